This design comes from an exercise in tuning for small area on the open sky130 flow, not from production work. In this exercise RTL edits were held to simulation tests only and were not proved equivalent to the original. Order is by start time. A run may have started before the one above it ended, and the first run may already hold edits. The series may have gaps, and a smaller design here may also do less where the tests do not look. Power is estimated from default activity; no workload was simulated.

`design/flow/constraint.sdc`:
```
create_clock -name core_clock -period 5.0 [get_ports {sdh_clk}]
set_input_delay 1.0000 -clock core_clock [delete_from_list [all_inputs] [get_ports {sdh_clk}]]
set_output_delay 1.0000 -clock core_clock [all_outputs]
set_load 0.01 [all_outputs]
```
`design/flow/config.mk`:
```
export PLATFORM = sky130hd
export DESIGN_NAME = top_sdh_proc
export DESIGN_NICKNAME = top_sdh_proc
export VERILOG_FILES = /design/flow/design.v
export SDC_FILE = /design/flow/constraint.sdc
export NUM_CORES = 4
export LEC_CHECK = 0
export CAP_MARGIN = 20
export CORE_MARGIN = 2
export CORE_UTILIZATION = 40
export SLEW_MARGIN = 20
```
`design/flow/design.v`:
```
`timescale 1ns/1ps
module b1_calculation
       (
        rst_n,
        sdh_clk, 
		    tx_int_scram_data,
		    start_of_frame_d1,
		    b1_cal
       );
input           rst_n, sdh_clk    ; 
input           start_of_frame_d1 ;
input    [7:0]  tx_int_scram_data ;
output   [7:0]  b1_cal ;
reg      [7:0]  b1_cal ;
reg      [7:0]  b1_cal_temp;
  always@(negedge rst_n or posedge sdh_clk)
  begin
	  if(!rst_n)
	  	b1_cal_temp <= 8'd0;
	  else
	  begin
	  	if( start_of_frame_d1 )
	      b1_cal_temp  <= tx_int_scram_data;
	    else
        b1_cal_temp  <= b1_cal_temp ^ tx_int_scram_data;
    end
	end
  always@(negedge rst_n or posedge sdh_clk)
  begin
	  if(!rst_n)
	  	b1_cal <= 8'd0;
	  else
	  begin
	  	if( start_of_frame_d1 )
	      b1_cal  <= b1_cal_temp;
    end
	end
endmodule
`timescale 1 ns/1ps
module tx_scram (
		rst_n, 
		sdh_clk, 
		start_of_frame,
		tx_no_scramble_data,
		tx_scramb_en,
		sdh_gtx_fifo_data,
		sdh_gtx_fifo_wen,
		tx_int_scram_data,
		start_of_frame_d1
	);
	input			        rst_n, sdh_clk     ;
	input			        tx_scramb_en       ;
	input             start_of_frame     ;
	input  [7:0]		  tx_no_scramble_data;
	output [31:0]	    sdh_gtx_fifo_data  ;
	output            sdh_gtx_fifo_wen   ;
	output [7:0]      tx_int_scram_data  ;
	output            start_of_frame_d1  ;
	reg    [31:0]		  sdh_gtx_fifo_data  ;
	reg               sdh_gtx_fifo_wen   ;
	reg               start_of_frame_d1  ;
  reg    [7:0]	    tx_scramb_byte;
  reg    [7:0]	    tx_int_scram_data;
  reg               sdh_gtx_fifo_wen_p2,   sdh_gtx_fifo_wen_p1;
  always@(negedge rst_n or posedge sdh_clk)
  	begin
		if(!rst_n)
			tx_scramb_byte <= 8'd0;
		else
			begin
				if(!tx_scramb_en)
					tx_scramb_byte <= 8'hfe;
				else
					begin
						tx_scramb_byte[7] <= tx_scramb_byte[6] ^ tx_scramb_byte[5];
						tx_scramb_byte[6] <= tx_scramb_byte[5] ^ tx_scramb_byte[4];
						tx_scramb_byte[5] <= tx_scramb_byte[4] ^ tx_scramb_byte[3];
						tx_scramb_byte[4] <= tx_scramb_byte[3] ^ tx_scramb_byte[2];
						tx_scramb_byte[3] <= tx_scramb_byte[2] ^ tx_scramb_byte[1];
						tx_scramb_byte[2] <= tx_scramb_byte[1] ^ tx_scramb_byte[0];
						tx_scramb_byte[1] <= tx_scramb_byte[0] ^ (tx_scramb_byte[6] ^ tx_scramb_byte[5]);
						tx_scramb_byte[0] <= tx_scramb_byte[6] ^ tx_scramb_byte[4];
					end
			end
	end
always@(negedge rst_n or posedge sdh_clk)
	begin
		if(!rst_n)
		begin
			tx_int_scram_data <= 16'd0;
			start_of_frame_d1 <= 1'b0;
		end
		else
			begin
				if(tx_scramb_en)
					tx_int_scram_data <= tx_no_scramble_data ^ tx_scramb_byte;
				else
					tx_int_scram_data <= tx_no_scramble_data;
				start_of_frame_d1 <= start_of_frame;
			end
	end
reg   [1:0]     btye_cnt     ;
always@(negedge rst_n or posedge sdh_clk)
	begin
		if(!rst_n)
		begin
			sdh_gtx_fifo_data <= 32'd0;
			btye_cnt <= 2'd0;
			sdh_gtx_fifo_wen_p2 <= 1'b0;
			sdh_gtx_fifo_wen_p1 <= 1'b0;
			sdh_gtx_fifo_wen <= 1'b0;
		end
		else
			begin
				btye_cnt <= btye_cnt + 1'b1;
				if(btye_cnt == 2'd3)
				  sdh_gtx_fifo_wen_p2 <= 1'b1;
				else
				  sdh_gtx_fifo_wen_p2 <= 1'b0;
				sdh_gtx_fifo_wen_p1 <= sdh_gtx_fifo_wen_p2  ;
				sdh_gtx_fifo_wen    <= sdh_gtx_fifo_wen_p1  ;
				sdh_gtx_fifo_data <= {sdh_gtx_fifo_data[23:0], tx_int_scram_data};
			end
	end
 endmodule
`timescale 1ns/1ps
module tx_sdh_framer 
           (
                   input             rst_n,
                   input             sdh_clk, 
                   input [7:0]       sdh_tx_din,
                   output reg        sdh_tx_din_req, 
                   input [7:0]       b1_cal,
				           output reg [7:0]	 tx_no_scramble_data,
				           output reg        start_of_frame,
				           output reg        tx_scramb_en
            			);
reg [1:0]			stm_mu_cnt;
reg [8:0]			stm_col; 	 
reg [3:0]			stm_row; 	 
always @(posedge sdh_clk or negedge rst_n)
begin
  if(!rst_n)
  	 stm_mu_cnt <= 2'b00;
  else
	   stm_mu_cnt <= stm_mu_cnt + 1'b1;
end		
always @(posedge sdh_clk or negedge rst_n)
begin
  if(!rst_n)
	  stm_col <= 9'd0;
  else
  begin
	if((stm_mu_cnt == 2'd3)&&(stm_col == 9'd269))
	  stm_col <= 9'd0;
	else if(stm_mu_cnt == 2'd3)
	  stm_col <= stm_col + 1'b1;
  end
end		
always @(posedge sdh_clk or negedge rst_n)
begin
  if(!rst_n)
	stm_row <= 4'd0;
  else
  begin
	if ((stm_mu_cnt == 2'd3)&&(stm_col  == 9'd269)&&(stm_row == 4'd8))
	  stm_row <= 4'd0;
	else if ((stm_mu_cnt == 2'd3)&&(stm_col  == 9'd269))
	  stm_row <= stm_row + 1'b1;
  end
end		
always @(posedge sdh_clk or negedge rst_n)
begin
  if(!rst_n)
	  sdh_tx_din_req <= 1'b0;                    
  else
	begin
	  if((stm_mu_cnt == 2'd2)&&(stm_col == 9'd269))
	    sdh_tx_din_req <= 1'b0;
	  else if((stm_mu_cnt == 2'd2)&&(stm_col == 9'd8))
		  sdh_tx_din_req <= 1'b1;
	end
end		
always @(posedge sdh_clk or negedge rst_n)
begin
  if(!rst_n)
  begin
	  tx_no_scramble_data <= 8'd0;
	  start_of_frame <= 1'b0;
	  tx_scramb_en <= 1'b0;
  end
  else
  begin
    if(stm_row == 4'd0 && stm_col <= 9'd2)
      tx_no_scramble_data <= 8'hf6;
    else if(stm_row == 4'd0 &&stm_col <= 9'd5)
      tx_no_scramble_data <= 8'h28;
    else if((stm_row == 4'd1) && (stm_col == 9'd0)&&(stm_mu_cnt == 2'd0))
      tx_no_scramble_data <= b1_cal ;
    else if(stm_col >= 9'd9)
      tx_no_scramble_data <= sdh_tx_din;
    else
      tx_no_scramble_data <= 8'h55;
    if((stm_row == 4'd0) && (stm_col == 9'd0)&&(stm_mu_cnt == 2'd0))   
      start_of_frame <= 1'b1;
    else
      start_of_frame <= 1'b0;
    if(stm_row == 4'd0 && stm_col <= 9'd8)   
      tx_scramb_en <= 1'b0;
    else
      tx_scramb_en <= 1'b1;
  end
end	
endmodule
`timescale 1ns/1ps
module sdh_transmitter 
           (
                   input             rst_n,
                   input             sdh_clk, 
                   input [7:0]       sdh_tx_din,
                   output            sdh_tx_din_req,    
		               output [31:0]	   sdh_gtx_fifo_data  ,
	                 output            sdh_gtx_fifo_wen   
            			);
wire   [7:0]	  tx_no_scramble_data        ;
wire            tx_scramb_en    ;
wire            start_of_frame  ,start_of_frame_d1;
wire   [7:0]    tx_int_scram_data   ;
wire   [7:0]    b1_cal ;
tx_sdh_framer  U_tx_sdh_framer 
           (
            .rst_n         (rst_n),
            .sdh_clk       (sdh_clk),
            .sdh_tx_din    (sdh_tx_din  ), 
            .sdh_tx_din_req(sdh_tx_din_req), 
            .b1_cal        (b1_cal),
			      .tx_no_scramble_data      (tx_no_scramble_data),
			      .start_of_frame           (start_of_frame),
			      .tx_scramb_en             (tx_scramb_en)
             );
tx_scram  U_tx_scram (
		.rst_n                   (rst_n),
		.sdh_clk                 (sdh_clk),
		.tx_no_scramble_data     (tx_no_scramble_data),
    .start_of_frame          (start_of_frame),
		.tx_scramb_en            (tx_scramb_en),
		.sdh_gtx_fifo_data       (sdh_gtx_fifo_data),
		.sdh_gtx_fifo_wen        (sdh_gtx_fifo_wen),
		.tx_int_scram_data       (tx_int_scram_data),
		.start_of_frame_d1       (start_of_frame_d1)
	);
b1_calculation  U_b1_calculation
       (
        .rst_n             (rst_n),
        .sdh_clk           (sdh_clk), 
		    .tx_int_scram_data (tx_int_scram_data),
		    .start_of_frame_d1 (start_of_frame_d1),
		    .b1_cal            (b1_cal)
       );
endmodule
`timescale 1ns/1ps
module b1_check
       (
        rst_n,
        sdh_clk, 
		    rec_b1 ,
		    b1_valid_d2,
		    rx_1st_byte_valid,
		    rx_rec_data,
		    b1_err
       );
input           rst_n, sdh_clk    ; 
input           b1_valid_d2  ;
input    [7:0]  rec_b1       ;
input           rx_1st_byte_valid;
input    [7:0]  rx_rec_data ;
output          b1_err ;
reg      [7:0]  b1_cal ;
reg      [7:0]  b1_cal_temp;
reg             b1_err ;
  always@(negedge rst_n or posedge sdh_clk)
  begin
	  if(!rst_n)
	  	b1_cal_temp <= 8'd0;
	  else
	  begin
	  	if( rx_1st_byte_valid )
	      b1_cal_temp  <= rx_rec_data;
	    else
        b1_cal_temp  <= b1_cal_temp ^ rx_rec_data;
    end
	end
  always@(negedge rst_n or posedge sdh_clk)
  begin
	  if(!rst_n)
	  	b1_cal <= 8'd0;
	  else
	  begin
	  	if( rx_1st_byte_valid )
	      b1_cal  <= b1_cal_temp;
    end
	end
  always@(negedge rst_n or posedge sdh_clk)
  begin
	  if(!rst_n)
	  	b1_err <= 1'b0;
	  else
	  begin
	  	if( b1_valid_d2 && (rec_b1!=b1_cal))
	      b1_err <= 1'b1;
	    else
	      b1_err <= 1'b0;
    end
	end
endmodule
`timescale 1ns/1ps
module rx_descram (
		rst_n, 
		sdh_clk, 
		rx_rec_data,
		rx_data_vld,
		b1_valid,
		rx_cpu_en, 
		rx_los_en, 
		rx_lof_en, 
		rx_oof_en,
		rx_stm_los, 
		rx_stm_oof, 
		rx_stm_lof,
		rx_descramb_en,
		rx_int_data,
		rx_int_data_vld,
		rec_b1 ,    
		b1_valid_d2
	);
	input			      rst_n, sdh_clk;
	input			      rx_cpu_en, rx_los_en, rx_lof_en, rx_oof_en;
	input			      rx_stm_los, rx_stm_oof, rx_stm_lof;
	input			      rx_descramb_en, rx_data_vld;
	input           b1_valid ;
	input  [7:0]		rx_rec_data;
	output [7:0]		rx_int_data;
	output          rx_int_data_vld ;
	output [7:0]		rec_b1;
	output          b1_valid_d2 ;
	reg    [7:0]		rx_int_data;
	reg             rx_int_data_vld, b1_valid_d2 ;
	reg    [7:0]		rec_b1;
  reg			          rx_ais_en;	
  reg      [7:0]	  rx_descramb_byte;
  reg               b1_valid_d1 ;
always@(negedge rst_n or posedge sdh_clk)
	begin
		if(!rst_n)
			rx_ais_en <= 1'd0;
		else
			rx_ais_en <=   rx_lof_en & rx_stm_lof ;
	end
  always@(negedge rst_n or posedge sdh_clk)
  	begin
		if(!rst_n)
			rx_descramb_byte <= 8'd0;
		else
			begin
				if(!rx_descramb_en)
					rx_descramb_byte <= 8'hfe;
				else
					begin
						rx_descramb_byte[7] <= rx_descramb_byte[6] ^ rx_descramb_byte[5];
						rx_descramb_byte[6] <= rx_descramb_byte[5] ^ rx_descramb_byte[4];
						rx_descramb_byte[5] <= rx_descramb_byte[4] ^ rx_descramb_byte[3];
						rx_descramb_byte[4] <= rx_descramb_byte[3] ^ rx_descramb_byte[2];
						rx_descramb_byte[3] <= rx_descramb_byte[2] ^ rx_descramb_byte[1];
						rx_descramb_byte[2] <= rx_descramb_byte[1] ^ rx_descramb_byte[0];
						rx_descramb_byte[1] <= rx_descramb_byte[0] ^ (rx_descramb_byte[6] ^ rx_descramb_byte[5]);
						rx_descramb_byte[0] <= rx_descramb_byte[6] ^ rx_descramb_byte[4];
					end
			end
	end
always@(negedge rst_n or posedge sdh_clk)
	begin
		if(!rst_n)
		begin
			rx_int_data <= 8'd0;
			rx_int_data_vld <= 1'b0;
		end
		else
			begin
				if(rx_ais_en)
					rx_int_data <= 8'hff;
				else if(rx_descramb_en)
					rx_int_data <= rx_rec_data ^ rx_descramb_byte;
				else
					rx_int_data <= rx_rec_data;
			  rx_int_data_vld <= rx_data_vld ;
			end
	end
  always@(negedge rst_n or posedge sdh_clk)
	begin
		if(!rst_n)
		begin
			rec_b1 <= 8'd0;
			b1_valid_d1 <= 1'b0;
			b1_valid_d2 <= 1'b0;
		end
		else
			begin
				if(b1_valid_d1)
					rec_b1 <= rx_int_data;
			  b1_valid_d1 <= b1_valid ;
			  b1_valid_d2 <= b1_valid_d1 ;
			end
	end
  endmodule
`timescale 1ns/1ps
module rx_byte_framer (
        	rst_n, 
        	sdh_clk, 
        	rx_data_i,
        	rx_rec_data_o, 
        	rx_1st_byte_valid,
        	b1_valid,
        	rx_descramb_en, 
        	rx_data_vld,
        	rx_stm_oof, 
        	rx_stm_lof
        );
	input 		      rst_n,  sdh_clk ;
	input    [7:0]	rx_data_i;
	output    		  rx_descramb_en;
	output   [7:0]  rx_rec_data_o;
	output          rx_1st_byte_valid;
	output          rx_data_vld;
  output          b1_valid ;
	output   		    rx_stm_oof, rx_stm_lof;
reg     [7:0]	  rx_rec_data_o;
reg     [7:0]	  rx_data_d1;
reg 	   		    cont_2frm_ok_flag;
wire    [7:0]	  rbyte_0, rbyte_1, rbyte_2, rbyte_3;
wire    [7:0]	  rbyte_4, rbyte_5, rbyte_6, rbyte_7;
wire    		    r_f6_0, r_f6_1, r_f6_2, r_f6_3, r_f6_4, r_f6_5, r_f6_6, r_f6_7;
wire    		    r_28_0, r_28_1, r_28_2, r_28_3, r_28_4, r_28_5, r_28_6, r_28_7;
wire    		    r_f6_int;
reg	    		    r_f6, r_28, rsel_equ, r_byte_pos_int;
reg     [2:0]	  rsel_cur, rsel_last, rsel_end, actual_loc_code;
reg     [4:0]   cont_frm_fnd_cnt;	
reg     			  rsch_sta;
reg     [1:0]   alarm_sta;
reg     [3:0]	  rsch_cnt;
reg     [4:0]	  cont_frm_lost_cnt;
reg     [13:0]	framer_cnt;
reg			        framer_cnt_tc;
reg     [1:0]		stm_mu_cnt;
reg     [8:0]		stm_col; 	 
reg     [3:0]		stm_row; 	 
parameter 	SDH_SEARCH_A1	= 1'b0 ,
          	SDH_SEARCH_A2	= 1'b1 ;
parameter   SDH_ALARM_LOF  = 2'd0 ,
            SDH_ALARM_NORM = 2'd1 ,
            SDH_ALARM_OOF  = 2'd2 ;
parameter   FRM_TOTAL_BYTE_NUM = 14'd9718 ;   
parameter   RSCH_NUM           = 4'd11    ;   
always@( negedge rst_n or posedge sdh_clk)
	begin
		if(!rst_n)
			rx_data_d1 <= 8'd0;
		else 
			rx_data_d1 <= rx_data_i;
	end
assign rbyte_0 =   rx_data_d1;
assign rbyte_1 = { rx_data_d1[6:0], rx_data_i[7]};
assign rbyte_2 = { rx_data_d1[5:0], rx_data_i[7:6]};
assign rbyte_3 = { rx_data_d1[4:0], rx_data_i[7:5]};
assign rbyte_4 = { rx_data_d1[3:0], rx_data_i[7:4]};
assign rbyte_5 = { rx_data_d1[2:0], rx_data_i[7:3]};
assign rbyte_6 = { rx_data_d1[1:0], rx_data_i[7:2]};
assign rbyte_7 = { rx_data_d1[0],   rx_data_i[7:1]};
assign r_f6_0 = ( rbyte_0 == 8'hf6) ? 1'b1 : 1'b0;
assign r_f6_1 = ( rbyte_1 == 8'hf6) ? 1'b1 : 1'b0;
assign r_f6_2 = ( rbyte_2 == 8'hf6) ? 1'b1 : 1'b0;
assign r_f6_3 = ( rbyte_3 == 8'hf6) ? 1'b1 : 1'b0;
assign r_f6_4 = ( rbyte_4 == 8'hf6) ? 1'b1 : 1'b0;
assign r_f6_5 = ( rbyte_5 == 8'hf6) ? 1'b1 : 1'b0;
assign r_f6_6 = ( rbyte_6 == 8'hf6) ? 1'b1 : 1'b0;
assign r_f6_7 = ( rbyte_7 == 8'hf6) ? 1'b1 : 1'b0;
assign r_28_0 = ( rbyte_0 == 8'h28) ? 1'b1 : 1'b0;
assign r_28_1 = ( rbyte_1 == 8'h28) ? 1'b1 : 1'b0;
assign r_28_2 = ( rbyte_2 == 8'h28) ? 1'b1 : 1'b0;
assign r_28_3 = ( rbyte_3 == 8'h28) ? 1'b1 : 1'b0;
assign r_28_4 = ( rbyte_4 == 8'h28) ? 1'b1 : 1'b0;
assign r_28_5 = ( rbyte_5 == 8'h28) ? 1'b1 : 1'b0;
assign r_28_6 = ( rbyte_6 == 8'h28) ? 1'b1 : 1'b0;
assign r_28_7 = ( rbyte_7 == 8'h28) ? 1'b1 : 1'b0;
assign r_f6_int = r_f6_0 | r_f6_1 | r_f6_2 | r_f6_3 |
			            r_f6_4 | r_f6_5 | r_f6_6 | r_f6_7;
always@( negedge rst_n or posedge sdh_clk)
	begin
		if(!rst_n)
			begin
				rsel_cur <= 3'b0;
				rsel_last <= 3'b0;
			end
		else
			begin
				rsel_last <= rsel_cur;
				if(r_f6_int)
					begin
						rsel_cur[0] <= r_f6_1 | r_f6_3 | r_f6_5 | r_f6_7;
						rsel_cur[1] <= r_f6_2 | r_f6_3 | r_f6_6 | r_f6_7;
						rsel_cur[2] <= r_f6_4 | r_f6_5 | r_f6_6 | r_f6_7;
					end
			end
	end
always@( negedge rst_n or posedge sdh_clk )
	begin
		if(!rst_n)
			begin
				r_28 <= 1'b0;
				r_f6 <= 1'b0;
			end
		else
			begin
				r_f6 <= r_f6_int;
				case(rsel_cur)
					3'b000 : r_28  <= r_28_0;
					3'b001 : r_28  <= r_28_1;
					3'b010 : r_28  <= r_28_2;
					3'b011 : r_28  <= r_28_3;
					3'b100 : r_28  <= r_28_4;
					3'b101 : r_28  <= r_28_5;
					3'b110 : r_28  <= r_28_6;
					3'b111 : r_28  <= r_28_7;
					default: r_28  <= r_28_0;
				endcase
			end
	end
always@(*)
	begin
		if( rsel_cur == rsel_last )
			rsel_equ = 1'b1;
		else
			rsel_equ = 1'b0;
	end
always@( negedge rst_n or posedge sdh_clk)
	begin
		if(!rst_n)
			rsch_sta <= SDH_SEARCH_A1;
		else
			case(rsch_sta)
				SDH_SEARCH_A1 :
					if(r_f6)
						begin
							if(rsel_equ)
								begin
									if(rsch_cnt == RSCH_NUM)
										rsch_sta <= SDH_SEARCH_A2;
								end
						end
				SDH_SEARCH_A2 :
					if(r_28)
						begin
							if(rsch_cnt == RSCH_NUM )
								rsch_sta <= SDH_SEARCH_A1;
						end
					else if((rsch_cnt == 4'd0) && r_f6 && rsel_equ)
					  rsch_sta <= SDH_SEARCH_A2;
					else
						rsch_sta <= SDH_SEARCH_A1;
				default : rsch_sta <= SDH_SEARCH_A1;
			endcase
	end
always@( negedge rst_n or posedge sdh_clk)
	begin
		if(!rst_n)
			rsch_cnt <= 4'd0;
		else 
			case(rsch_sta)
				SDH_SEARCH_A1 :
					if(r_f6)
						begin
							if(rsel_equ)
								begin
									if(rsch_cnt == RSCH_NUM)
									  rsch_cnt <= 4'd0;
									else
										rsch_cnt <= rsch_cnt + 1'b1;
								end
							else
								rsch_cnt <= 4'd1;
						end
					else
						rsch_cnt <= 4'd0;
				SDH_SEARCH_A2 :
					if(r_28)
						begin
							if(rsch_cnt == RSCH_NUM )
								rsch_cnt <= 4'd0;
							else
								rsch_cnt <= rsch_cnt + 1'b1;
						end
					else
						begin
							if(r_f6 && (rsch_cnt!=4'd0))
								rsch_cnt <= 4'd1;
							else
								rsch_cnt <= 4'd0;
						end
				default : rsch_cnt <= 4'd0;
			endcase
	end
always@( negedge rst_n or posedge sdh_clk)
	begin
		if(!rst_n)
			r_byte_pos_int <= 1'b0;
		else 
			begin
				if( (rsch_sta == SDH_SEARCH_A2) && r_28 && (rsch_cnt == RSCH_NUM ) )
					r_byte_pos_int <= 1'b1;
				else
					r_byte_pos_int <= 1'b0;
			end
	end
always@( negedge rst_n or posedge sdh_clk)
	begin
		if(!rst_n)
			rsel_end <= 3'b0;
		else 
			begin
				if( (rsch_sta == SDH_SEARCH_A2) && r_28 && (rsch_cnt == RSCH_NUM ) )
					rsel_end <= rsel_cur;
			end
	end
always@( negedge rst_n or posedge sdh_clk)
	begin
		if(!rst_n)
			begin
				framer_cnt <= 12'd0;
				framer_cnt_tc <= 1'b0;
			end
		else 
			begin
				if(r_byte_pos_int)
					begin
						framer_cnt <= 14'd0;
						framer_cnt_tc <= 1'b0;
					end
				else
					begin
						if(framer_cnt == FRM_TOTAL_BYTE_NUM)
							framer_cnt_tc <= 1'b1;
						else
							framer_cnt_tc <= 1'b0;
						if(framer_cnt_tc)
							framer_cnt <= 14'd0;
						else
							framer_cnt <= framer_cnt + 1'b1;
					end
			end
	end
always@(negedge rst_n or posedge sdh_clk)
	begin
		if(!rst_n)
			cont_frm_fnd_cnt <= 5'd0;	
		else 
			begin
				if(r_byte_pos_int)
					begin
						if(cont_frm_fnd_cnt < 5'd31)	
							cont_frm_fnd_cnt <= cont_frm_fnd_cnt + 1'b1;
					end
				else if(framer_cnt_tc)
					cont_frm_fnd_cnt <= 5'd0;	
			end
	end
always@(negedge rst_n or posedge sdh_clk)
	begin
		if(!rst_n)
			cont_2frm_ok_flag <= 1'b0;
		else
			begin
				if(r_byte_pos_int && framer_cnt_tc && (cont_frm_fnd_cnt==5'd1))
					cont_2frm_ok_flag <= 1'b1;
				else
					cont_2frm_ok_flag <= 1'b0;
			end
	end
always@(negedge rst_n or posedge sdh_clk)
	begin
		if(!rst_n)
			actual_loc_code <= 3'b0;
		else 
			begin
				if(cont_2frm_ok_flag)
					actual_loc_code <= rsel_end;
			end
	end
always@( negedge rst_n or posedge sdh_clk)
	begin
		if(!rst_n)
			rx_rec_data_o <= 8'd0;
		else 
			begin
				case(actual_loc_code)
					3'b000 :  rx_rec_data_o <= rbyte_0;
					3'b001 :  rx_rec_data_o <= rbyte_1;
					3'b010 :  rx_rec_data_o <= rbyte_2;
					3'b011 :  rx_rec_data_o <= rbyte_3;
					3'b100 :  rx_rec_data_o <= rbyte_4;
					3'b101 :  rx_rec_data_o <= rbyte_5;
					3'b110 :  rx_rec_data_o <= rbyte_6;
					3'b111 :  rx_rec_data_o <= rbyte_7;
					default : rx_rec_data_o <= rbyte_0;
				endcase
			end
	end
always@(negedge rst_n or posedge sdh_clk)
	begin
		if(!rst_n)
			cont_frm_lost_cnt <= 5'd0;
		else 
			begin
				if(r_byte_pos_int && framer_cnt_tc)
					cont_frm_lost_cnt <= 5'd0;
				else if(framer_cnt_tc)
					begin
						if(cont_frm_lost_cnt < 5'd31)
							cont_frm_lost_cnt <= cont_frm_lost_cnt + 1'b1;
					end
			end
	end
always@( negedge rst_n or posedge sdh_clk)
	begin
		if(!rst_n)
			alarm_sta <= SDH_ALARM_LOF;
		else
			case(alarm_sta)
				SDH_ALARM_LOF :
				begin
					if (cont_frm_fnd_cnt >= 5'd8) 
					  alarm_sta <= SDH_ALARM_NORM;
				end
				SDH_ALARM_NORM :
				begin
					if (cont_frm_lost_cnt >= 5'd5)
					  alarm_sta <= SDH_ALARM_OOF;
				end
				SDH_ALARM_OOF:
				begin
					if (cont_frm_fnd_cnt >= 5'd2)
					  alarm_sta <= SDH_ALARM_NORM;
					else if (cont_frm_lost_cnt >= 5'd24)
					  alarm_sta <= SDH_ALARM_LOF;
				end
				default : alarm_sta <= SDH_ALARM_LOF;
			endcase
	end
	assign  rx_stm_oof  =  (alarm_sta != SDH_ALARM_NORM)?   1'b1 : 1'b0 ;
	assign	rx_stm_lof  =  (alarm_sta == SDH_ALARM_LOF)?    1'b1 : 1'b0 ;
always@(negedge rst_n or posedge sdh_clk)
	begin
		if(!rst_n)
  	  stm_mu_cnt <= 2'b00;
    else
    begin
    	if(cont_2frm_ok_flag)
    	  stm_mu_cnt <= 2'd2;
    	else
	      stm_mu_cnt <= stm_mu_cnt + 1'b1;
	  end
  end		
always@(negedge rst_n or posedge sdh_clk)
	begin
		if(!rst_n)
	    stm_col <= 9'd0;
    else
    begin
    	if(cont_2frm_ok_flag)
    	  stm_col <= 9'd6;
	    else if((stm_mu_cnt == 2'd3)&&(stm_col == 9'd269))
	      stm_col <= 9'd0;
	    else if(stm_mu_cnt == 3'd3)
	      stm_col <= stm_col + 1'b1;
    end
end		
always@(negedge rst_n or posedge sdh_clk)
	begin
		if(!rst_n)
	    stm_row <= 4'd0;
    else
    begin
    	if(cont_2frm_ok_flag)
    	  stm_row <= 4'd0;
	    else if ((stm_mu_cnt == 2'd3)&&(stm_col  == 9'd269)&&(stm_row == 4'd8))
	      stm_row <= 4'd0;
	    else if ((stm_mu_cnt == 2'd3)&&(stm_col  == 9'd269))
	      stm_row <= stm_row + 1'b1;
    end
end		
assign  rx_descramb_en    = ((stm_row==9'd0) && (stm_col<=9'd8))? 1'b0 : 1'b1;
assign  rx_data_vld       = (stm_col<=9'd8)? 1'b0 : 1'b1;
assign  rx_1st_byte_valid = ((stm_row==9'd0) && (stm_col==9'd0) && (stm_mu_cnt==2'd0))? 1'b1 : 1'b0;
assign  b1_valid          = ((stm_row==9'd1) && (stm_col==9'd0) && (stm_mu_cnt==2'd0))? 1'b1 : 1'b0;
endmodule
`timescale 1ns/1ps
module sdh_receiver 
           (
                   input             rst_n,
                   input             sdh_clk, 
                   input  [7:0]      gtx_sdh_fifo_rdata,
                   output [7:0]      rx_int_data,
                   output            rx_int_data_vld,
                   output            warn_out
            			);
wire   [7:0]     rx_rec_data     ;
wire         	   rx_stm_oof      ;
wire         	   rx_stm_lof      ;
wire             rx_data_vld     ;
wire   [7:0]     rec_b1          ;
wire             b1_valid_d2     ;
wire             rx_1st_byte_valid;
wire             b1_err ;
assign   warn_out = rx_stm_oof | rx_stm_lof | b1_err ;
rx_byte_framer U_rx_byte_framer (
		.rst_n              (rst_n             ),
		.sdh_clk            (sdh_clk           ),
		.rx_data_i          (gtx_sdh_fifo_rdata),
		.rx_rec_data_o      (rx_rec_data      ),
		.rx_descramb_en     (rx_descramb_en   ),
		.rx_data_vld        (rx_data_vld      ),
		.rx_1st_byte_valid  (rx_1st_byte_valid),
		.b1_valid           (b1_valid         ),
		.rx_stm_oof         (rx_stm_oof       ),
		.rx_stm_lof         (rx_stm_lof       )
	);
rx_descram  U_rx_descram (
		.rst_n          (rst_n),         
		.sdh_clk        (sdh_clk),
		.rx_rec_data    (rx_rec_data),
		.rx_data_vld    (rx_data_vld),
		.b1_valid       (b1_valid),
		.rx_cpu_en      (1'b0),
		.rx_los_en      (1'b0),
		.rx_lof_en      (1'b1),
		.rx_oof_en      (1'b1),
		.rx_stm_los     (1'b0),
		.rx_stm_oof     (rx_stm_oof),
		.rx_stm_lof     (rx_stm_lof),
		.rx_descramb_en (rx_descramb_en ),
		.rx_int_data    (rx_int_data    ),
		.rx_int_data_vld(rx_int_data_vld),
		.rec_b1         (rec_b1),    
		.b1_valid_d2    (b1_valid_d2)
	);
b1_check  U_b1_check
       (
        .rst_n              (rst_n  ),
        .sdh_clk            (sdh_clk), 
		    .rec_b1             (rec_b1),
		    .b1_valid_d2        (b1_valid_d2),
		    .rx_1st_byte_valid  (rx_1st_byte_valid),
		    .rx_rec_data        (rx_rec_data),
		    .b1_err             (b1_err)
       );
endmodule
`timescale 1ns/1ps
module top_sdh_proc 
           (
                   input             rst_n,
                   input             sdh_clk, 
                   input [7:0]       sdh_tx_din,
                   output            sdh_tx_din_req, 
  				         output [31:0]     sdh_gtx_fifo_data,
                   output            sdh_gtx_fifo_wen,
                   input  [7:0]      gtx_sdh_fifo_rdata,
                   output [7:0]      rx_int_data,
                   output            rx_int_data_vld,
                   output            warn_out
            			);
sdh_transmitter  U_sdh_transmitter 
     (
     .rst_n                (rst_n),
     .sdh_clk              (sdh_clk), 
     .sdh_tx_din           (sdh_tx_din  ),
     .sdh_tx_din_req       (sdh_tx_din_req),
		 .sdh_gtx_fifo_data    (sdh_gtx_fifo_data),
	   .sdh_gtx_fifo_wen     (sdh_gtx_fifo_wen )
   	);
sdh_receiver  U_sdh_receiver 
   (
     .rst_n              (rst_n),
     .sdh_clk            (sdh_clk), 
		 .gtx_sdh_fifo_rdata (gtx_sdh_fifo_rdata),
	   .rx_int_data        (rx_int_data       ),
	   .rx_int_data_vld    (rx_int_data_vld   ),
	   .warn_out           (warn_out          )
     );
endmodule
```
`design/flow/run.sh`:
```
#!/bin/bash
# synth_recipe.tcl (not shown) runs the flow's synth.tcl, then flattens the netlist and writes it again
# the make line also repeats each setting of config.mk as NAME=value (left out here)
make -C /OpenROAD-flow-scripts/flow DESIGN_CONFIG=/design/flow/config.mk WORK_HOME=/design/flow/orfs CLKGATE_MAP_FILE= SYNTH_SCRIPT=/design/flow/synth_recipe.tcl finish
```
==> results.sh, run 1 <==
export IMPL_rows=57
export IMPL_avgViaCountPerCell=5.17
export IMPL_yosys_area_top_type="dfrtp_1"
export IMPL_drtAntennaViolNets=0
export IMPL_crit_path_cell_trace="nand2b_1 > or2_2 > clkdlybuf4s50_1"
export IMPL_syn_nets=975
export IMPL_worst_slew_pin_slew_ns=1.04
export IMPL_clkSinkCount=220
export IMPL_synth_edf_count=0
export IMPL_die_width_um=162
export IMPL_core_area_sq_um=24500
export IMPL_hold_path_class="flip-flop to flip-flop"
export IMPL_dp_cells=1273
export IMPL_postSynth_asyncResetShare_pct=100
export IMPL_drt_first_iter_violations=443
export IMPL_intPower_mw=3.11
export IMPL_hold_violations=0
export IMPL_yosysSeqAreaShare_pct=54.8
export IMPL_n_antenna_cell=0
export IMPL_path_max_fanout=4
export IMPL_fin_ws_ns=2.07
export IMPL_power_frac_clock_pct=42.6
export IMPL_skew_ns=0.0152
export IMPL_ios=62
export IMPL_wirelength_um=19600
export IMPL_p_sw_share_pct=23.7
export IMPL_period_needed_ns=2.93
export IMPL_vias=6792
export IMPL_maxCapViolCount=0
export IMPL_yosysMostFrequentCell="dfrtp_1"
export IMPL_antenna_found_initial=0
export IMPL_wl_per_cell_um=15.0
export IMPL_p_comb_share_pct=8.4
export IMPL_fin_setup_tns_ns=0
export IMPL_layout_drive_gt1_share_pct=10.4
export IMPL_syn_area_sq_um=10000
export IMPL_finalNetCount=1020
export IMPL_yosys_warnings=8
export IMPL_status="complete, no violations"
export IMPL_cp_num_buf_inv=1
export IMPL_dieArea_sq_um=26400
export IMPL_grt_pass1_vias=6617
export IMPL_syn_mean_instance_area_sq_um=10.8
export IMPL_overflow=0
export IMPL_root_buffer="clkbuf_16"
export IMPL_setup_violations=0
export IMPL_synth_compound_area_share_pct=10.7
export IMPL_cts_htree_levels=1
export IMPL_p_sw_mw=0.965
export IMPL_end_kind="output pin"
export IMPL_yosysUniqueCellTypes=68
export IMPL_dp_worst_setup_slack_ns=1.82
export IMPL_grt_pass1_wl_um=33800
export IMPL_grt_max_degree=124
export IMPL_crit_path_start_kind="flip-flop"
export IMPL_synth_top_area_share_pct=54.8
export IMPL_synth_seq_cells=220
export IMPL_cts_setup_buffers=0
export IMPL_p_per_area_nw_per_um2=349
export IMPL_max_stage_delay_ns=0.47
export IMPL_p_leak_nw=5.06
export IMPL_critPathKind="flip-flop to output pin"
export IMPL_clk_latency_ns=0.51
export IMPL_cp_required_ns=4.00
export IMPL_slew_headroom_pct=30.1
export IMPL_instances_no_fill=1314
export IMPL_seq_power_share_pct=49.0
export IMPL_synth_cells_most_frequent="dfrtp_1, nand2_1, nor2_1, xnor2_1, o21ai_0"
export IMPL_drc=0
export IMPL_cts_tree="done"
export IMPL_slowest_stage="clkdlybuf4s50_1"
export IMPL_port_buffers=61
export IMPL_synth_main_ff_cell="dfrtp_1"
export IMPL_finalCritPeriodShare_pct=58.6
export IMPL_cts_resized=0
export IMPL_cp_arrival_ns=1.93
export IMPL_dp_final_hpwl_um=13000
export IMPL_ys_top_cells_by_area="dfrtp_1, xnor2_1, mux2_2"
export IMPL_crit_family="simple AND/OR/NAND/NOR gates"
export IMPL_max_freq_mhz=342
export IMPL_initial_core_util_pct=41.1
export IMPL_hold_buffers=0
export IMPL_ir_drop_v=0.000186
export IMPL_maxSlewViolCount=0
export IMPL_area_growth_pct=16.4
export IMPL_cts_buffer_depth=3
export IMPL_synth_cells=929
export IMPL_yosys_area_share_xor_xnor_pct=6.63
export IMPL_clkTransAtPathRegs_ns=0.06
export IMPL_die_h_um=162
export IMPL_synthMuxAreaShare_pct=4.75
export IMPL_rsz0062_at_grt="no"
export IMPL_synth_simple_area_share_pct=16.3
export IMPL_synth_top_family_by_area="simple AND/OR/NAND/NOR gates"
export IMPL_first_pass_iters=4
export IMPL_numCtsBuffers=23
export IMPL_place_gp_congestion=0.816
export IMPL_grt_usage_pct=15.4
export IMPL_synth_adder_area_share_pct=3.49
registers in the layout (all words and copies together), names as in the netlist, 9 cells and up:
register	flops
U_sdh_transmitter.U_tx_sdh_framer.stm_col	9
U_sdh_transmitter.U_tx_scram.sdh_gtx_fifo_data	32
U_sdh_receiver.U_rx_byte_framer.stm_col	9
U_sdh_receiver.U_rx_byte_framer.framer_cnt	14
power groups by stage:
stage / clock (mW) / sequential, mW / combinational [mW]
final: 1.74 / 2.00 / 0.342
after global routing: 1.86 / 2.02 / 0.390
after CTS: 1.79 / 2.00 / 0.347
after detailed placement: 0 / 2.03 / 0.345
after global placement: 0 / 2.03 / 0.340
after floorplan: 0 / 1.97 / 0.263
placed cells by master (no fill, tap or decap), types with 6 or more instances in the layout:
cell	synthesis	final
dfrtp_1	220	220
nand2_1	94	94
clkdlybuf4s50_1	0	60
nor2_1	58	58
xnor2_1	53	53
o21ai_0	44	44
inv_1	42	42
a21oi_1	41	41
mux2_2	33	33
nand3_1	28	28
ha_1	28	28
xor2_1	23	23
clkbuf_16	0	23
nand2b_1	21	21
nor2b_1	19	19
nor3_1	19	19
nand4_1	12	12
a31oi_1	9	9
and3_1	9	9
or2_2	7	7
o21bai_1	7	7
nor4_1	7	7
a221oi_1	6	6
o22ai_1	6	6
nand3b_1	6	6
mux2i_1	6	6
worst reg2reg max path, delay by kind of cell, from the launching register on:
kind | cells | cell delay [ns]
adders and majority gates | 1 | 0.16
buffers and inverters | 1 | 0.06
DFF | 1 | 0.39
muxes | 1 | 0.48
and+or+nand+nor | 3 | 1.02
cell families after synthesis:
logic type,after synthesis
and+or+nand+nor,314
DFF,220
AOI/OAI and AO/OA,165
buffers and inverters,85
xor gates and xnor gates,76
muxes,41
adders and majority gates,28
worst paths after layout:
check	slack (ns)	endpoint	start	cells after the start
min in group asynchronous	0.59	U_sdh_receiver.U_rx_byte_framer.rx_data_d1[0]	rst_n	1
max reg2reg	2.76	U_sdh_receiver.U_b1_check.b1_cal[7]	U_sdh_receiver.U_rx_byte_framer.stm_mu_cnt[0]	6
min reg2reg	0.35	U_sdh_transmitter.U_tx_scram.start_of_frame_d1	U_sdh_transmitter.U_tx_sdh_framer.start_of_frame	0
max in group asynchronous	3.38	U_sdh_receiver.U_rx_byte_framer.stm_col[7]	rst_n	2
min	0.35	U_sdh_transmitter.U_tx_scram.start_of_frame_d1	U_sdh_transmitter.U_tx_sdh_framer.start_of_frame	0
max	2.07	warn_out	U_sdh_receiver.U_rx_byte_framer.alarm_sta[1]	3
metrics by stage:
step                      cell area, sq um  hold WS, ns  power (mW)  utilization [%]
final                                11700        0.345        4.08             47.8
after global routing                 11700        0.355        4.27             47.8
after CTS                            11700        0.349        4.14             47.8
after detailed placement             10900        0.336        2.38             44.6
after global placement               10900        0.334        2.37             44.6
after floorplan                      10000        0.331        2.24                -
routing by layer:
layer,vias up,global-route usage [%],routed length (um)
met2,137,23.7,8910
met4,0,3.82,467
met3,36,2.24,753
met1,3307,23.1,9510
li1,3312,-,-
met5,-,0,0
layout make-up:
cell class | count | area (sq um)
Clock buffer | 29 | 628
Clock inverter | 12 | 149
Fill cell | 2223 | 12800
Inverter | 42 | 158
Multi-Input combinational cell | 624 | 4210
Sequential cell | 220 | 5510
Tap cell | 324 | 405
Timing Repair Buffer | 63 | 643
==> inputs of run 2 (changes only) <==
==> design/flow/design.v (replaced) <==
`timescale 1ns/1ps
module top_sdh_proc (
    input             rst_n,
    input             sdh_clk,
    input      [7:0]  sdh_tx_din,
    output            sdh_tx_din_req,
    output reg [31:0] sdh_gtx_fifo_data,
    output            sdh_gtx_fifo_wen,
    input      [7:0]  gtx_sdh_fifo_rdata,
    output reg [7:0]  rx_int_data,
    output reg        rx_int_data_vld,
    output            warn_out
);
reg [1:0] t_mu;
reg [8:0] t_col;
reg [3:0] t_row;
reg       t_started;
reg [7:0] t_raw;         
reg       t_scr_en;
reg [6:0] t_scr;         
reg [7:0] t_out;         
reg [7:0] t_b1_acc;
reg [7:0] t_b1;
wire t_mu3    = (t_mu == 2'd3);
wire t_col269 = (t_col == 9'd269);
wire t_row0   = (t_row == 4'd0);
wire t_col0   = (t_col == 9'd0);
wire t_hi     = (t_col >= 9'd9);
wire t_sof_d  = t_row0 & t_col0 & (t_mu == 2'd2);
assign sdh_tx_din_req   = (t_hi & ~(t_col269 & t_mu3)) | ((t_col == 9'd8) & t_mu3);
assign sdh_gtx_fifo_wen = t_started & (t_mu == 2'd2);
always @(posedge sdh_clk or negedge rst_n)
  if (!rst_n) begin
    t_mu <= 2'd0; t_col <= 9'd0; t_row <= 4'd0; t_started <= 1'b0;
  end else begin
    t_mu <= t_mu + 1'b1;
    if (t_mu3) t_started <= 1'b1;
    if (t_mu3) begin
      if (t_col269) begin
        t_col <= 9'd0;
        t_row <= (t_row == 4'd8) ? 4'd0 : t_row + 1'b1;
      end else
        t_col <= t_col + 1'b1;
    end
  end
always @(posedge sdh_clk or negedge rst_n)
  if (!rst_n) begin
    t_raw <= 8'd0; t_scr_en <= 1'b0; t_out <= 8'd0; sdh_gtx_fifo_data <= 32'd0; t_b1_acc <= 8'd0;
  end else begin
    if (t_row0 && t_col <= 9'd2)       t_raw <= 8'hf6;
    else if (t_row0 && t_col <= 9'd5)  t_raw <= 8'h28;
    else if ((t_row == 4'd1) && t_col0 && (t_mu == 2'd0)) t_raw <= t_b1;
    else if (t_hi)                     t_raw <= sdh_tx_din;
    else                               t_raw <= 8'h55;
    t_scr_en <= ~(t_row0 & ~t_hi);
    t_out <= t_scr_en ? (t_raw ^ {t_scr[6] ^ t_scr[0], t_scr}) : t_raw;
    sdh_gtx_fifo_data <= {sdh_gtx_fifo_data[23:0], t_out};
    t_b1_acc <= t_sof_d ? t_out : (t_b1_acc ^ t_out);
  end
always @(posedge sdh_clk) begin
  if (!t_scr_en) t_scr <= 7'h7e;
  else t_scr <= {t_scr[5] ^ t_scr[4], t_scr[4] ^ t_scr[3], t_scr[3] ^ t_scr[2],
                 t_scr[2] ^ t_scr[1], t_scr[1] ^ t_scr[0], t_scr[0] ^ t_scr[6] ^ t_scr[5],
                 t_scr[6] ^ t_scr[4]};
  if (t_sof_d) t_b1 <= t_b1_acc;
end
reg [7:0] r_d1;
reg [2:0] r_sel;
reg       r_f6, r_f6e, r_28;
reg       r_sta;             
reg [3:0] r_cnt;
reg       r_pos;
reg [2:0] r_sel_end;
reg [13:0] r_fc;
reg [3:0] r_fnd;             
reg [4:0] r_lost;            
reg       r_ok;
reg [2:0] r_loc;
reg [7:0] r_rec;
reg       r_lof, r_oof;
reg       r_ais;
reg [1:0] r_mu;
reg [8:0] r_col;
reg [3:0] r_row;
reg [6:0] r_dsc;
reg [7:0] r_b1_acc;
reg [7:0] r_b1;
reg       r_b1v_d, r_b1_ne, r_b1_err;
wire [14:0] win = {r_d1, gtx_sdh_fifo_rdata[7:1]};
wire [7:0] f6, m28;
genvar gi;
generate for (gi = 0; gi < 8; gi = gi + 1) begin : g_cmp
  assign f6[gi]  = (win[14-gi -: 8] == 8'hf6);
  assign m28[gi] = (win[14-gi -: 8] == 8'h28);
end endgenerate
wire       f6_any = |f6;
wire [2:0] code = {f6[4] | f6[5] | f6[6] | f6[7], f6[2] | f6[3] | f6[6] | f6[7], f6[1] | f6[3] | f6[5] | f6[7]};
wire [7:0] rbyte = win[14 - r_loc -: 8];
wire       cnt11 = (r_cnt == 4'd11);
wire       hit = r_sta & r_28 & cnt11;
wire       tc = (r_fc == 14'd9719);
wire r_row0 = (r_row == 4'd0);
wire r_lo   = (r_col <= 9'd8);
wire r_c0m0 = (r_col == 9'd0) & (r_mu == 2'd0);
wire r_dsc_en = ~(r_row0 & r_lo);
wire r_first  = r_row0 & r_c0m0;
wire r_b1v    = (r_row == 4'd1) & r_c0m0;
assign warn_out = r_oof | r_b1_err;
always @(posedge sdh_clk or negedge rst_n)
  if (!rst_n) begin
    r_d1 <= 8'd0; r_sel <= 3'd0; r_f6 <= 1'b0; r_f6e <= 1'b0; r_28 <= 1'b0;
    r_sta <= 1'b0; r_cnt <= 4'd0; r_pos <= 1'b0; r_fc <= 14'd0;
    r_fnd <= 4'd0; r_lost <= 5'd0; r_ok <= 1'b0; r_loc <= 3'd0; r_rec <= 8'd0;
    r_lof <= 1'b1; r_oof <= 1'b1; r_ais <= 1'b0;
    r_mu <= 2'd0; r_col <= 9'd0; r_row <= 4'd0;
    rx_int_data <= 8'd0; rx_int_data_vld <= 1'b0;
    r_b1_acc <= 8'd0; r_b1v_d <= 1'b0; r_b1_ne <= 1'b0; r_b1_err <= 1'b0;
  end else begin
    r_d1 <= gtx_sdh_fifo_rdata;
    if (f6_any) r_sel <= code;
    r_f6  <= f6_any;
    r_f6e <= f6_any & (code == r_sel);
    r_28  <= m28[r_sel];
    if (!r_sta) begin
      if (r_f6e) begin
        if (cnt11) begin r_sta <= 1'b1; r_cnt <= 4'd0; end
        else r_cnt <= r_cnt + 1'b1;
      end else
        r_cnt <= {3'd0, r_f6};
    end else begin
      if (r_28) begin
        if (cnt11) begin r_sta <= 1'b0; r_cnt <= 4'd0; end
        else r_cnt <= r_cnt + 1'b1;
      end else begin
        r_sta <= (r_cnt == 4'd0) & r_f6e;
        r_cnt <= {3'd0, r_f6 & (r_cnt != 4'd0)};
      end
    end
    r_pos <= hit;
    r_fc <= (r_pos | tc) ? 14'd0 : r_fc + 1'b1;
    if (r_pos) begin
      if (!r_fnd[3]) r_fnd <= r_fnd + 1'b1;
    end else if (tc)
      r_fnd <= 4'd0;
    if (r_pos & tc) r_lost <= 5'd0;
    else if (tc & ~(r_lost[4] & r_lost[3])) r_lost <= r_lost + 1'b1;
    r_ok <= r_pos & tc & (r_fnd == 4'd1);
    if (r_ok) r_loc <= r_sel_end;
    r_rec <= rbyte;
    if (r_lof) begin
      if (r_fnd[3]) begin r_lof <= 1'b0; r_oof <= 1'b0; end
    end else if (!r_oof) begin
      if (r_lost >= 5'd5) r_oof <= 1'b1;
    end else begin
      if (r_fnd >= 4'd2) r_oof <= 1'b0;
      else if (r_lost[4] & r_lost[3]) r_lof <= 1'b1;
    end
    r_ais <= r_lof;
    if (r_ok) begin
      r_mu <= 2'd2; r_col <= 9'd6; r_row <= 4'd0;
    end else begin
      r_mu <= r_mu + 1'b1;
      if (r_mu == 2'd3) begin
        if (r_col == 9'd269) begin
          r_col <= 9'd0;
          r_row <= (r_row == 4'd8) ? 4'd0 : r_row + 1'b1;
        end else
          r_col <= r_col + 1'b1;
      end
    end
    if (r_ais) rx_int_data <= 8'hff;
    else if (r_dsc_en) rx_int_data <= r_rec ^ {r_dsc[6] ^ r_dsc[0], r_dsc};
    else rx_int_data <= r_rec;
    rx_int_data_vld <= ~r_lo;
    r_b1_acc <= r_first ? r_rec : (r_b1_acc ^ r_rec);
    r_b1v_d  <= r_b1v;
    r_b1_ne  <= r_b1v_d & (rx_int_data != r_b1);
    r_b1_err <= r_b1_ne;
  end
always @(posedge sdh_clk) begin
  if (hit) r_sel_end <= r_sel;
  if (!r_dsc_en) r_dsc <= 7'h7e;
  else r_dsc <= {r_dsc[5] ^ r_dsc[4], r_dsc[4] ^ r_dsc[3], r_dsc[3] ^ r_dsc[2],
                 r_dsc[2] ^ r_dsc[1], r_dsc[1] ^ r_dsc[0], r_dsc[0] ^ r_dsc[6] ^ r_dsc[5],
                 r_dsc[6] ^ r_dsc[4]};
  if (r_first) r_b1 <= r_b1_acc;
end
endmodule
==> results.sh, run 2 <==
export IMPL_synth_cells=810
export IMPL_drc=0
export IMPL_slew_headroom_pct=35.4
export IMPL_skew_ns=0.0101
export IMPL_n_fill_cell=1960
export IMPL_period_needed_ns=3.68
export IMPL_maxCapViolCount=0
export IMPL_rows=54
export IMPL_clk_latency_ns=0.43
export IMPL_worstReg2RegEnd="r_rec[0]"
export IMPL_cp_arrival_ns=2.68
export IMPL_final_cell_mix="dfrtp_1, nand2_1, clkdlybuf4s50_1, xnor2_1, nor2_1"
export IMPL_status="complete, no violations"
export IMPL_r2r_cells=6
export IMPL_vias=6017
export IMPL_p_total_mw=3.49
export IMPL_use_met2_pct=22.7
export IMPL_maxSlewViolCount=0
export IMPL_place_gp_congestion=0.804
export IMPL_numCtsBuffers=17
export IMPL_finalCritPeriodShare_pct=73.6
export IMPL_dp_cells=1121
export IMPL_layout_drive_gt1_share_pct=7.33
export IMPL_ys_top_cells_by_area="dfrtp_1, edfxtp_1, xnor2_1"
export IMPL_cts_tree="done"
export IMPL_end_kind="output pin"
export IMPL_avgViaCountPerCell=5.22
export IMPL_p_leak_nw=4.40
export IMPL_wl_per_cell_um=15.1
export IMPL_finalNetCount=905
export IMPL_holdWs_ns=0.353
export IMPL_synth_top_area_share_pct=45.6
export IMPL_cp_required_ns=4.00
export IMPL_worst_slew_pin_slew_ns=0.962
export IMPL_rsz0062_at_grt="no"
export IMPL_ff_latch_area_sq_um=5010
export IMPL_fin_setup_tns_ns=0
export IMPL_grt_usage_pct=15.6
export IMPL_instances_no_fill=1153
export IMPL_met1_usage_pct=23.6
export IMPL_multiInputGateArea_sq_um=3730
export IMPL_synth_edf_count=19
export IMPL_yosysMostFrequentCell="dfrtp_1"
export IMPL_max_flop_register="sdh_gtx_fifo_data"
export IMPL_initial_core_util_pct=41.0
export IMPL_hold_path_class="flip-flop to flip-flop"
export IMPL_first_pass_iters=5
export IMPL_syn_area_sq_um=8990
export IMPL_dieArea_sq_um=23700
export IMPL_fin_util_pct=47.7
export IMPL_cts_htree_levels=4
export IMPL_grt_busiest_layer="met1"
export IMPL_critPathKind="flip-flop to output pin"
export IMPL_dp_final_hpwl_um=11900
export IMPL_grt_util_met3_pct=3.18
export IMPL_wirelength_um=17400
export IMPL_synth_cells_most_frequent="dfrtp_1, nand2_1, xnor2_1, nor2_1, a21oi_1"
export IMPL_yosysUniqueCellTypes=68
export IMPL_n_antenna_cell=0
export IMPL_max_freq_mhz=272
export IMPL_drtAntennaViolNets=0
export IMPL_hold_violations=0
export IMPL_hold_end="r_b1_err"
export IMPL_overflow=0
export IMPL_dp_worst_setup_slack_ns=1.55
export IMPL_reg2reg_from="r_loc[0]"
export IMPL_synth_seq_cells=199
export IMPL_min_from="r_b1_ne"
export IMPL_area_growth_pct=16.4
export IMPL_setup_violations=0
export IMPL_cts_setup_buffers=0
export IMPL_syn_mean_instance_area_sq_um=11.1
export IMPL_grt_pass1_wl_um=30000
export IMPL_grt_max_degree=87
export IMPL_yosys_warnings=2
export IMPL_placed_area_sq_um=9860
export IMPL_cts_buffer_depth=2
export IMPL_clkSinkCount=199
export IMPL_crit_path_start_kind="flip-flop"
export IMPL_hold_buffers=0
export IMPL_path_max_fanout=9
export IMPL_yosys_area_top_type="dfrtp_1"
export IMPL_reg2reg_setup_slack_ns=1.53
export IMPL_ir_drop_v=0.000222
export IMPL_ios=62
export IMPL_p_per_area_nw_per_um2=333
export IMPL_largest_reg_flops=32
export IMPL_reg_top3="sdh_gtx_fifo_data (32), r_fc (14)"
export IMPL_antenna_found_initial=0
export IMPL_port_buffers=61
export IMPL_clkTransAtPathRegs_ns=0.07
export IMPL_final_area_sq_um=10500
export IMPL_die_h_um=154
export IMPL_drt_first_iter_violations=375
export IMPL_root_buffer="clkbuf_16"
export IMPL_syn_nets=855
export IMPL_grt_pass1_vias=5828
export IMPL_yosysSeqAreaShare_pct=55.7
export IMPL_synth_main_ff_cell="dfrtp_1"
export IMPL_postSynth_asyncResetShare_pct=83.4
export IMPL_die_width_um=154
export IMPL_core_area_sq_um=22000
export IMPL_cts_resized=0
export IMPL_mostFrequentLayoutCell="dfrtp_1"
export IMPL_min_path_cells=0
export IMPL_fin_ws_ns=1.32
==> run 2: worst max path at each step <==
| stage | from | endpoint | slack [ns] | depth (start not counted) |
|---|---|---|---|---|
| floorplan | t_col[5] | sdh_tx_din_req | 2.29 | 4 |
| CTS | t_col[1] | sdh_tx_din_req | 1.30 | 6 |
| detailed placement | r_loc[0] | r_rec[0] | 1.55 | 6 |
| finish | t_col[1] | sdh_tx_din_req | 1.32 | 6 |
| global route | t_col[1] | sdh_tx_din_req | 1.08 | 6 |
| global placement | r_loc[0] | r_rec[0] | 1.60 | 6 |
==> run 2: cells by family after synthesis <==
logic type	Yosys count	synth area share, %
xor gates and xnor gates	70	6.82
and+or+nand+nor	276	16.5
adders and majority gates	27	3.76
buffers and inverters	66	2.80
AOI/OAI and AO/OA	148	10.3
muxes	24	4.17
DFF	199	55.7
==> run 2: worst max-delay path, stage by stage, from the launching register on <==
cell             delay, ns
dfrtp_1               0.51
inv_1                 0.13
ha_1                  0.23
o41ai_1               0.45
and2_1                0.30
o21ai_0               0.14
clkdlybuf4s50_1       0.49
==> run 2: metal layers <==
layer / share of wire [%] / vias to the layer above / wire, um
met5: 0 / - / 0
met4: 1.4 / 0 / 242
met3: 3.7 / 20 / 644
met2: 44 / 127 / 7730
met1: 50 / 2909 / 8760
li1: - / 2961 / -
==> run 2: final cells by class <==
cell class	count	share of cell area [%]
Timing Repair Buffer	62	6.04
Clock inverter	15	1.79
Tap cell	280	3.35
Multi-Input combinational cell	545	35.7
Inverter	35	1.25
Clock buffer	17	4.06
Sequential cell	199	47.8
==> run 2: where the power goes <==
group          switching [mW]  internal (mW)
Clock                   0.640          0.760
Combinational           0.120          0.134
Sequential             0.0815           1.76
==> inputs of run 3 (changes only) <==
--- a/design/flow/design.v
+++ b/design/flow/design.v
@@ -80,6 +80,6 @@
 reg       r_lof, r_oof;
 reg       r_ais;
-reg [1:0] r_mu;
-reg [8:0] r_col;
+reg [10:0] r_q;
+reg        r_hi;             
 reg [3:0] r_row;
 reg [6:0] r_dsc;
@@ -96,12 +96,15 @@
 wire       f6_any = |f6;
 wire [2:0] code = {f6[4] | f6[5] | f6[6] | f6[7], f6[2] | f6[3] | f6[6] | f6[7], f6[1] | f6[3] | f6[5] | f6[7]};
-wire [7:0] rbyte = win[14 - r_loc -: 8];
+wire [10:0] sh4 = r_loc[2] ? win[10:0] : win[14:4];
+wire [8:0]  sh2 = r_loc[1] ? sh4[8:0] : sh4[10:2];
+wire [7:0] rbyte = r_loc[0] ? sh2[7:0] : sh2[8:1];
 wire       cnt11 = (r_cnt == 4'd11);
 wire       hit = r_sta & r_28 & cnt11;
-wire       tc = (r_fc == 14'd9719);
+wire       tc = ({r_fc[13:11], r_fc[8:0]} == 12'b110_100000001);    
 wire r_row0 = (r_row == 4'd0);
-wire r_lo   = (r_col <= 9'd8);
-wire r_c0m0 = (r_col == 9'd0) & (r_mu == 2'd0);
-wire r_dsc_en = ~(r_row0 & r_lo);
+wire r_c0m0 = (r_q[8:0] == 9'd0);
+wire r_q35  = ({r_q[9:8], r_q[6:3], r_q[1:0]} == 8'b11_0110_11);
+wire r_wrap = ({r_q[10:8], r_q[6], r_q[4:0]} == 9'b111_0_10111);
+wire r_dsc_en = ~(r_row0 & ~r_hi);
 wire r_first  = r_row0 & r_c0m0;
 wire r_b1v    = (r_row == 4'd1) & r_c0m0;
@@ -109,17 +112,15 @@
 always @(posedge sdh_clk or negedge rst_n)
   if (!rst_n) begin
-    r_d1 <= 8'd0; r_sel <= 3'd0; r_f6 <= 1'b0; r_f6e <= 1'b0; r_28 <= 1'b0;
+    r_d1 <= 8'd0; r_f6 <= 1'b0; r_f6e <= 1'b0;
     r_sta <= 1'b0; r_cnt <= 4'd0; r_pos <= 1'b0; r_fc <= 14'd0;
     r_fnd <= 4'd0; r_lost <= 5'd0; r_ok <= 1'b0; r_loc <= 3'd0; r_rec <= 8'd0;
     r_lof <= 1'b1; r_oof <= 1'b1; r_ais <= 1'b0;
-    r_mu <= 2'd0; r_col <= 9'd0; r_row <= 4'd0;
+    r_q <= 11'd0; r_hi <= 1'b0; r_row <= 4'd0;
     rx_int_data <= 8'd0; rx_int_data_vld <= 1'b0;
     r_b1_acc <= 8'd0; r_b1v_d <= 1'b0; r_b1_ne <= 1'b0; r_b1_err <= 1'b0;
   end else begin
     r_d1 <= gtx_sdh_fifo_rdata;
-    if (f6_any) r_sel <= code;
     r_f6  <= f6_any;
     r_f6e <= f6_any & (code == r_sel);
-    r_28  <= m28[r_sel];
     if (!r_sta) begin
       if (r_f6e) begin
@@ -138,5 +139,5 @@
     end
     r_pos <= hit;
-    r_fc <= (r_pos | tc) ? 14'd0 : r_fc + 1'b1;
+    r_fc <= (r_pos | tc) ? 14'd0 : {r_fc[12:0], ~(r_fc[13] ^ r_fc[4] ^ r_fc[2] ^ r_fc[0])};
     if (r_pos) begin
       if (!r_fnd[3]) r_fnd <= r_fnd + 1'b1;
@@ -158,19 +159,16 @@
     r_ais <= r_lof;
     if (r_ok) begin
-      r_mu <= 2'd2; r_col <= 9'd6; r_row <= 4'd0;
+      r_q <= 11'd1807; r_hi <= 1'b0; r_row <= 4'd0;
+    end else if (r_wrap) begin
+      r_q <= 11'd0; r_hi <= 1'b0;
+      r_row <= (r_row == 4'd8) ? 4'd0 : r_row + 1'b1;
     end else begin
-      r_mu <= r_mu + 1'b1;
-      if (r_mu == 2'd3) begin
-        if (r_col == 9'd269) begin
-          r_col <= 9'd0;
-          r_row <= (r_row == 4'd8) ? 4'd0 : r_row + 1'b1;
-        end else
-          r_col <= r_col + 1'b1;
-      end
+      r_q <= {r_q[9:0], ~(r_q[10] ^ r_q[8])};
+      if (r_q35) r_hi <= 1'b1;
     end
     if (r_ais) rx_int_data <= 8'hff;
     else if (r_dsc_en) rx_int_data <= r_rec ^ {r_dsc[6] ^ r_dsc[0], r_dsc};
     else rx_int_data <= r_rec;
-    rx_int_data_vld <= ~r_lo;
+    rx_int_data_vld <= r_hi;
     r_b1_acc <= r_first ? r_rec : (r_b1_acc ^ r_rec);
     r_b1v_d  <= r_b1v;
@@ -179,4 +177,6 @@
   end
 always @(posedge sdh_clk) begin
+  if (f6_any) r_sel <= code;
+  r_28 <= m28[r_sel];
   if (hit) r_sel_end <= r_sel;
   if (!r_dsc_en) r_dsc <= 7'h7e;
==> results.sh, run 3 <==
export IMPL_synth_cells=707
export IMPL_instances_no_fill=1046
export IMPL_n_fill_cell=1794
export IMPL_wl_per_cell_um=15.1
export IMPL_finalNetCount=801
export IMPL_fin_ws_ns=1.20
export IMPL_area_growth_pct=17.4
export IMPL_grt_usage_pct=15.3
export IMPL_rsz0062_at_grt="no"
export IMPL_p_per_area_nw_per_um2=345
export IMPL_slew_headroom_pct=43.0
export IMPL_cts_htree_levels=4
export IMPL_wirelength_um=15800
export IMPL_root_buffer="clkbuf_16"
export IMPL_fin_setup_tns_ns=0
export IMPL_worst_slew_pin_slew_ns=0.854
export IMPL_reg2reg_from="t_col[7]"
export IMPL_hold_end="r_b1_err"
export IMPL_syn_nets=745
export IMPL_syn_area_sq_um=8240
export IMPL_yosys_warnings=1
export IMPL_hold_buffers=0
export IMPL_synth_top_area_share_pct=48.9
export IMPL_yosysSeqAreaShare_pct=61.2
export IMPL_avgViaCountPerCell=5.04
export IMPL_worstReg2RegEnd="t_b1[4]"
export IMPL_maxCapViolCount=0
export IMPL_cp_required_ns=4.00
export IMPL_max_flop_register="sdh_gtx_fifo_data"
export IMPL_min_from="r_b1_ne"
export IMPL_reg_top3="sdh_gtx_fifo_data (32), r_fc (14), r_q (11)"
export IMPL_yosysUniqueCellTypes=62
export IMPL_skew_ns=0.0127
export IMPL_dp_final_hpwl_um=11000
export IMPL_synth_cells_most_frequent="dfrtp_1, nand2_1, xnor2_1, nor2_1, a21oi_1"
export IMPL_first_pass_iters=5
export IMPL_dp_cells=1014
export IMPL_maxSlewViolCount=0
export IMPL_setup_violations=0
export IMPL_clkSinkCount=200
export IMPL_port_buffers=61
export IMPL_layout_drive_gt1_share_pct=6.44
export IMPL_final_cell_mix="dfrtp_1, nand2_1, clkdlybuf4s50_1, xnor2_1, nor2_1"
export IMPL_dp_worst_setup_slack_ns=1.67
export IMPL_yosys_area_top_type="dfrtp_1"
export IMPL_drc=0
export IMPL_drtAntennaViolNets=0
export IMPL_cp_arrival_ns=2.80
export IMPL_drt_first_iter_violations=353
export IMPL_cts_resized=0
export IMPL_place_gp_congestion=0.874
export IMPL_ios=62
export IMPL_yosysMostFrequentCell="dfrtp_1"
export IMPL_ir_drop_v=0.000226
export IMPL_status="complete, no violations"
export IMPL_min_path_cells=0
export IMPL_crit_path_start_kind="flip-flop"
export IMPL_cts_buffer_depth=2
export IMPL_grt_pass1_wl_um=26700
export IMPL_numCtsBuffers=17
export IMPL_r2r_cells=4
export IMPL_path_max_fanout=5
export IMPL_rows=52
export IMPL_largest_reg_flops=32
export IMPL_fin_util_pct=47.8
export IMPL_dieArea_sq_um=21800
export IMPL_period_needed_ns=3.80
export IMPL_synth_main_ff_cell="dfrtp_1"
export IMPL_die_width_um=148
export IMPL_ys_top_cells_by_area="dfrtp_1, edfxtp_1, xnor2_1"
export IMPL_synth_edf_count=22
export IMPL_end_kind="output pin"
export IMPL_n_antenna_cell=0
export IMPL_cts_setup_buffers=0
export IMPL_grt_pass1_vias=5331
export IMPL_postSynth_asyncResetShare_pct=81.5
export IMPL_clk_latency_ns=0.43
export IMPL_slowest_stage="or4_4"
export IMPL_hold_violations=0
export IMPL_finalCritPeriodShare_pct=76.0
export IMPL_max_stage_delay_ns=0.58
export IMPL_crit_path_cell_trace="or4_4 > or4b_4 > o21ai_0 > clkdlybuf4s50_1"
export IMPL_synth_seq_cells=200
export IMPL_grt_max_degree=90
export IMPL_reg2reg_setup_slack_ns=2.16
export IMPL_max_freq_mhz=263
export IMPL_cts_tree="done"
export IMPL_hold_path_class="flip-flop to flip-flop"
export IMPL_initial_core_util_pct=40.7
export IMPL_p_leak_nw=4.09
export IMPL_mostFrequentLayoutCell="dfrtp_1"
export IMPL_core_area_sq_um=20200
export IMPL_clkTransAtPathRegs_ns=0.07
export IMPL_overflow=0
export IMPL_die_h_um=148
export IMPL_antenna_found_initial=0
export IMPL_critPathKind="flip-flop to output pin"
export IMPL_vias=5273
export IMPL_syn_mean_instance_area_sq_um=11.7
run 3: cell types whose count changed after synthesis, moves of 6 or more:
cell	before	now
nor2_1	45	33
nand3_1	20	10
ha_1	27	20
a21oi_1	39	27
xor2_1	24	17
o21ai_0	38	23
inv_1	34	25
mux4_2	10	0
nand4_1	15	9
nor2b_1	9	15
o22ai_1	14	5
mux2i_1	9	20
run 3: stage by stage:
stage,area (sq um),hold WS [ns],power [mW]
after floorplan,8240,0.331,1.96
after global placement,9120,0.338,2.07
after detailed placement,9120,0.341,2.08
after CTS,9680,0.358,3.38
after global routing,9680,0.372,3.49
final,9680,0.354,3.34
run 3: cells by family after synthesis:
group / after synthesis / synth area share [%]
AO/OA/AOI/OAI: 98 / 7.48
buffers and inverters: 51 / 2.32
adder cells (fa/ha/maj): 20 / 3.04
AND/OR/NAND/NOR: 250 / 16.1
multiplexers: 28 / 3.52
flip-flops: 200 / 61.2
XOR/XNOR: 60 / 6.38
run 3: critical path, delay by kind of cell, from the launching register on:
| family | cells | cell delay [ns] |
|---|---|---|
| simple gates | 2 | 1.14 |
| buf+inv | 1 | 0.58 |
| flops | 1 | 0.41 |
| compound gates | 1 | 0.24 |
run 3: layout make-up:
cell class	instances	area, sq um	area share, %
clock buffer	22	464	4.80
clock inverter	10	96.3	0.995
inverter	26	97.6	1.01
multi-input combinational	456	3010	31.1
sequential	200	5040	52.1
tap	270	338	3.49
timing repair buffer	62	632	6.53
run 3: how the worst max path moves through the flow:
stage,start,endpoint,slack (ns),cells after the start
finish,t_col[7],sdh_tx_din_req,1.20,4
global route,t_col[7],sdh_tx_din_req,1.12,4
CTS,t_col[7],sdh_tx_din_req,1.17,4
detailed placement,t_col[7],sdh_tx_din_req,1.67,4
global placement,t_col[7],sdh_tx_din_req,1.66,4
floorplan,t_col[7],sdh_tx_din_req,2.22,3
run 3: power breakdown:
part | total (mW) | internal (mW) | switching, mW
Sequential | 1.82 | 1.76 | 0.0621
Combinational | 0.224 | 0.114 | 0.110
Clock | 1.30 | 0.716 | 0.582
Total | 3.34 | 2.59 | 0.754
run 3: layer usage:
metal  global-route usage (%)  part of all wire, %  up-vias
met2                     24.4                   49       99
met4                     5.19                  1.3        0
met3                     2.90                  3.3       16
met1                     21.1                   47     2608
met5                        0                    0        -
li1                         -                    -     2550
==> inputs of run 4 (changes only) <==
==> design/flow/flow/run.sh (new file) <==
#!/bin/bash
# Own layout flow: the standard ORFS flow (standard.sh, unchanged synthesis),
# with three changes to how the layout is made:
#  - port buffers use sky130_fd_sc_hd__buf_1 instead of the default buffer choice
#  - clock tree built from clkbuf_8 (root and leaves), without dummy loads
#  - power recovery (downsizing of non-critical gates) before global routing
# The make output goes to flow_make.log in the work folder; ORFS keeps each step's
# log under orfs/logs/.
set -e
CTS="-sink_clustering_enable -repair_clock_nets -dont_use_dummy_load"
CTS="$CTS -buf_list sky130_fd_sc_hd__clkbuf_8 -root_buf sky130_fd_sc_hd__clkbuf_8"
bash standard.sh \
  "CTS_ARGS=$CTS" \
  "BUFFER_PORTS_ARGS=-buffer_cell sky130_fd_sc_hd__buf_1" \
  "RECOVER_POWER=100" \
  finish > flow_make.log 2>&1
test -f out/final.def
==> design/flow/standard.sh (new file) <==
#!/bin/bash
# synth_recipe.tcl (not shown) runs the flow's synth.tcl, then flattens the netlist and writes it again
# the make line also repeats each setting of config.mk as NAME=value (left out here)
make -C /OpenROAD-flow-scripts/flow DESIGN_CONFIG=/design/flow/config.mk WORK_HOME=/design/flow/orfs CLKGATE_MAP_FILE= SYNTH_SCRIPT=/design/flow/synth_recipe.tcl "${@:-finish}"
removed: design/flow/run.sh
==> results.sh, run 4 <==
export IMPL_max_flop_register="sdh_gtx_fifo_data"
export IMPL_wl_per_cell_um=15.0
export IMPL_yosys_area_top_type="dfrtp_1"
export IMPL_reg_top3="sdh_gtx_fifo_data (32), r_fc (14), r_q (11)"
export IMPL_min_from="r_b1_ne"
export IMPL_worstReg2RegEnd="t_b1[6]"
export IMPL_so_faults="max-capacitance violations, max-slew violations"
export IMPL_ios=62
export IMPL_synthMuxAreaShare_pct=3.52
export IMPL_wirelength_um=15400
export IMPL_ys_top_cells_by_area="dfrtp_1, edfxtp_1, xnor2_1"
export IMPL_drc=0
export IMPL_syn_area_sq_um=8240
export IMPL_syn_nets=745
export IMPL_area_growth_pct=8.56
export IMPL_use_met2_pct=22.9
export IMPL_finalCritPeriodShare_pct=70.1
export IMPL_clkSinkCount=200
export IMPL_r2r_cells=4
export IMPL_p_per_area_nw_per_um2=311
export IMPL_syn_mean_instance_area_sq_um=11.7
export IMPL_synth_seq_cells=200
export IMPL_status="finished with violations"
export IMPL_grt_util_met3_pct=3.86
export IMPL_rsz0062_at_grt="no"
export IMPL_overflow=0
export IMPL_yosysUniqueCellTypes=62
export IMPL_yosysSeqAreaShare_pct=61.2
export IMPL_yosys_warnings=1
export IMPL_crit_path_start_kind="flip-flop"
export IMPL_maxCapViolCount=1
export IMPL_first_pass_iters=5
export IMPL_synth_compound_area_share_pct=7.48
export IMPL_mostFrequentLayoutCell="dfrtp_1"
export IMPL_dieArea_sq_um=21800
export IMPL_slew_headroom_pct=-43.6
export IMPL_synth_top_area_share_pct=48.9
export IMPL_ir_drop_v=0.000148
export IMPL_synth_cells=707
export IMPL_synth_main_ff_cell="dfrtp_1"
export IMPL_cp_arrival_ns=2.51
export IMPL_p_leak_nw=3.76
export IMPL_antenna_found_initial=0
export IMPL_max_freq_mhz=285
export IMPL_maxSlewViolCount=90
export IMPL_cts_buffer_depth=2
export IMPL_grt_usage_pct=14.9
export IMPL_layout_drive_gt1_share_pct=4.07
export IMPL_hold_path_class="flip-flop to flip-flop"
export IMPL_die_width_um=148
export IMPL_n_fill_cell=1867
export IMPL_cts_htree_levels=4
export IMPL_cts_setup_buffers=0
export IMPL_grt_pass1_wl_um=26300
export IMPL_period_needed_ns=3.51
export IMPL_synth_edf_count=22
export IMPL_reg2reg_setup_slack_ns=2.08
export IMPL_rows=52
export IMPL_hold_buffers=0
export IMPL_finalNetCount=802
export IMPL_cts_resized=0
export IMPL_yosysMostFrequentCell="dfrtp_1"
export IMPL_clk_latency_ns=0.46
export IMPL_cts_tree="done"
export IMPL_fin_util_pct=44.2
export IMPL_path_max_fanout=5
export IMPL_avgViaCountPerCell=5.06
export IMPL_fin_setup_tns_ns=0
export IMPL_p_comb_share_pct=6.9
export IMPL_met1_usage_pct=21.0
export IMPL_n_antenna_cell=0
export IMPL_min_path_cells=0
export IMPL_cp_required_ns=4.00
export IMPL_drt_first_iter_violations=292
export IMPL_intPower_mw=2.14
export IMPL_initial_core_util_pct=40.7
export IMPL_synth_top_family_by_area="simple AND/OR/NAND/NOR gates"
export IMPL_numCtsBuffers=17
export IMPL_skew_ns=0.0316
export IMPL_drtAntennaViolNets=0
export IMPL_seq_power_share_pct=65.4
export IMPL_power_frac_clock_pct=27.7
export IMPL_critPathKind="flip-flop to output pin"
export IMPL_synth_simple_area_share_pct=16.1
export IMPL_synth_cells_most_frequent="dfrtp_1, nand2_1, xnor2_1, nor2_1, a21oi_1"
export IMPL_vias=5218
export IMPL_die_h_um=148
export IMPL_root_buffer="clkbuf_8"
export IMPL_setup_violations=0
export IMPL_hold_end="r_b1_err"
export IMPL_grt_busiest_layer="met2"
export IMPL_worst_slew_pin_slew_ns=2.15
export IMPL_clkTransAtPathRegs_ns=0.09
export IMPL_p_sw_share_pct=23.2
export IMPL_port_buffers=61
export IMPL_dp_final_hpwl_um=10800
export IMPL_yosys_area_share_xor_xnor_pct=6.38
export IMPL_place_gp_congestion=0.819
export IMPL_p_sw_mw=0.646
export IMPL_end_kind="output pin"
export IMPL_grt_max_degree=90
export IMPL_hold_violations=0
export IMPL_final_cell_mix="dfrtp_1, nand2_1, buf_1, xnor2_1, nor2_1"
export IMPL_largest_reg_flops=32
export IMPL_core_area_sq_um=20200
export IMPL_synth_adder_area_share_pct=3.04
export IMPL_reg2reg_from="t_col[7]"
export IMPL_grt_pass1_vias=5293
export IMPL_postSynth_asyncResetShare_pct=81.5
==> run 4: cell count changes in the layout (fill, tap and decap cells not counted), moves of 5 or more <==
cell,previous run,this run
clkbuf_8,2,17
and2_0,0,5
clkbuf_16,17,0
clkdlybuf4s50_1,60,0
buf_1,0,55
and2_1,10,5
==> run 4: worst max-delay path by stage <==
stage	end	slack (ns)	from
3_3_place_gp	sdh_tx_din_req	2.05	t_col[7]
3_5_place_dp	sdh_tx_din_req	2.07	t_col[7]
4_1_cts	sdh_tx_din_req	1.54	t_col[7]
6_report	sdh_tx_din_req	1.49	t_col[7]
5_1_grt	r_loc[0]	0.91	rst_n
2_1_floorplan	sdh_tx_din_req	2.22	t_col[7]
==> run 4: final cells by class <==
class	count	area [sq um]	share of cell area, %
Clock buffer	17	234	2.61
Tap cell	270	338	3.78
Multi-Input combinational cell	456	3000	33.5
Timing Repair Buffer	63	241	2.70
Inverter	26	97.6	1.09
Sequential cell	200	5040	56.3
==> run 4: power groups by stage <==
stage,sequential [mW],combinational (mW),clock [mW]
floorplan,1.83,0.126,0
global placement,1.85,0.193,0
detailed placement,1.85,0.200,0
CTS,1.82,0.199,0.808
global route,1.84,0.219,0.871
finish,1.82,0.192,0.772
==> run 4: through the flow <==
step                      instance area (sq um)  hold slack, ns  instances  power (mW)  worst slack (ns)
final                                      8950           0.353       1032        2.79              1.49
after global routing                       8950           0.365       1032        2.93             0.906
after CTS                                  8980           0.356       1032        2.83              1.54
after detailed placement                   8750           0.335       1015        2.05              2.07
after global placement                     8750           0.339       1015        2.04              2.05
after floorplan                            8240           0.331        707        1.96              2.22
==> run 4: routing by layer <==
metal  part of all wire, %  wire [um]
met1                    48       7360
met5                     0          0
met2                    47       7290
met4                   1.2        187
met3                   3.9        610
==> run 4: worst max-delay path, stage by stage, from the launching register on <==
cell	delay (ns)
dfrtp_1	0.41
or4_1	0.62
or4b_1	0.61
o21ai_0	0.22
buf_1	0.19
==> run 4: kinds of logic after synthesis <==
kind of cell	count (synthesis)
buffers and inverters	51
multiplexers	28
AO/OA/AOI/OAI	98
AND/OR/NAND/NOR	250
XOR/XNOR	60
adder cells (fa/ha/maj)	20
flip-flops	200
==> inputs of run 5 (changes only) <==
--- a/design/flow/design.v
+++ b/design/flow/design.v
@@ -14,5 +14,5 @@
 reg [1:0] t_mu;
 reg [8:0] t_col;
-reg [3:0] t_row;
+reg [3:0] t_row;         
 reg       t_started;
 reg [7:0] t_raw;         
@@ -39,5 +39,5 @@
       if (t_col269) begin
         t_col <= 9'd0;
-        t_row <= (t_row == 4'd8) ? 4'd0 : t_row + 1'b1;
+        t_row <= (t_row[2] & t_row[1]) ? 4'd0 : {t_row[2:0], ~(t_row[3] ^ t_row[0])};
       end else
         t_col <= t_col + 1'b1;
@@ -69,5 +69,5 @@
 reg       r_f6, r_f6e, r_28;
 reg       r_sta;             
-reg [3:0] r_cnt;
+reg [3:0] r_cnt;             
 reg       r_pos;
 reg [2:0] r_sel_end;
@@ -82,5 +82,5 @@
 reg [10:0] r_q;
 reg        r_hi;             
-reg [3:0] r_row;
+reg [3:0] r_row;             
 reg [6:0] r_dsc;
 reg [7:0] r_b1_acc;
@@ -99,5 +99,9 @@
 wire [8:0]  sh2 = r_loc[1] ? sh4[8:0] : sh4[10:2];
 wire [7:0] rbyte = r_loc[0] ? sh2[7:0] : sh2[8:1];
-wire       cnt11 = (r_cnt == 4'd11);
+wire       cnt11 = (r_cnt[2:0] == 3'b111);
+wire [3:0] cnt_inc = {r_cnt[2:0], ~(r_cnt[3] ^ r_cnt[0])};
+wire       fnd8 = r_fnd[2] & r_fnd[1];
+wire       lost24 = r_lost[4] & ~r_lost[3] & ~r_lost[1] & ~r_lost[0];
+wire       lost_lt5 = ~r_lost[4] & (r_lost[3] ? (r_lost[2:0] == 3'b110) : (r_lost[1] | ~r_lost[2]) & (r_lost[0] | ~r_lost[1]));
 wire       hit = r_sta & r_28 & cnt11;
 wire       tc = ({r_fc[13:11], r_fc[8:0]} == 12'b110_100000001);    
@@ -126,5 +130,5 @@
       if (r_f6e) begin
         if (cnt11) begin r_sta <= 1'b1; r_cnt <= 4'd0; end
-        else r_cnt <= r_cnt + 1'b1;
+        else r_cnt <= cnt_inc;
       end else
         r_cnt <= {3'd0, r_f6};
@@ -132,5 +136,5 @@
       if (r_28) begin
         if (cnt11) begin r_sta <= 1'b0; r_cnt <= 4'd0; end
-        else r_cnt <= r_cnt + 1'b1;
+        else r_cnt <= cnt_inc;
       end else begin
         r_sta <= (r_cnt == 4'd0) & r_f6e;
@@ -141,19 +145,19 @@
     r_fc <= (r_pos | tc) ? 14'd0 : {r_fc[12:0], ~(r_fc[13] ^ r_fc[4] ^ r_fc[2] ^ r_fc[0])};
     if (r_pos) begin
-      if (!r_fnd[3]) r_fnd <= r_fnd + 1'b1;
+      if (!fnd8) r_fnd <= {r_fnd[2:0], ~(r_fnd[3] ^ r_fnd[0])};
     end else if (tc)
       r_fnd <= 4'd0;
     if (r_pos & tc) r_lost <= 5'd0;
-    else if (tc & ~(r_lost[4] & r_lost[3])) r_lost <= r_lost + 1'b1;
+    else if (tc & ~lost24) r_lost <= {r_lost[3:0], ~(r_lost[4] ^ r_lost[2])};
     r_ok <= r_pos & tc & (r_fnd == 4'd1);
     if (r_ok) r_loc <= r_sel_end;
     r_rec <= rbyte;
     if (r_lof) begin
-      if (r_fnd[3]) begin r_lof <= 1'b0; r_oof <= 1'b0; end
+      if (fnd8) begin r_lof <= 1'b0; r_oof <= 1'b0; end
     end else if (!r_oof) begin
-      if (r_lost >= 5'd5) r_oof <= 1'b1;
+      if (!lost_lt5) r_oof <= 1'b1;
     end else begin
-      if (r_fnd >= 4'd2) r_oof <= 1'b0;
-      else if (r_lost[4] & r_lost[3]) r_lof <= 1'b1;
+      if (r_fnd[3:1] != 3'd0) r_oof <= 1'b0;
+      else if (lost24) r_lof <= 1'b1;
     end
     r_ais <= r_lof;
@@ -162,5 +166,5 @@
     end else if (r_wrap) begin
       r_q <= 11'd0; r_hi <= 1'b0;
-      r_row <= (r_row == 4'd8) ? 4'd0 : r_row + 1'b1;
+      r_row <= (r_row[2] & r_row[1]) ? 4'd0 : {r_row[2:0], ~(r_row[3] ^ r_row[0])};
     end else begin
       r_q <= {r_q[9:0], ~(r_q[10] ^ r_q[8])};
==> design/flow/flow/run.sh (replaced) <==
#!/bin/bash
# Own layout flow: the standard ORFS flow (standard.sh, unchanged synthesis) with these
# changes to how the layout is made:
#  - port buffers use sky130_fd_sc_hd__buf_1
#  - clock tree from clkbuf_8 with a clkbuf_16 root and no dummy loads; leaves whose slew is
#    high are upsized to clkbuf_16 before global routing (flow/pre_grt.tcl)
#  - power recovery (downsizing of non-critical gates) after global routing, with high-fanout
#    drivers kept as they are
# The finished layout is checked (flow/check.tcl); if it shows any slew or capacitance
# violation, a clock-pin slew above 115 ps or little slack, the flow is run again without
# power recovery. Each run's make output goes to its own log file in the work folder;
# ORFS keeps each step's log under orfs/logs/.
W=$(pwd)
RES=$W/orfs/results/sky130hd/top_sdh_proc/base
CTS="-sink_clustering_enable -repair_clock_nets -dont_use_dummy_load"
CTS="$CTS -buf_list sky130_fd_sc_hd__clkbuf_8 -root_buf sky130_fd_sc_hd__clkbuf_16"
common=("CTS_ARGS=$CTS" "BUFFER_PORTS_ARGS=-buffer_cell sky130_fd_sc_hd__buf_1"
        "PRE_GLOBAL_ROUTE_TCL=$W/flow/pre_grt.tcl" "POST_GLOBAL_ROUTE_TCL=$W/flow/post_grt.tcl")
check() {
  RES=$RES openroad -no_init -exit "$W/flow/check.tcl" > "$W/$1" 2>&1
  grep -q "CHECK pass" "$W/$1"
}
if bash standard.sh "${common[@]}" RECOVER_POWER=100 finish > flow_make_1.log 2>&1 \
   && [ -f out/final.def ] && check flow_check_1.log; then
  exit 0
fi
rm -rf orfs out/final.def
bash standard.sh "${common[@]}" finish > flow_make_2.log 2>&1
check flow_check_2.log || true
test -f out/final.def
==> design/flow/flow/check.tcl (new file) <==
# Checks the finished layout: max slew / max cap violations and the flip-flop clock-pin slew.
set r $::env(RES)
read_liberty $::env(FLOW_HOME)/platforms/sky130hd/lib/sky130_fd_sc_hd__tt_025C_1v80.lib
read_db $r/6_final.odb
read_sdc $r/6_final.sdc
read_spef $r/6_final.spef
set_propagated_clock [all_clocks]
set mx 0
foreach p [get_pins -hierarchical */CLK] {
  foreach rf {rise fall} {
    set s [get_property $p slew_max_$rf]
    if {$s > $mx} {set mx $s}
  }
}
set bad [expr {[sta::max_slew_violation_count] + [sta::max_capacitance_violation_count]}]
puts "CHECK violations $bad clkslew $mx setup [worst_slack -max] hold [worst_slack -min]"
if {$bad > 0 || $mx > 0.115 || [worst_slack -max] < 0.1 || [worst_slack -min] < 0.02} {
  puts "CHECK fail"
} else {
  puts "CHECK pass"
}
==> design/flow/flow/post_grt.tcl (new file) <==
# Sourced by ORFS global_route.tcl at its end (POST_GLOBAL_ROUTE_TCL).
if {[info exists ::keep_cells] && [llength $::keep_cells] > 0} { unset_dont_touch $::keep_cells }
==> design/flow/flow/pre_grt.tcl (new file) <==
# Sourced by ORFS global_route.tcl before global routing (PRE_GLOBAL_ROUTE_TCL).
# 1) Clock tree leaves whose estimated output slew is high are upsized to clkbuf_16,
#    then the placement is legalized again.
# 2) Gates that drive many pins are kept out of the power-recovery downsizing.
estimate_parasitics -placement
set_propagated_clock [all_clocks]
set n_up 0
foreach inst [get_cells clkbuf_*] {
  set master [get_property $inst ref_name]
  if {$master ne "sky130_fd_sc_hd__clkbuf_8"} { continue }
  set out [get_pins -of_objects $inst -filter "direction==output"]
  set s [get_property $out slew_max_rise]
  if {$s > 0.095} {
    replace_cell $inst sky130_fd_sc_hd__clkbuf_16
    incr n_up
  }
}
puts "pre_grt: upsized $n_up clock buffers"
if {$n_up > 0} {
  detailed_placement
  check_placement -verbose
  estimate_parasitics -placement
}
set ::keep_cells {}
foreach inst [get_cells *] {
  set outs [get_pins -of_objects $inst -filter "direction==output"]
  foreach o $outs {
    set n [get_nets -quiet -of_objects $o]
    if {$n eq ""} { continue }
    if {[llength [get_pins -of_objects $n -filter "direction==input"]] >= 6} {
      lappend ::keep_cells $inst
      break
    }
  }
}
if {[llength $::keep_cells] > 0} { set_dont_touch $::keep_cells }
puts "pre_grt: kept [llength $::keep_cells] high-fanout drivers from downsizing"
==> results.sh, run 5 <==
export IMPL_status="complete, no violations"
export IMPL_path_max_fanout=5
export IMPL_port_buffers=61
export IMPL_synth_top_area_share_pct=50.6
export IMPL_place_gp_congestion=0.864
export IMPL_grt_usage_pct=14.8
export IMPL_syn_area_sq_um=7960
export IMPL_p_leak_nw=3.73
export IMPL_cts_setup_buffers=0
export IMPL_core_area_sq_um=19500
export IMPL_slew_headroom_pct=42.1
export IMPL_clkTransAtPathRegs_ns=0.08
export IMPL_final_cell_mix="dfrtp_1, nand2_1, buf_1, xnor2_1, o21ai_0"
export IMPL_max_flop_register="sdh_gtx_fifo_data"
export IMPL_fin_setup_tns_ns=0
export IMPL_p_sw_mw=0.650
export IMPL_cp_arrival_ns=2.41
export IMPL_worst_slew_pin_slew_ns=0.868
export IMPL_dp_worst_setup_slack_ns=2.12
export IMPL_grt_max_degree=164
export IMPL_clkSinkCount=200
export IMPL_die_width_um=145
export IMPL_numCtsBuffers=17
export IMPL_finalCritPeriodShare_pct=68.2
export IMPL_grt_pass1_vias=5100
export IMPL_synth_cells=660
export IMPL_syn_mean_instance_area_sq_um=12.1
export IMPL_reg2reg_setup_slack_ns=2.12
export IMPL_synth_edf_count=22
export IMPL_fin_ws_ns=1.59
export IMPL_yosysMostFrequentCell="dfrtp_1"
export IMPL_ys_top_cells_by_area="dfrtp_1, edfxtp_1, xnor2_1"
export IMPL_period_needed_ns=3.41
export IMPL_critPathKind="flip-flop to output pin"
export IMPL_n_antenna_cell=0
export IMPL_cts_tree="done"
export IMPL_r2r_cells=4
export IMPL_hold_violations=0
export IMPL_dieArea_sq_um=21000
export IMPL_synth_cells_most_frequent="dfrtp_1, nand2_1, xnor2_1, o21ai_0, xor2_1"
export IMPL_reg_top3="sdh_gtx_fifo_data (32), r_fc (14), r_q (11)"
export IMPL_ir_drop_v=0.000218
export IMPL_finalNetCount=745
export IMPL_max_freq_mhz=293
export IMPL_rows=51
export IMPL_largest_reg_flops=32
export IMPL_antenna_found_initial=0
export IMPL_clk_latency_ns=0.39
export IMPL_root_buffer="clkbuf_16"
export IMPL_seq_power_share_pct=63.5
export IMPL_hold_buffers=0
export IMPL_avgViaCountPerCell=5.11
export IMPL_drtAntennaViolNets=0
export IMPL_initial_core_util_pct=40.8
export IMPL_p_per_area_nw_per_um2=329
export IMPL_grt_pass1_wl_um=25600
export IMPL_setup_violations=0
export IMPL_wl_per_cell_um=15.1
export IMPL_ff_latch_area_sq_um=5040
export IMPL_die_h_um=145
export IMPL_cts_resized=0
export IMPL_p_sw_share_pct=22.7
export IMPL_overflow=0
export IMPL_hold_path_class="flip-flop to flip-flop"
export IMPL_yosysUniqueCellTypes=62
export IMPL_area_growth_pct=9.29
export IMPL_cts_htree_levels=4
export IMPL_holdWs_ns=0.358
export IMPL_instances_no_fill=983
export IMPL_ios=62
export IMPL_postSynth_asyncResetShare_pct=81.5
export IMPL_intPower_mw=2.21
export IMPL_dp_final_hpwl_um=10200
export IMPL_p_comb_share_pct=6.8
export IMPL_n_fill_cell=1807
export IMPL_min_path_cells=0
export IMPL_layout_drive_gt1_share_pct=4.04
export IMPL_mostFrequentLayoutCell="dfrtp_1"
export IMPL_maxCapViolCount=0
export IMPL_crit_path_start_kind="flip-flop"
export IMPL_yosys_warnings=1
export IMPL_skew_ns=0.0274
export IMPL_dp_cells=966
export IMPL_drt_first_iter_violations=367
export IMPL_vias=5023
export IMPL_maxSlewViolCount=0
export IMPL_power_frac_clock_pct=29.7
export IMPL_synth_seq_cells=200
export IMPL_multiInputGateArea_sq_um=2750
export IMPL_yosys_area_top_type="dfrtp_1"
export IMPL_drc=0
export IMPL_first_pass_iters=7
export IMPL_cp_required_ns=4.00
export IMPL_wirelength_um=14800
export IMPL_synth_main_ff_cell="dfrtp_1"
export IMPL_syn_nets=685
export IMPL_yosysSeqAreaShare_pct=63.3
export IMPL_cts_buffer_depth=2
export IMPL_end_kind="output pin"
run 5: changes by cell type in the layout (fill, tap and decap cells not counted), moves of 9 or more:
cell,delta
a21o_1,+9
ha_1,-13
inv_1,-13
nor2_1,-15
run 5: cells by family (layout without fill, tap and decap cells):
logic type      after synthesis  in the layout  share of synthesized area (%)
simple gates                236            236                           16.0
flops                       200            200                           63.3
compound gates               93             93                           7.43
xor+xnor                     67             67                           7.37
buf+inv                      33             91                           1.59
mux                          24             24                           3.13
fa+ha+maj                     7              7                           1.10
run 5: area by class of cell:
type	instances	share of cell area, %
tap	265	3.81
multi-input combinational	427	31.7
timing repair buffer	62	2.86
inverter	12	0.518
sequential	200	58.0
clock buffer	17	3.21
run 5: layer usage:
| layer | wire [um] | global-route usage [%] | share of wire, % |
|---|---|---|---|
| met5 | 0 | 0 | 0 |
| met4 | 177 | 3.53 | 1.2 |
| met3 | 512 | 4.06 | 3.4 |
| met2 | 7450 | 25.0 | 50 |
| met1 | 6700 | 19.1 | 45 |
run 5: worst max-delay path: stages, from the launching register on:
cell     delay (ns)
dfrtp_1        0.42
or4_1          0.65
nor4b_1        0.56
a32o_1         0.26
buf_1          0.15
run 5: path summary, 6_finish.rpt:
kind / end / startpoint
worst max-delay path: sdh_tx_din_req / t_col[7]
worst min-delay path: r_b1_err / r_b1_ne
worst max register to register: t_b1[0] / t_col[7]
worst min register to register: r_b1_err / r_b1_ne
max in group asynchronous: r_fc[7] / rst_n
min in group asynchronous: r_b1_acc[1] / rst_n
run 5: stage by stage:
step	total power [mW]	util, %	cell area [sq um]
2_1_floorplan	1.96	-	7960
3_3_place_gp	2.04	43.3	8460
3_5_place_dp	2.05	43.3	8460
4_1_cts	2.84	44.6	8710
6_report	2.86	44.6	8700
run 5: power by group through the flow:
stage	registers, mW	logic (mW)	clock network, mW
after floorplan	1.84	0.123	0
after global placement	1.85	0.192	0
after detailed placement	1.85	0.199	0
after CTS	1.82	0.200	0.827
final	1.82	0.193	0.852
==> inputs of run 6 (changes only) <==
==> design/flow/flow/run.sh (replaced) <==
#!/bin/bash
# Own layout flow, built on the standard ORFS flow (standard.sh):
#  1. standard synthesis, unchanged (standard.sh synth)
#  2. the combinational logic of that netlist is mapped again for area (flow/resyn.sh,
#     flow/resyn.ys.in, flow/area.abc); every flip-flop keeps its instance name and cell
#     type. If this step fails or changes the flip-flops, the standard netlist is used.
#  3. standard.sh finish, with:
#     - port buffers of sky130_fd_sc_hd__buf_1
#     - clock tree of clkbuf_8 with a clkbuf_16 root and no dummy loads; leaves whose slew is
#       high are upsized to clkbuf_16 before global routing (flow/pre_grt.tcl)
#     - power recovery (downsizing of non-critical gates) after global routing, with
#       high-fanout drivers kept as they are
#  4. the finished layout is checked (flow/check.tcl); on any slew or capacitance violation, a
#     clock-pin slew above 115 ps or little slack, steps 1-3 run again without power recovery.
# Each tool's output goes to its own log file in the work folder; ORFS keeps each step's log
# under orfs/logs/.
W=$(pwd)
RES=$W/orfs/results/sky130hd/top_sdh_proc/base
CTS="-sink_clustering_enable -repair_clock_nets -dont_use_dummy_load"
CTS="$CTS -buf_list sky130_fd_sc_hd__clkbuf_8 -root_buf sky130_fd_sc_hd__clkbuf_16"
common=("CTS_ARGS=$CTS" "BUFFER_PORTS_ARGS=-buffer_cell sky130_fd_sc_hd__buf_1"
        "PRE_GLOBAL_ROUTE_TCL=$W/flow/pre_grt.tcl" "POST_GLOBAL_ROUTE_TCL=$W/flow/post_grt.tcl")

flops() { grep -E '^\s+sky130_fd_sc_hd__(df|edf|sdf|dl)' "$1" | awk '{print $1, $2}' | sort; }

synth_and_resyn() {  # $1: run tag
  bash standard.sh synth > "flow_synth_$1.log" 2>&1 || return 1
  cp "$RES/1_2_yosys.v" "$W/netlist_standard.v"
  if bash flow/resyn.sh "$W/netlist_standard.v" "$W/netlist_resyn.v" "$W/flow_resyn_$1.log" \
     && [ -s "$W/netlist_resyn.v" ] \
     && [ "$(flops "$W/netlist_standard.v" | md5sum)" = "$(flops "$W/netlist_resyn.v" | md5sum)" ] \
     && [ -n "$(flops "$W/netlist_resyn.v")" ]; then
    cp "$W/netlist_resyn.v" "$RES/1_2_yosys.v"
    rm -f "$RES/1_synth.odb" "$RES/1_synth.sdc"
    echo "resyn used" >> "flow_resyn_$1.log"
  else
    echo "resyn not used" >> "flow_resyn_$1.log"
  fi
}

check() {
  RES=$RES openroad -no_init -exit "$W/flow/check.tcl" > "$W/$1" 2>&1
  grep -q "CHECK pass" "$W/$1"
}

synth_and_resyn 1
if bash standard.sh "${common[@]}" RECOVER_POWER=100 finish > flow_make_1.log 2>&1 \
   && [ -f out/final.def ] && check flow_check_1.log; then
  exit 0
fi
rm -rf orfs out/final.def
synth_and_resyn 2
bash standard.sh "${common[@]}" finish > flow_make_2.log 2>&1
check flow_check_2.log || true
test -f out/final.def
==> design/flow/flow/area.abc (new file) <==
strash
dch -f
map -a
topo
dnsize
strash
&get -n
&dch -f
&nf -R 1000
&put
strash
&get -n
&dch -f
&nf -R 1000
&put
buffer -c
topo
dnsize -c
==> design/flow/flow/resyn.sh (new file) <==
#!/bin/bash
# resyn.sh IN.v OUT.v LOG : area re-mapping of a mapped netlist (see resyn.ys.in)
D=$(cd "$(dirname "$0")" && pwd)
LIB=$FLOW_HOME/platforms/sky130hd/lib/sky130_fd_sc_hd__tt_025C_1v80.lib
DU=$(sed -n '/DONT_USE_CELLS/,/^$/p' $FLOW_HOME/platforms/sky130hd/config.mk | grep -o 'sky130_fd_sc_hd__[a-z0-9_]*' | sort -u | sed 's/^/-dont_use /' | tr '\n' ' ')
sed -e "s#@LIB@#$LIB#g" -e "s#@IN@#$1#" -e "s#@OUT@#$2#" -e "s#@TOP@#${FLOW_TOP:-top_sdh_proc}#g" \
    -e "s#@ABC@#$D/area.abc#" -e "s#@DONTUSE@#$DU#" $D/resyn.ys.in > "$2.ys"
yosys -l "$3" -q "$2.ys" > /dev/null 2>&1
==> design/flow/flow/resyn.ys.in (new file) <==
# Re-maps the combinational logic of the standard synthesis's netlist for area.
# Registers (every flip-flop instance, its name and cell type) are kept as they are.
read_liberty -ignore_miss_func @LIB@
read_verilog @IN@
hierarchy -top @TOP@
setattr -mod -set keep_hierarchy 1 sky130_fd_sc_hd__df* sky130_fd_sc_hd__edf* sky130_fd_sc_hd__sdf* sky130_fd_sc_hd__dl* sky130_fd_sc_hd__conb*
flatten
blackbox sky130_fd_sc_hd__*
opt -purge
techmap
opt -purge
abc -liberty @LIB@ @DONTUSE@ -script @ABC@
opt_clean -purge
setundef -zero
splitnets
opt_clean -purge
hilomap -singleton -hicell sky130_fd_sc_hd__conb_1 HI -locell sky130_fd_sc_hd__conb_1 LO @TOP@
insbuf -buf sky130_fd_sc_hd__buf_4 A X @TOP@
rename -enumerate -pattern rsyn_%_
select -assert-none w:*:* w:*/*
select -clear
stat -liberty @LIB@
write_verilog -noattr -nohex -nodec @OUT@
==> results.sh, run 6 <==
export IMPL_cp_arrival_ns=2.16
export IMPL_status="complete, no violations"
export IMPL_cts_buffer_depth=2
export IMPL_initial_core_util_pct=40.8
export IMPL_hold_buffers=0
export IMPL_avgViaCountPerCell=5.17
export IMPL_vias=4806
export IMPL_skew_ns=0.0219
export IMPL_ir_drop_v=0.000183
export IMPL_intPower_mw=2.22
export IMPL_dp_worst_setup_slack_ns=2.25
export IMPL_max_stage_delay_ns=0.45
export IMPL_dp_final_hpwl_um=9960
export IMPL_setup_violations=0
export IMPL_power_frac_clock_pct=29.1
export IMPL_cts_htree_levels=4
export IMPL_overflow=0
export IMPL_cts_tree="done"
export IMPL_layout_drive_gt1_share_pct=4.60
export IMPL_place_gp_congestion=0.887
export IMPL_rows=50
export IMPL_cp_required_ns=4.00
export IMPL_min_path_cells=0
export IMPL_port_buffers=61
export IMPL_worstReg2RegEnd="t_b1_acc[3]"
export IMPL_crit_path_cell_trace="nor4_1 > nand2b_1 > a21oi_1 > o21ai_0 > buf_1"
export IMPL_p_sw_mw=0.635
export IMPL_numCtsBuffers=17
export IMPL_n_antenna_cell=0
export IMPL_drtAntennaViolNets=0
export IMPL_finalCritPeriodShare_pct=63.2
export IMPL_p_sw_share_pct=22.2
export IMPL_wirelength_um=14000
export IMPL_grt_pass1_vias=4680
export IMPL_first_pass_iters=5
export IMPL_p_per_area_nw_per_um2=340
export IMPL_fin_setup_tns_ns=0
export IMPL_syn_area_sq_um=7630
export IMPL_cts_resized=0
export IMPL_yosys_warnings=1
export IMPL_grt_max_degree=67
export IMPL_antenna_found_initial=0
export IMPL_p_leak_nw=3.53
export IMPL_grt_usage_pct=14.7
export IMPL_reg2reg_from="t_col[5]"
export IMPL_min_from="r_b1_ne"
export IMPL_mostFrequentLayoutCell="dfrtp_1"
export IMPL_final_cell_mix="dfrtp_1, nand2_1, buf_1, xnor2_1, nor2_1"
export IMPL_die_width_um=142
export IMPL_clkSinkCount=200
export IMPL_dieArea_sq_um=20200
export IMPL_hold_end="r_b1_err"
export IMPL_largest_reg_flops=32
export IMPL_fin_util_pct=44.8
export IMPL_synth_cells=627
export IMPL_core_area_sq_um=18700
export IMPL_wl_per_cell_um=15.0
export IMPL_slew_headroom_pct=40.0
export IMPL_syn_mean_instance_area_sq_um=12.2
export IMPL_end_kind="output pin"
export IMPL_clkTransAtPathRegs_ns=0.07
export IMPL_clk_latency_ns=0.39
export IMPL_die_h_um=142
export IMPL_grt_pass1_wl_um=23200
export IMPL_slowest_stage="nor4_1"
export IMPL_period_needed_ns=3.16
export IMPL_root_buffer="clkbuf_16"
export IMPL_max_flop_register="sdh_gtx_fifo_data"
export IMPL_seq_power_share_pct=63.9
export IMPL_finalNetCount=716
export IMPL_r2r_cells=8
export IMPL_reg_top3="sdh_gtx_fifo_data (32), r_fc (14), r_q (11)"
export IMPL_max_freq_mhz=317
export IMPL_critPathKind="flip-flop to output pin"
export IMPL_p_comb_share_pct=7.0
export IMPL_maxCapViolCount=0
export IMPL_hold_violations=0
export IMPL_path_max_fanout=6
export IMPL_maxSlewViolCount=0
export IMPL_crit_path_start_kind="flip-flop"
export IMPL_reg2reg_setup_slack_ns=2.75
export IMPL_hold_path_class="flip-flop to flip-flop"
export IMPL_area_growth_pct=9.90
export IMPL_ios=62
export IMPL_worst_slew_pin_slew_ns=0.900
export IMPL_fin_ws_ns=1.84
export IMPL_syn_nets=645
export IMPL_drc=0
export IMPL_drt_first_iter_violations=252
export IMPL_cts_setup_buffers=0
## run 6: changes by cell type in the layout (fill, tap and decap cells not counted), sizes merged, moves of 5 or more
cell	before	now
a21oi	20	28
a22o	1	8
ha	7	0
inv	12	7
mux2i	17	9
nand2	94	77
nand2b	16	7
nand3	9	21
nor2	18	42
nor2b	10	16
nor4b	8	2
o21ai	28	35
xor2	24	9
## run 6: layout make-up
class / instances / area (sq um)
Multi-Input combinational cell: 407 / 2490
Fill cell: 1704 / 10300
Sequential cell: 200 / 5040
Clock buffer: 17 / 279
Timing Repair Buffer: 65 / 263
Tap cell: 234 / 293
Inverter: 7 / 26.3
## run 6: stage by stage
stage	power (mW)	instances	hold WS (ns)	cell area (sq um)
after global placement	2.05	913	0.342	8110
after CTS	2.84	930	0.362	8360
final	2.85	930	0.362	8390
after floorplan	1.97	627	0.331	7630
after detailed placement	2.06	913	0.350	8110
## run 6: routing by layer
layer	global-route usage (%)	wire [um]	vias to the layer above	share of wire, %
li1	-	-	2325	-
met1	20.3	6650	2360	48
met2	22.4	6570	108	47
met3	4.51	587	13	4.2
met4	4.21	167	0	1.2
met5	0	0	-	0
## run 6: how the worst max path moves through the flow
stage             start        endpoint  cells after the start
2_1_floorplan  t_col[7]         t_b1[0]                      5
3_3_place_gp   t_col[7]  sdh_tx_din_req                      5
3_5_place_dp   t_col[5]  sdh_tx_din_req                      5
4_1_cts        t_col[5]  sdh_tx_din_req                      5
6_report       t_col[5]  sdh_tx_din_req                      5
## run 6: worst max-delay path: cells and delay by family, from the launching register on
family,cells,cell delay (ns)
compound gates,2,0.60
simple gates,2,0.62
flops,1,0.40
buf+inv,1,0.16
## run 6: power by group through the flow
stage	registers [mW]	clock network [mW]	logic, mW
after detailed placement	1.86	0	0.202
after CTS	1.82	0.813	0.203
final	1.82	0.831	0.199
after global placement	1.85	0	0.195
after floorplan	1.84	0	0.130
==> inputs of run 7 (changes only) <==
--- a/design/flow/flow/run.sh
+++ b/design/flow/flow/run.sh
@@ -9,8 +9,7 @@
 #     - clock tree of clkbuf_8 with a clkbuf_16 root and no dummy loads; leaves whose slew is
 #       high are upsized to clkbuf_16 before global routing (flow/pre_grt.tcl)
-#     - power recovery (downsizing of non-critical gates) after global routing, with
-#       high-fanout drivers kept as they are
 #  4. the finished layout is checked (flow/check.tcl); on any slew or capacitance violation, a
-#     clock-pin slew above 115 ps or little slack, steps 1-3 run again without power recovery.
+#     clock-pin slew above 115 ps or little slack, steps 1-3 run again with a clock tree of
+#     clkbuf_16 only and no clock-buffer resizing.
 # Each tool's output goes to its own log file in the work folder; ORFS keeps each step's log
 # under orfs/logs/.
@@ -20,5 +19,5 @@
 CTS="$CTS -buf_list sky130_fd_sc_hd__clkbuf_8 -root_buf sky130_fd_sc_hd__clkbuf_16"
 common=("CTS_ARGS=$CTS" "BUFFER_PORTS_ARGS=-buffer_cell sky130_fd_sc_hd__buf_1"
-        "PRE_GLOBAL_ROUTE_TCL=$W/flow/pre_grt.tcl" "POST_GLOBAL_ROUTE_TCL=$W/flow/post_grt.tcl")
+        "PRE_GLOBAL_ROUTE_TCL=$W/flow/pre_grt.tcl")
 
 flops() { grep -E '^\s+sky130_fd_sc_hd__(df|edf|sdf|dl)' "$1" | awk '{print $1, $2}' | sort; }
@@ -45,11 +44,15 @@
 
 synth_and_resyn 1
-if bash standard.sh "${common[@]}" RECOVER_POWER=100 finish > flow_make_1.log 2>&1 \
+if bash standard.sh "${common[@]}" finish > flow_make_1.log 2>&1 \
    && [ -f out/final.def ] && check flow_check_1.log; then
   exit 0
 fi
+# fallback: clock tree of clkbuf_16 only, left as CTS built it
 rm -rf orfs out/final.def
 synth_and_resyn 2
-bash standard.sh "${common[@]}" finish > flow_make_2.log 2>&1
+CTS2="-sink_clustering_enable -repair_clock_nets -dont_use_dummy_load"
+CTS2="$CTS2 -buf_list sky130_fd_sc_hd__clkbuf_16 -root_buf sky130_fd_sc_hd__clkbuf_16"
+bash standard.sh "CTS_ARGS=$CTS2" "BUFFER_PORTS_ARGS=-buffer_cell sky130_fd_sc_hd__buf_1" \
+  finish > flow_make_2.log 2>&1
 check flow_check_2.log || true
 test -f out/final.def
==> design/flow/flow/pre_grt.tcl (replaced) <==
# Sourced by ORFS global_route.tcl before global routing (PRE_GLOBAL_ROUTE_TCL).
# Clock tree leaves are resized to the smallest clock buffer that keeps their estimated
# output slew low, then the placement is legalized again.
estimate_parasitics -placement
set_propagated_clock [all_clocks]
# Each clock buffer below the root gets the smallest clkbuf whose estimated output slew stays
# under 95 ps; the rest of the tree is left as CTS built it.
set sizes {sky130_fd_sc_hd__clkbuf_2 sky130_fd_sc_hd__clkbuf_4 sky130_fd_sc_hd__clkbuf_8 sky130_fd_sc_hd__clkbuf_16}
set n_up 0
foreach inst [get_cells clkbuf_*] {
  set master [get_property $inst ref_name]
  if {[lsearch $sizes $master] < 0} { continue }
  set out [get_pins -of_objects $inst -filter "direction==output"]
  set n [get_nets -of_objects $out]
  # leaves only: every load is a flip-flop clock pin
  set leaf 1
  foreach p [get_pins -of_objects $n -filter "direction==input"] {
    if {[get_property $p lib_pin_name] ne "CLK"} { set leaf 0 }
  }
  if {!$leaf} { continue }
  foreach m $sizes {
    replace_cell $inst $m
    set o [get_pins -of_objects $inst -filter "direction==output"]
    set s [expr {max([get_property $o slew_max_rise], [get_property $o slew_max_fall])}]
    if {$s <= 0.095} { break }
  }
  if {[get_property $inst ref_name] ne $master} { incr n_up }
}
puts "pre_grt: resized $n_up clock buffers"
if {$n_up > 0} {
  detailed_placement
  check_placement -verbose
  estimate_parasitics -placement
}
--- a/design/flow/config.mk
+++ b/design/flow/config.mk
@@ -8,4 +8,4 @@
 export CAP_MARGIN = 20
 export CORE_MARGIN = 2
-export CORE_UTILIZATION = 40
+export CORE_UTILIZATION = 60
 export SLEW_MARGIN = 20
removed: design/flow/flow/post_grt.tcl
==> results.sh, run 7 <==
export IMPL_p_per_area_nw_per_um2=334
export IMPL_ios=62
export IMPL_instances_no_fill=866
export IMPL_grt_max_degree=94
export IMPL_area_growth_pct=8.23
export IMPL_vias=4719
export IMPL_cts_buffer_depth=2
export IMPL_use_met2_pct=31.3
export IMPL_period_needed_ns=3.06
export IMPL_reg2reg_from="t_col[7]"
export IMPL_core_area_sq_um=12500
export IMPL_drc=0
export IMPL_reg_top3="sdh_gtx_fifo_data (32), r_fc (14), r_q (11)"
export IMPL_avgViaCountPerCell=5.45
export IMPL_first_pass_iters=5
export IMPL_finalNetCount=714
export IMPL_end_kind="output pin"
export IMPL_grt_busiest_layer="met1"
export IMPL_cp_arrival_ns=2.06
export IMPL_p_leak_nw=3.51
export IMPL_root_buffer="clkbuf_16"
export IMPL_slew_headroom_pct=41.2
export IMPL_cts_tree="done"
export IMPL_hold_path_class="flip-flop to flip-flop"
export IMPL_cts_htree_levels=4
export IMPL_mostFrequentLayoutCell="dfrtp_1"
export IMPL_path_max_fanout=6
export IMPL_status="complete, no violations"
export IMPL_synth_cells=627
export IMPL_antenna_found_initial=0
export IMPL_dp_final_hpwl_um=9530
export IMPL_yosys_warnings=1
export IMPL_die_width_um=117
export IMPL_place_gp_congestion=0.895
export IMPL_final_cell_mix="dfrtp_1, nand2_1, buf_1, xnor2_1, nor2_1"
export IMPL_drt_first_iter_violations=317
export IMPL_fin_setup_tns_ns=0
export IMPL_max_freq_mhz=326
export IMPL_grt_usage_pct=21.2
export IMPL_r2r_cells=8
export IMPL_finalCritPeriodShare_pct=61.3
export IMPL_worstReg2RegEnd="t_b1_acc[7]"
export IMPL_numCtsBuffers=17
export IMPL_syn_nets=645
export IMPL_rsz0062_at_grt="no"
export IMPL_worst_slew_pin_slew_ns=0.882
export IMPL_clkTransAtPathRegs_ns=0.09
export IMPL_max_flop_register="sdh_gtx_fifo_data"
export IMPL_reg2reg_setup_slack_ns=2.75
export IMPL_dp_cells=849
export IMPL_drtAntennaViolNets=0
export IMPL_overflow=0
export IMPL_n_antenna_cell=0
export IMPL_maxSlewViolCount=0
export IMPL_wirelength_um=13400
export IMPL_skew_ns=0.0263
export IMPL_setup_violations=0
export IMPL_grt_util_met3_pct=5.30
export IMPL_hold_buffers=0
export IMPL_clkSinkCount=200
export IMPL_maxCapViolCount=0
export IMPL_initial_core_util_pct=61.0
export IMPL_dieArea_sq_um=13600
export IMPL_cp_required_ns=4.00
export IMPL_p_total_mw=2.76
export IMPL_fin_util_pct=66.0
export IMPL_hold_violations=0
export IMPL_clk_latency_ns=0.38
export IMPL_rows=41
export IMPL_cts_resized=0
export IMPL_port_buffers=61
export IMPL_largest_reg_flops=32
export IMPL_ir_drop_v=0.000219
export IMPL_syn_area_sq_um=7630
export IMPL_wl_per_cell_um=15.5
export IMPL_grt_pass1_vias=4457
export IMPL_syn_mean_instance_area_sq_um=12.2
export IMPL_die_h_um=117
export IMPL_critPathKind="flip-flop to output pin"
export IMPL_crit_end="sdh_tx_din_req"
export IMPL_crit_path_start_kind="flip-flop"
export IMPL_met1_usage_pct=31.5
export IMPL_layout_drive_gt1_share_pct=4.76
export IMPL_cts_setup_buffers=0
export IMPL_grt_pass1_wl_um=22000
export IMPL_critical_path_startpoint="t_col[7]"
==> run 7: through the flow <==
| stage | setup slack, ns | hold slack [ns] | cell area (sq um) |
|---|---|---|---|
| final | 1.94 | 0.354 | 8260 |
| after global placement | 2.36 | 0.349 | 8030 |
| after CTS | 1.93 | 0.355 | 8280 |
| after global routing | 1.64 | 0.374 | 8260 |
| after detailed placement | 2.32 | 0.335 | 8030 |
| after floorplan | 2.46 | 0.331 | 7630 |
==> run 7: layout make-up <==
| type | instances | area (sq um) |
|---|---|---|
| fill | 986 | 4260 |
| clock buffer | 17 | 231 |
| tap | 172 | 215 |
| sequential | 200 | 5040 |
| inverter | 7 | 26.3 |
| multi-input combinational | 407 | 2490 |
| timing repair buffer | 63 | 260 |
==> run 7: critical path: stages (launching register included) <==
cell and delay [ns]:
dfrtp_1 0.40, nor4_1 0.43, nand2b_1 0.16, a21oi_1 0.38, o21ai_0 0.16, buf_1 0.15
==> run 7: how the worst min path moves through the flow <==
stage / start / end / depth (start not counted)
after detailed placement: r_b1_ne / r_b1_err / 0
after global placement: r_b1_ne / r_b1_err / 0
after floorplan: r_b1_ne / r_b1_err / 0
after CTS: r_b1_ne / r_b1_err / 0
final: r_b1_ne / r_b1_err / 0
after global routing: sdh_gtx_fifo_data[13] / sdh_gtx_fifo_data[21] / 0
==> run 7: where the power goes <==
group          switching [mW]  internal [mW]  leakage, nW
sequential             0.0632           1.76         2.29
clock                   0.438          0.306        0.122
combinational           0.111         0.0881         1.09
total                   0.612           2.15         3.51
==> run 7: layer usage <==
| metal | vias up | share of wire, % |
|---|---|---|
| met2 | 105 | 45 |
| met5 | - | 0 |
| met3 | 14 | 4.7 |
| met1 | 2286 | 49 |
| met4 | 0 | 1.1 |
| li1 | 2314 | - |

[what the ideal ports hide]
In the flow no input, the clock included, has a driving cell. The finished layouts below were timed again as built, in two steps.
Step 1 assumes that a clkbuf_16 drives the clock port and a buf_2 every other input.
Step 2, shift: input delay + t, output delay - t, t = (earliest + latest rising clock arrival at the registers) / 2. This alone moves slack from input paths to output paths.
a / b / c = ideal / step 1 / step 2; a / b = the first two.
run | shift t [ns] | slack for setup (ns) | cell pins on the clock port's net
run 1 | 0.542 | 2.072 / 2.029 / 1.737 | 1
run 2 | 0.465 | 1.322 / 1.278 / 1.529 | 1
run 3 | 0.459 | 1.199 / 1.160 / 1.619 | 1
run 4 | 0.477 | 1.494 / 1.459 / 1.051 | 1
run 5 | 0.418 | 1.588 / 1.549 / 1.967 | 1
run 6 | 0.415 | 1.841 / 1.799 / 2.214 | 1
run 7 | 0.411 | 1.936 / 1.892 / 2.279 | 1
The setup slack of run 4, which loses most, moves by -0.035 ns with the drivers and by -0.443 ns with both steps. The worst setup slack also covers recovery checks on asynchronous resets.
